What follows belongs to an exercise in optimizing a design on an open flow for a short achievable clock period and few clock cycles; a production flow would make more cautious choices.
Where RTL was checked, it was by simulation tests only, not by an equivalence proof against the original.
Runs are listed by start time; runs that overlapped did not see each other's results, and the first one shown may already differ from the original design.
The series may have gaps, and a smaller design here may also do less where the tests do not look.
Function not checked in run 2: the RTL went through the layout flow alone.
Power and IR drop assume default switching activity.

## flow/config.mk

```make
export PLATFORM = sky130hd
export DESIGN_NAME = CPU
export DESIGN_NICKNAME = CPU
export VERILOG_FILES = /design/flow/design.v
export SDC_FILE = /design/flow/constraint.sdc
export NUM_CORES = 4
export LEC_CHECK = 0
export CAP_MARGIN = 20
export CORE_MARGIN = 2
export CORE_UTILIZATION = 40
export PLACE_DENSITY = 0.6
export SLEW_MARGIN = 20
```

## flow/design.v

```verilog
module setHexValue (output reg [6:0] display, input [3:0] value);
always @(*)begin 
	case(value)
		0: display  <= 7'b0000001;
		1: display  <= 7'b1001111;
		2: display  <= 7'b0010010;
		3: display  <= 7'b0000110;
		4: display  <= 7'b1001100;
		5: display  <= 7'b0100100;
		6: display  <= 7'b0100000;
		7: display  <= 7'b0001111;
		8: display  <= 7'b0000000;
		9: display  <= 7'b0001100;
		10: display  <= 7'b0001000;
		11: display  <= 7'b1100000;
		12: display  <= 7'b0110001;
		14: display  <= 7'b0110000;
		15: display  <= 7'b0111000;
		default: display <= 7'b1111111;  
		endcase
end
endmodule
module displayHex(output [6:0] Out0, Out1, Out2, Out3, 
					output reg [6:0]Out4, Out5, 
					 Out6, Out7, Out8, Out9, Out10, Out11, Out12, Out13,
					 input [13:0] inputBinary);
reg [3:0] temp0, temp1, temp2, temp3;
wire [6:0] tempOut0, tempOut1, tempOut2, tempOut3;
always @(*)begin
	temp0 <= (inputBinary[0]*1) + (inputBinary[1]*2) +
			(inputBinary[2]*4)+ (inputBinary[3]*8);		
	temp1 <= (inputBinary[4]*1) + (inputBinary[5]*2) +
			(inputBinary[6]*4)+ (inputBinary[7]*8);			
	temp2 <= (inputBinary[8]*1) + (inputBinary[9]*2) +
			(inputBinary[10]*4)+ (inputBinary[11]*8);		
	temp3 <= (inputBinary[12]*1) + (inputBinary[13]*2);	
	Out4 <= 7'b1111111;
	Out5 <= 7'b1111111;
	Out6 <= 7'b1111111;
	Out7 <= 7'b1111111;
	Out8 <= 7'b1111111;
	Out9 <= 7'b1111111;
	Out10 <= 7'b1111111;
	Out11 <= 7'b1111111;
	Out12 <= 7'b1111111;
	Out13 <= 7'b1111111;	
end
setHexValue u1(tempOut0, temp0);
setHexValue u2(tempOut1, temp1);
setHexValue u3(tempOut2, temp2);
setHexValue u4(tempOut3, temp3);
assign Out0 = tempOut0;
assign Out1 = tempOut1;
assign Out2 = tempOut2;
assign Out3 = tempOut3;
endmodule
module displayBinary(output reg [6:0] Out0, Out1, Out2, Out3, Out4, Out5, 
					 Out6, Out7, Out8, Out9, Out10, Out11, Out12, Out13,
					input [13:0] inputBinary);
always @(*)begin
	Out0 <= (inputBinary[0] == 1'b0)?(7'b0000001):(7'b1001111);
	Out1 <= (inputBinary[1] == 1'b0)?(7'b0000001):(7'b1001111);
	Out2 <= (inputBinary[2] == 1'b0)?(7'b0000001):(7'b1001111);
	Out3 <= (inputBinary[3] == 1'b0)?(7'b0000001):(7'b1001111);
	Out4 <= (inputBinary[4] == 1'b0)?(7'b0000001):(7'b1001111);
	Out5 <= (inputBinary[5] == 1'b0)?(7'b0000001):(7'b1001111);
	Out6 <= (inputBinary[6] == 1'b0)?(7'b0000001):(7'b1001111);
	Out7 <= (inputBinary[7] == 1'b0)?(7'b0000001):(7'b1001111);
	Out8 <= (inputBinary[8] == 1'b0)?(7'b0000001):(7'b1001111);
	Out9 <= (inputBinary[9] == 1'b0)?(7'b0000001):(7'b1001111);
	Out10 <= (inputBinary[10] == 1'b0)?(7'b0000001):(7'b1001111);
	Out11 <= (inputBinary[11] == 1'b0)?(7'b0000001):(7'b1001111);
	Out12 <= (inputBinary[12] == 1'b0)?(7'b0000001):(7'b1001111);
	Out13 <= (inputBinary[13] == 1'b0)?(7'b0000001):(7'b1001111);
end 
endmodule
module mux21( 
output reg [6:0] disp0, disp1, disp2, disp3, disp4, disp5, disp6, disp7,  
				disp8, disp9, disp10, disp11, disp12, disp13,
input [13:0] inputBinary, 
input DispSelect);
wire [6:0]Out0, Out1, Out2, Out3, Out4, Out5, Out6, 
	Out7, Out8, Out9, Out10, Out11, Out12, Out13, 
	Out14, Out15, Out16, Out17, Out18, Out19, Out20, 
	Out21, Out22, Out23, Out24, Out25, Out26, Out27;
displayHex hex(Out0, Out1, Out2, Out3, Out4, Out5, Out6, Out7, Out8, 
			Out9, Out10, Out11, Out12, Out13,inputBinary);
displayBinary binary(Out14, Out15, Out16, Out17, Out18, Out19, Out20, 
			Out21, Out22, Out23, Out24, Out25, Out26, Out27, inputBinary);	
always@ (*)begin
	if (DispSelect == 1'b1)begin 
		disp0 <= Out0;
		disp1 <= Out1;
		disp2 <= Out2;
		disp3 <= Out3;
		disp4 <= Out4;
		disp5 <= Out5;
		disp6 <= Out6;
		disp7 <= Out7;
		disp8 <= Out8;
		disp9 <= Out9;
		disp10 <= Out10;
		disp11 <= Out11;
		disp12 <= Out12;
		disp13 <= Out13;
		end
	else begin 
		disp0 <= Out14;
		disp1 <= Out15;
		disp2 <= Out16;
		disp3 <= Out17;
		disp4 <= Out18;
		disp5 <= Out19;
		disp6 <= Out20;
		disp7 <= Out21;
		disp8 <= Out22;
		disp9 <= Out23;
		disp10 <= Out24;
		disp11 <= Out25;
		disp12 <= Out26;
		disp13 <= Out27;
		end
end
endmodule
module MUX81 (
    output reg [13:0] dout,
    input [2:0] sel,
    input [13:0] d1, d2, d3, d4, d5, d6, d7, d8,
    input clk);
    always @ (posedge clk) begin
        casez(sel)
            3'b000: dout <= d1;
            3'b001: dout <= d2;
            3'b010: dout <= d3;
            3'b011: dout <= d4;
            3'b100: dout <= d5;
            3'b101: dout <= d6;
            3'b110: dout <= d7;
            3'b111: dout <= d8;
            default: dout <= 14'bz;
        endcase
    end
endmodule
module register(
    output reg [13:0] q,
    input [13:0] R, ALUout,
    input clk, ldR, ldALU, rst);
    always @ (posedge clk) begin
        if (rst == 1'b1) q <= 14'b0;
        else if (ldR == 1'b1) q <= R;
        else if (ldALU == 1'b1) q <= ALUout;
    end
endmodule
module registerArray(
    output [13:0] rout1, rout2, ramOut,
    input [13:0] rin, ALUin,
    input [7:0] ldR, ldALU,
    input [2:0] selrd1, selrd2, selram,
    input clk, rst);
    wire [13:0] rd0, rd1, rd2, rd3, rd4, rd5, rd6, rd7;
    register R0 (rd0, rin, ALUin, clk, ldR[0], ldALU[0], rst);  
    register R1 (rd1, rin, ALUin, clk, ldR[1], ldALU[1], rst);  
    register R2 (rd2, rin, ALUin, clk, ldR[2], ldALU[2], rst);  
    register R3 (rd3, rin, ALUin, clk, ldR[3], ldALU[3], rst);  
    register R4 (rd4, rin, ALUin, clk, ldR[4], ldALU[4], rst);  
    register R5 (rd5, rin, ALUin, clk, ldR[5], ldALU[5], rst);  
    register R6 (rd6, rin, ALUin, clk, ldR[6], ldALU[6], rst);  
    register R7 (rd7, rin, ALUin, clk, ldR[7], ldALU[7], rst);  
    MUX81 M1 (rout1, selrd1, rd0, rd1, rd2, rd3, rd4, rd5, rd6, rd7, clk);
    MUX81 M2 (rout2, selrd2, rd0, rd1, rd2, rd3, rd4, rd5, rd6, rd7, clk);
    MUX81 M3 (ramOut, selram, rd0, rd1, rd2, rd3, rd4, rd5, rd6, rd7, clk);
endmodule
module ALU (ALU_OUTPUT, ALU_FLAGS, A, B, ALU_OpCode, en, rstFlags, clk);
	output reg [13:0] ALU_OUTPUT;
	output reg [2:0] ALU_FLAGS;
	input [13:0] A, B;
	input [4:0] ALU_OpCode;
	input en, rstFlags, clk;
	reg [27:0] tempMult;
	reg [14:0] tempOver;
	always @(posedge clk or posedge rstFlags) begin
		if (rstFlags == 1'b1) begin  
			ALU_OUTPUT <= 14'd0;
			ALU_FLAGS <= 2'd0;
			tempMult <= 15'd0;
			tempOver <= 15'd0;
		end
		else if (en) case (ALU_OpCode)
			5'b00000: ALU_OUTPUT <= 14'b0;  
			5'b00001: ALU_OUTPUT <= 14'b0;  
			5'b00010: ALU_OUTPUT <= 14'b0;  
			5'b00011: begin  
					tempOver = A + B;
					if (tempOver[14] == 1'b1) ALU_FLAGS <= 3'd3;  
					ALU_OUTPUT <= tempOver[13:0];
			end
			5'b00100: begin  
					if (A < B) begin
						ALU_FLAGS <= 3'd4;  
						ALU_OUTPUT <= 14'b0;
					end
					else ALU_OUTPUT <= A - B; 
			end
			5'b00101: begin  
					tempMult = A * B;
					if (tempMult > 14'd255) ALU_FLAGS <= 3'd3;  
					ALU_OUTPUT <= tempMult[13:0];
			end
			5'b00110: begin  
					if (B == 1'd0) begin
						ALU_FLAGS <= 3'd5;  
						ALU_OUTPUT <= A;
					end
					else ALU_OUTPUT <= A / B; 
			end
			5'b00111: ALU_FLAGS <= (A < B) ? 3'd1:3'd2;  
			5'b01000: ALU_FLAGS <= (A > B) ? 3'd1:3'd2;  
			5'b01001: ALU_FLAGS <= (A <= B) ? 3'd1:3'd2;  
			5'b01010: ALU_FLAGS <= (A >= B) ? 3'd1:3'd2;  
			5'b01011: ALU_FLAGS <= (A == B) ? 3'd1:3'd2;  
			5'b01100: ALU_FLAGS <= (A != B) ? 3'd1:3'd2;  
			5'b01101: ALU_OUTPUT <= A & B;  
			5'b01110: ALU_OUTPUT <= A | B;  
			5'b01111: ALU_OUTPUT <= ~A;  
			5'b10000: ALU_OUTPUT <= A ^ B;  
			5'b10001: begin  
					tempOver = (~A) + 1; 
					if (tempOver[14] == 1'b1) ALU_FLAGS <= 3'd3;  
					ALU_OUTPUT <= tempOver[13:0];
			end
			5'b10010: ALU_OUTPUT <= A << B;  
			5'b10011: ALU_OUTPUT <= A >> B;  
			5'b10100: ALU_OUTPUT <= A << 1;  
			5'b10101: ALU_OUTPUT <= A >> 1;  
			5'b10110: ALU_OUTPUT <= A <<< 1;  
			5'b10111: ALU_OUTPUT <= A >>> 1;  
			5'b11000: ALU_OUTPUT <= {A[12:0], A[13]};  
			5'b11001: ALU_OUTPUT <= {A[0], A[13:1]};  
			5'b11010: ALU_OUTPUT <= 14'b0;  
			5'b11011: ALU_OUTPUT <= 14'b0;  
			5'b11100: begin 
					if((A % 2'd2)== 0) ALU_FLAGS <= 3'd6;
					else ALU_FLAGS <= 3'd7;
			end	
			5'b11101: ALU_OUTPUT <= A;  
			5'b11110: ALU_OUTPUT <= 14'b0;  
			5'b11111: ALU_OUTPUT <= 14'b0;  
			default: ALU_FLAGS <= 3'd0;
		endcase
	end
endmodule
module controlUnit (
    output reg readRAM, writeRAM, ldA, ldB,
    output reg [5:0] address,
    output reg [4:0] opcode,
    output reg [7:0] ldALU, ldR,
    output reg [2:0] result, rega, regb, selram,
    output reg displaySelect,
    output aluEn, halted,
    input [13:0] RAMdata,
    input clk, rst);
    reg [3:0] state;
    reg [5:0] pc;
    reg [13:0] currentInstruction;
    assign aluEn = (state == 4'b0011) || (state == 4'b0110);
    assign halted = (state == 4'b1111);
    always @ (posedge clk, posedge rst) begin
        if (rst == 1'b1) begin
            state <= 4'b0000;
            readRAM <= 1'b0;
            writeRAM <= 1'b0;
            ldA <= 1'b0;
            ldB <= 1'b0;
            displaySelect <= 1'b0;
            selram <= 3'b000;
            opcode <= 5'b00000;
            address <= 6'b000000;
            result <= 3'b000;
            rega <= 3'b000;
            regb <= 3'b000;
            ldALU <= 8'b00000000;
            ldR <= 8'b00000000;
            pc <= 6'b000000;
            currentInstruction <= 14'b0;
        end
        else begin
            case(state)
                4'b0000: begin  
                    readRAM <= 1'b1;
                    state <= 4'b0001;
                    address <= pc;
                end
                4'b0001: begin  
                    readRAM <= 1'b0;
                    opcode <= RAMdata[13:9];
                    result <= RAMdata[8:6];
                    rega <= RAMdata[5:3];
                    regb <= RAMdata[2:0];
                    currentInstruction <= RAMdata[13:0];
                    state <= 4'b0010;
                end
                4'b0010: begin  
                    case (opcode)
                        5'b00000:     state <= 4'b0110;
                        5'b00001:       state <= 4'b0110;
                        5'b00010:      state <= 4'b0110;
                        5'b00011:       state <= 4'b0011;
                        5'b00100:       state <= 4'b0011;
                        5'b00101:       state <= 4'b0011;
                        5'b00110:       state <= 4'b0011;
                        5'b00111:     state <= 4'b0110;
                        5'b01000:     state <= 4'b0110;
                        5'b01001:     state <= 4'b0110;
                        5'b01010:     state <= 4'b0110;
                        5'b01011:     state <= 4'b0110;
                        5'b01100:     state <= 4'b0110;
                        5'b01101:      state <= 4'b0011;
                        5'b01110:       state <= 4'b0011;
                        5'b01111:      state <= 4'b0011;
                        5'b10000:      state <= 4'b0011;
                        5'b10001:   state <= 4'b0011;
                        5'b10010:      state <= 4'b0011;
                        5'b10011:      state <= 4'b0011;
                        5'b10100:       state <= 4'b0011;
                        5'b10101:       state <= 4'b0011;
                        5'b10110:       state <= 4'b0011;
                        5'b10111:       state <= 4'b0011;
                        5'b11000:       state <= 4'b0011;
                        5'b11001:       state <= 4'b0011;
                        5'b11010:     state <= 4'b1100;
                        5'b11011:     state <= 4'b1101;
                        5'b11100:       state <= 4'b0110;
                        5'b11101:       state <= 4'b0011;
                        5'b11110:       state <= 4'b0100;
                        5'b11111:       state <= 4'b0101;
                        default:    state <= 4'b0000;
                    endcase
                end
                4'b0011: begin  
                    case(result)
                        3'b000: ldALU <= 8'b00000001;
                        3'b001: ldALU <= 8'b00000010;
                        3'b010: ldALU <= 8'b00000100;
                        3'b011: ldALU <= 8'b00001000;
                        3'b100: ldALU <= 8'b00010000;
                        3'b101: ldALU <= 8'b00100000;
                        3'b110: ldALU <= 8'b01000000;
                        3'b111: ldALU <= 8'b10000000;
                        default: ldALU <= 8'b00000000;
                    endcase
                    state <= 4'b0111;
                end
                4'b0100: begin  
                    readRAM <= 1'b1;
                    address <= RAMdata[5:0];
                    case(result)
                        3'b000: ldR <= 8'b00000001;
                        3'b001: ldR <= 8'b00000010;
                        3'b010: ldR <= 8'b00000100;
                        3'b011: ldR <= 8'b00001000;
                        3'b100: ldR <= 8'b00010000;
                        3'b101: ldR <= 8'b00100000;
                        3'b110: ldR <= 8'b01000000;
                        3'b111: ldR <= 8'b10000000;
                        default: ldR <= 8'b00000000;
                    endcase
                    state <= 4'b0111;
                end
                4'b0101: begin  
                    address <= RAMdata[5:0];
                    selram <= result;
                    state <= 4'b0111;
                end
                4'b0110: begin  
                    if (opcode == 5'b00001) state <= 4'b1111;
                    else state <= 4'b0111;
                end
                4'b0111: begin  
                    if (opcode == 5'b11111) writeRAM <= 1'b1;
                    if (opcode == 5'b11010) displaySelect <= 1'b0;
                    if (opcode == 5'b11011) displaySelect <= 1'b1;
                    state <= 4'b1000;
                end 
                4'b1000: begin  
                    state <= 4'b1011;
                end
                4'b1001: begin
                end
                4'b1010: begin
                end
                4'b1011: begin  
                    ldALU <= 8'b00000000;
                    readRAM <= 1'b0;
                    ldR <= 8'b00000000;
                    writeRAM <= 1'b0;
                    ldA <= 1'b0;
                    pc <= pc + 1;
                    state <= 4'b0000;
                end
                4'b1100: begin  
                    ldA <= 1'b1;
                    state <= 4'b0111;
                end
                4'b1101: begin  
                    ldA <= 1'b1;
                    state <= 4'b0111;
                end
                4'b1111: begin  
                    state <= 4'b1111;
                end
                default: state <= 4'b0000;
            endcase
        end
    end
endmodule
module CPU (
    output [6:0] disp0, disp1, disp2, disp3, disp4, disp5, disp6, disp7, disp8, disp9, disp10, disp11, disp12, disp13,
    output [2:0] flags,
    output halted,
    output [5:0] mem_addr,
    output mem_wr,
    output [13:0] mem_wdata,
    input [13:0] mem_rdata,
    input clk, rst);
    wire [13:0] data_o, A, B, ALUout, ramOut, inputBinary;
    wire [7:0] ldR, ldALU;
    wire [5:0] address;
    wire [4:0] opcode;
    wire [2:0] result, rega, regb, selram;
    wire readRAM, writeRAM, displaySelect, ldA, ldB, aluEn;
    assign data_o = mem_rdata;
    assign mem_addr = address;
    assign mem_wr = writeRAM;
    assign mem_wdata = ramOut;
    registerArray RA1 (A, B, ramOut, data_o, ALUout, ldR, ldALU, rega, regb, selram, clk, rst);
    ALU A1 (ALUout, flags, A, B, opcode, aluEn, rst, clk);
    controlUnit CU1 (readRAM, writeRAM, ldA, ldB, address, opcode, ldALU, ldR, result, rega, regb, selram, displaySelect, aluEn, halted, data_o, clk, rst);
    register disreg (inputBinary, A, B, clk, ldA, ldB, rst);
    mux21 display (disp0, disp1, disp2, disp3, disp4, disp5, disp6, disp7, disp8, disp9, disp10, disp11, disp12, disp13, inputBinary, displaySelect); 
endmodule
```

## flow/constraint.sdc

```tcl
create_clock -name core_clock -period 24.0 [get_ports {clk}]
set_input_delay 4.8000 -clock core_clock [delete_from_list [all_inputs] [get_ports {clk}]]
set_output_delay 4.8000 -clock core_clock [all_outputs]
set_load 0.01 [all_outputs]
```

## flow/run.sh

```bash
#!/bin/bash
# synth_recipe.tcl (not shown) runs the flow's synth.tcl, then flattens the netlist and writes it again
# the make line also repeats each setting of config.mk as NAME=value (left out here)
make -C /OpenROAD-flow-scripts/flow DESIGN_CONFIG=/design/flow/config.mk WORK_HOME=/design/flow/orfs CLKGATE_MAP_FILE= SYNTH_SCRIPT=/design/flow/synth_recipe.tcl finish
```

==> impl_metrics.py, run 1 <==
metrics = {
    "worst_setup_path": {
        "r2r_start": "RA1.M2.dout[0]",
        "arrival_ns": 23.21,
        "start_kind": "flop",
        "cp_max_fo": 10,
        "required_ns": 24.44,
        "crit_path_end_kind": "flop",
        "reg2reg_setup_slack_ns": 1.23,
        "critPathSlowestCell": "or4b_1",
        "max_stage_delay_ns": 0.53,
        "r2r_end": "A1.ALU_OUTPUT[0]",
        "crit_start": "RA1.M2.dout[0]",
        "r2r_cells": 109,
        "crit_type": "flop to flop",
        "path_common_cell": "ha_1",
    },
    "sta": {
        "final.setup.tns_ns": 0,
        "max_clock_freq_mhz": 43.92,
        "maxSlewHeadroom_pct": 29.55,
        "holdWs_ns": 0.4731,
        "worst_slack_ns": 1.233,
        "finalCritPeriodShare_pct": 94.86,
        "worstMarginPinSlew_ns": 1.046,
        "period_needed_ns": 22.77,
        "clock-skew-final_ns": 0.02771,
        "finalSetupViolations": 0,
        "drv_slew": 0,
        "finalHoldViolations": 0,
    },
    "placed_design": {
        "gp_congestion": 1.029,
        "dp_hpwl_mm": 78.21,
        "placed_area_sq_um": 31290,
        "place_ws_ns": -0.1211,
        "port_buffers": 127,
    },
    "route": {
        "avgRoutedWirePerCell_microns": 23.57,
        "first_pass_iters": 6,
        "vias": 28237,
        "wirelength_mm": 110.3,
        "drt_iter0_drc": 3025,
        "ant_nets": 0,
        "via_per_inst": 6.031,
        "drc": 0,
    },
    "layout": {
        "num_antenna_cells": 0,
        "area_delta_synth_final_pct": 10.35,
        "finalInstanceArea_sq_um": 32460,
        "nNetsFinal": 4121,
        "drive_above_1_share_pct": 10.10,
    },
    "yosys": {
        "yosys_warnings": 9,
        "yosysTopAreaCellShare_pct": 11.43,
        "synthesis.area_sq_um": 29410,
        "ys.flop_type": "dfxtp_1",
        "synth-edff-count": 0,
        "ys_top_cells_by_area": "dfxtp_1 (11%), ha_1 (11%), fa_1 (9.7%)",
        "synth_top_cell_by_area": "dfxtp_1",
        "ys_seq_area_share_pct": 17.30,
        "synth-async-reset-ratio_pct": 29.11,
        "syn_avg_cell_area_sq_um": 7.837,
        "synth_cells": 3753,
        "ys_ff_latch": 237,
        "synth_cell_types": 99,
    },
    "floorplan": {
        "fp.dieW_microns": 275.2,
        "ios": 139,
        "die_h_microns": 275.2,
        "dieArea_sq_um": 75720,
        "start_util_pct": 40.38,
        "core-area_sq_um": 72830,
        "rows": 99,
    },
    "min_path": {
        "hold_depth": 1,
        "hold_end": "CU1.pc[5]",
        "hp-start": "CU1.pc[5]",
        "hp-class": "flop to flop",
    },
    "clock_network": {
        "root_buffer": "clkbuf_16",
        "clock_path_buffers": 3,
        "cts.hold.buffers_added": 0,
        "cts_sinks": 237,
        "clkLatencyLatePin_ns": 0.60,
        "clkTransAtPathRegs_ns": 0.06,
        "htreeDepth": 1,
        "cts_buffers": 29,
        "tritoncts": "yes",
    },
    "grt": {
        "grt_usage_pct": 28.39,
        "grt_max_degree": 78,
        "grt_pass1_vias": 26472,
        "antenna_found_initial": 1,
        "grt_pass1_wl_mm": 165.5,
        "grt_overflow": 0,
    },
    "run_status": {
        "outcome": "complete, no violations",
    },
    "job": {
        "drv_cap": 0,
    },
}
==> cell usage after synthesis (all sizes together), types with 13 or more instances <==
master   count
o21ai      196
fa         143
o21a        55
buf        101
nor2       552
and3        26
a21oi      271
mux2        67
nor2b       35
o22ai       20
o21bai      16
clkbuf     233
o2111ai     13
xor2        29
nand2      328
or3         21
dfrtp       69
a211oi      24
a221oi      22
nand2b      25
mux2i      166
ha         260
a22oi       21
nor4        16
o211ai      17
nor3        92
inv        252
nand3       49
dfxtp      168
xnor2       47
a22o        23
o31ai       26
a31oi       34
nand4       18
or2         32
a2111oi     16
a21o        32
mux4        54
and2        22
==> cell type report <==
class                   count  area (sq um)
multi-input cells        2931         22110
clock buffers              44         822.0
inverters                 260         975.9
fillers                  7286         40380
repair buffers            243          2160
clock inverters             8         92.59
flip-flops and latches    237          5096
well taps                 959          1200
==> worst max-delay path by stage <==
stage                  endpoint  slack [ns]
2_1_floorplan  A1.ALU_OUTPUT[0]        0.11
3_3_place_gp   A1.ALU_OUTPUT[0]        0.44
3_5_place_dp   A1.ALU_OUTPUT[0]       -0.12
4_1_cts        A1.ALU_OUTPUT[0]       0.001
5_1_grt        A1.ALU_OUTPUT[0]       -0.18
6_report       A1.ALU_OUTPUT[0]        1.23
==> critical path: cells and delay by family, from the launching register on <==
family / cells / cell delay [ns]
DFF: 1 / 0.33
AOI/OAI and AO/OA: 53 / 10.45
and+or+nand+nor: 31 / 5.45
adders and majority gates: 14 / 4.09
muxes: 3 / 1.08
buffers and inverters: 8 / 1.24
==> per-layer routing <==
| layer | GRT usage [%] | wire, microns | up-vias |
|---|---|---|---|
| met5 | 0 | 0 | - |
| met4 | 11.58 | 5300 | 0 |
| met3 | 5.001 | 10120 | 292 |
| met2 | 45.16 | 49250 | 1367 |
| met1 | 38.06 | 45660 | 13596 |
| li1 | - | - | 12982 |
==> cell families after synthesis <==
kind of cell,synth area share (%)
simple gates,18.83
compound gates,20.04
buf+inv,8.380
fa+ha+maj,20.79
mux,12.36
flops,17.30
xor+xnor,2.263
other cells,0.02553
==> timing repair <==
item                                    CTS  global route
setup buffers                             0             5
pin swaps                                 0             5
resized for setup                         2            40
endpoints found under the setup margin    1             1
==> placed cells by master (no fill, tap or decap), types with 32 or more instances in the layout <==
cell / count
a21o_1: 32
a21oi_1: 267
buf_4: 116
clkdlybuf4s50_1: 126
dfrtp_1: 66
dfxtp_1: 166
fa_1: 143
ha_1: 258
inv_1: 245
mux2_2: 66
mux2i_1: 164
mux4_2: 54
nand2_1: 327
nand3_1: 49
nor2_1: 550
nor2b_1: 35
nor3_1: 86
o21a_1: 54
o21ai_0: 185
or2_2: 32
xnor2_1: 47
==> metrics by stage <==
step	instances	util, %
floorplan	3762	-
global placement	4624	42.92
detailed placement	4625	42.96
CTS	4677	44.23
global route	4682	44.56
finish	4682	44.56
Testbench counts, summed over its fixed seeds: cycles 315,326.
Power of run 1 is left out: the tool's default activity adds up to more than one toggle a clock period on the data nets, which glitch-free logic cannot reach.
==> run 2: changes to the inputs <==
==> flow/design.v (replaced) <==
module CPU (
    output [6:0] disp0, disp1, disp2, disp3, disp4, disp5, disp6, disp7, disp8, disp9, disp10, disp11, disp12, disp13,
    output [2:0] flags,
    output halted,
    output [5:0] mem_addr,
    output mem_wr,
    output [13:0] mem_wdata,
    input [13:0] mem_rdata,
    input clk, rst);
    parameter K = 3;  
    reg [5:0] addr;         
    reg [5:0] pc;           
    reg halt_r;
    reg dcyc;               
    reg wr_r;
    reg [13:0] wdata_r;
    reg ev;                 
    reg [13:0] ir;
    reg [111:0] rf;         
    reg [2:0] flags_r;
    reg [97:0] disp_r;
    reg mph;
    reg [20:0] p0, p1;
    reg dbusy;
    reg [2:0] dcnt;
    reg [13:0] drem, dq;
    reg [28:0] dd;
    assign mem_addr = addr;
    assign mem_wr = wr_r;
    assign mem_wdata = wdata_r;
    assign flags = flags_r;
    assign halted = halt_r;
    assign {disp13, disp12, disp11, disp10, disp9, disp8, disp7,
            disp6, disp5, disp4, disp3, disp2, disp1, disp0} = disp_r;
    wire [4:0] op = ir[13:9];
    wire [2:0] rd = ir[8:6];
    wire [2:0] ra = ir[5:3];
    wire [2:0] rb = ir[2:0];
    wire [13:0] A = rf[ra*14 +: 14];
    wire [13:0] B = rf[rb*14 +: 14];
    wire [14:0] addAB = {1'b0, A} + {1'b0, B};
    wire [14:0] subAB = {1'b0, A} - {1'b0, B};
    wire ltAB = subAB[14];
    wire eqAB = (A == B);
    wire [14:0] B2 = {B, 1'b0};
    wire lt2B = ({1'b0, A} < B2);
    wire bz = (B == 14'd0);
    wire bbig = |B[13:4];
    wire [13:0] shl = bbig ? 14'd0 : (A << B[3:0]);
    wire [13:0] shr = bbig ? 14'd0 : (A >> B[3:0]);
    wire [13:0] mulres = p0[13:0] + {p1[6:0], 7'd0};
    wire mulovf = (p1 > 21'd1) || (p1 == 21'd1 && p0 >= 21'd128) || (p0 >= 21'd256);
    function [3:0] msb14(input [13:0] x);
        integer i;
        begin
            msb14 = 4'd0;
            for (i = 0; i < 14; i = i + 1) if (x[i]) msb14 = i;
        end
    endfunction
    wire [3:0] ma = msb14(A);
    wire [3:0] mb = msb14(B);
    wire [3:0] s0 = ma - mb;
    wire [2:0] ngrp = (s0 + K) / K;          
    wire [4:0] dshift = ngrp * K - 1;
    wire div_slow = !bz && !lt2B;            
    reg [13:0] dr_n;
    reg [K-1:0] dbits;
    integer j;
    always @(*) begin
        dr_n = drem;
        for (j = 0; j < K; j = j + 1) begin
            if ({15'd0, dr_n} >= (dd >> j)) begin
                dr_n = dr_n - (dd >> j);
                dbits[K-1-j] = 1'b1;
            end else
                dbits[K-1-j] = 1'b0;
        end
    end
    wire [13:0] dq_n = (dq << K) | dbits;
    wire dlast = (dcnt == 3'd1);
    wire isMUL = (op == 5'b00101);
    wire isDIV = (op == 5'b00110);
    wire stall = ev && ((isMUL && !mph) ||
                        (isDIV && !dbusy && div_slow) ||
                        (isDIV && dbusy && !dlast));
    reg [13:0] res;
    reg wreg;
    always @(*) begin
        wreg = 1'b1;
        res = 14'd0;
        case (op)
            5'b00011: res = addAB[13:0];
            5'b00100: res = ltAB ? 14'd0 : subAB[13:0];
            5'b00101: res = mulres;
            5'b00110: res = dbusy ? dq_n : (bz ? A : (ltAB ? 14'd0 : 14'd1));
            5'b01101: res = A & B;
            5'b01110: res = A | B;
            5'b01111: res = ~A;
            5'b10000: res = A ^ B;
            5'b10001: res = 14'd0 - A;
            5'b10010: res = shl;
            5'b10011: res = shr;
            5'b10100, 5'b10110: res = {A[12:0], 1'b0};
            5'b10101, 5'b10111: res = {1'b0, A[13:1]};
            5'b11000: res = {A[12:0], A[13]};
            5'b11001: res = {A[0], A[13:1]};
            5'b11101: res = A;
            default: wreg = 1'b0;
        endcase
    end
    reg fset;
    reg [2:0] fval;
    always @(*) begin
        fset = 1'b0;
        fval = 3'd0;
        case (op)
            5'b00011: begin fset = addAB[14]; fval = 3'd3; end
            5'b00100: begin fset = ltAB; fval = 3'd4; end
            5'b00101: begin fset = mulovf; fval = 3'd3; end
            5'b00110: begin fset = !dbusy && bz; fval = 3'd5; end
            5'b00111: begin fset = 1'b1; fval = ltAB ? 3'd1 : 3'd2; end
            5'b01000: begin fset = 1'b1; fval = (!ltAB && !eqAB) ? 3'd1 : 3'd2; end
            5'b01001: begin fset = 1'b1; fval = (ltAB || eqAB) ? 3'd1 : 3'd2; end
            5'b01010: begin fset = 1'b1; fval = !ltAB ? 3'd1 : 3'd2; end
            5'b01011: begin fset = 1'b1; fval = eqAB ? 3'd1 : 3'd2; end
            5'b01100: begin fset = 1'b1; fval = !eqAB ? 3'd1 : 3'd2; end
            5'b10001: begin fset = (A != 14'd0); fval = 3'd3; end
            5'b11100: begin fset = 1'b1; fval = A[0] ? 3'd7 : 3'd6; end
            default: ;
        endcase
    end
    function [6:0] hex7(input [3:0] v);
        case (v)
            4'd0: hex7 = 7'b0000001;
            4'd1: hex7 = 7'b1001111;
            4'd2: hex7 = 7'b0010010;
            4'd3: hex7 = 7'b0000110;
            4'd4: hex7 = 7'b1001100;
            4'd5: hex7 = 7'b0100100;
            4'd6: hex7 = 7'b0100000;
            4'd7: hex7 = 7'b0001111;
            4'd8: hex7 = 7'b0000000;
            4'd9: hex7 = 7'b0001100;
            4'd10: hex7 = 7'b0001000;
            4'd11: hex7 = 7'b1100000;
            4'd12: hex7 = 7'b0110001;
            4'd14: hex7 = 7'b0110000;
            4'd15: hex7 = 7'b0111000;
            default: hex7 = 7'b1111111;
        endcase
    endfunction
    reg [97:0] dispb, disph;
    integer k;
    always @(*) begin
        for (k = 0; k < 14; k = k + 1)
            dispb[k*7 +: 7] = A[k] ? 7'b1001111 : 7'b0000001;
        disph = {98{1'b1}};
        disph[6:0] = hex7(A[3:0]);
        disph[13:7] = hex7(A[7:4]);
        disph[20:14] = hex7(A[11:8]);
        disph[27:21] = hex7({2'b00, A[13:12]});
    end
    wire ex = ev && !stall;                   
    wire [7:0] wsel = (ex && wreg) ? (8'd1 << rd) : 8'd0;
    wire [7:0] lsel = (ev && op == 5'b11110) ? (8'd1 << rd) : 8'd0;
    reg [111:0] rf_fwd;
    always @(*) begin
        for (k = 0; k < 8; k = k + 1)
            rf_fwd[k*14 +: 14] = wsel[k] ? res : rf[k*14 +: 14];
    end
    wire fetch = !halt_r && !dcyc && !stall;
    wire [4:0] fop = mem_rdata[13:9];
    wire fmem = (fop == 5'b11110) || (fop == 5'b11111);
    wire [5:0] addr1 = addr + 6'd1;
    always @(posedge clk or posedge rst) begin
        if (rst) begin
            addr <= 6'd0;
            pc <= 6'd0;
            halt_r <= 1'b0;
            dcyc <= 1'b0;
            wr_r <= 1'b0;
            ev <= 1'b0;
            ir <= 14'd0;
            mph <= 1'b0;
            dbusy <= 1'b0;
            dcnt <= 3'd0;
        end else begin
            wr_r <= fetch && fop == 5'b11111;
            if (fetch) begin
                pc <= addr1;
                addr <= fmem ? mem_rdata[5:0] : addr1;
                dcyc <= fmem;
                ir <= mem_rdata;
                ev <= (fop != 5'b00001);
                if (fop == 5'b00001) halt_r <= 1'b1;
            end else if (dcyc) begin
                addr <= pc;
                dcyc <= 1'b0;
                ev <= 1'b0;
            end
            if (ev && isMUL) mph <= !mph;
            if (ev && isDIV) begin
                if (!dbusy) begin
                    dbusy <= div_slow;
                    dcnt <= ngrp;
                end else begin
                    dcnt <= dcnt - 3'd1;
                    if (dlast) dbusy <= 1'b0;
                end
            end
        end
    end
    always @(posedge clk) begin
        if (fetch) wdata_r <= rf_fwd[mem_rdata[8:6]*14 +: 14];
        if (ev && isMUL && !mph) begin
            p0 <= A * B[6:0];
            p1 <= A * B[13:7];
        end
        if (ev && isDIV) begin
            if (!dbusy) begin
                drem <= A;
                dq <= 14'd0;
                dd <= {15'd0, B} << dshift;
            end else begin
                drem <= dr_n;
                dq <= dq_n;
                dd <= dd >> K;
            end
        end
    end
    always @(posedge clk or posedge rst) begin
        if (rst) begin
            rf <= 112'd0;
            flags_r <= 3'd0;
            disp_r <= {14{7'b0000001}};
        end else begin
            for (k = 0; k < 8; k = k + 1) begin
                if (lsel[k]) rf[k*14 +: 14] <= mem_rdata;
                else if (wsel[k]) rf[k*14 +: 14] <= res;
            end
            if (ex && fset) flags_r <= fval;
            if (ev && op == 5'b11010) disp_r <= dispb;
            if (ev && op == 5'b11011) disp_r <= disph;
        end
    end
endmodule
==> impl_metrics.py, run 2 <==
metrics = {
    "yosys": {
        "ys_top_cells_by_area": "dfrtp_1 (15%), edfxtp_1 (11%), ha_1 (8.8%)",
        "synth_cell_types": 95,
        "yosys_warnings": 1,
        "ys_ff_latch": 297,
        "synth.most_common_cell": "nand2_1",
        "yosysTopAreaCellShare_pct": 14.69,
        "ys.flop_type": "dfrtp_1",
        "syn_avg_cell_area_sq_um": 8.654,
        "synth-edff-count": 110,
        "synthTopCellsByCount": "nand2_1 (467), o21ai_0 (301), nor2_1 (280)",
        "synth_cells": 3603,
        "synth_top_cell_by_area": "dfrtp_1",
        "synthesis.area_sq_um": 31180,
        "ys_seq_area_share_pct": 25.62,
        "synth-async-reset-ratio_pct": 62.96,
    },
    "worst_setup_path": {
        "crit_type": "flop to flop",
        "arrival_ns": 11.52,
        "critPathSlowestCell": "fa_1",
        "max_stage_delay_ns": 0.99,
        "crit_path_end_kind": "flop",
        "path_buf_inv": 6,
        "cp_top_family": "adder cells",
        "required_ns": 24.35,
        "cp_max_fo": 23,
        "start_kind": "flop",
    },
    "clock_network": {
        "cts_setup_buffers": 0,
        "cts_sinks": 297,
        "cts.hold.buffers_added": 0,
        "clkLatencyLatePin_ns": 0.63,
        "cts_buffers": 40,
        "clkTransAtPathRegs_ns": 0.06,
        "clock_path_buffers": 3,
        "cts_resized": 0,
        "htreeDepth": 2,
        "root_buffer": "clkbuf_16",
        "tritoncts": "yes",
    },
    "layout": {
        "nNetsFinal": 3954,
        "fillers": 7553,
        "num_antenna_cells": 0,
        "drive_above_1_share_pct": 10.32,
        "largest_reg_flops": 112,
        "fin_cells": 4664,
        "mostFrequentLayoutCell": "nand2_1",
        "final_cell_mix": "nand2_1 (467), o21ai_0 (301), nor2_1 (271)",
        "area_delta_synth_final_pct": 11.18,
        "final_util_pct": 44.82,
        "seqCellArea_sq_um": 7993,
        "multi_input_area_sq_um": 21090,
    },
    "sta": {
        "max_clock_freq_mhz": 89.50,
        "drv_slew": 0,
        "finalHoldViolations": 0,
        "final.setup.tns_ns": 0,
        "grt_setup_unrepaired": "false",
        "clock-skew-final_ns": 0.06614,
        "finalCritPeriodShare_pct": 46.55,
        "finalSetupViolations": 0,
        "worst_slack_ns": 12.83,
        "maxSlewHeadroom_pct": 16.74,
        "worstMarginPinSlew_ns": 1.241,
        "period_needed_ns": 11.17,
    },
    "floorplan": {
        "dieArea_sq_um": 80200,
        "start_util_pct": 40.32,
        "core-area_sq_um": 77340,
        "die_h_microns": 283.2,
        "rows": 102,
        "ios": 139,
        "fp.dieW_microns": 283.2,
    },
    "route": {
        "first_pass_iters": 8,
        "drc": 0,
        "drt_iter0_drc": 3149,
        "vias": 28751,
        "via_per_inst": 6.164,
        "ant_nets": 0,
        "wirelength_mm": 117.5,
        "avgRoutedWirePerCell_microns": 25.19,
    },
    "placed_design": {
        "port_buffers": 127,
        "dp_hpwl_mm": 83.07,
        "gp_congestion": 1.017,
        "place_ws_ns": 13.02,
        "dp.cells": 4589,
    },
    "job": {
        "drv_cap": 0,
    },
    "run_status": {
        "outcome": "complete, no violations",
    },
    "grt": {
        "grt_pass1_wl_mm": 176.7,
        "grt_overflow": 0,
        "grt_pass1_vias": 27520,
        "antenna_found_initial": 4,
        "grt_max_degree": 69,
        "grt_usage_pct": 28.57,
    },
    "min_path": {
        "hp-class": "flop to flop",
    },
}
run 2: worst min-delay path, cell delays in order (launching register included):
cell	delay [ns]
dfrtp_1	0.34
nand2_1	0.05
nand2_1	0.04
run 2: layer usage:
layer / vias to the layer above / share of wire (%) / GRT usage, %
met2: 1605 / 44 / 43.79
met3: 352 / 9.7 / 5.250
met1: 13927 / 41 / 39.18
met5: - / 0.020 / 0
li1: 12863 / - / -
met4: 4 / 5.3 / 13.06
run 2: layout make-up:
| class | instances | area share [%] |
|---|---|---|
| Tap cell | 1040 | 3.754 |
| Multi-Input combinational cell | 2783 | 60.83 |
| Clock inverter | 26 | 0.7904 |
| Timing Repair Buffer | 227 | 5.832 |
| Sequential cell | 297 | 23.06 |
| Inverter | 243 | 2.653 |
| Clock buffer | 48 | 3.089 |
run 2: stage by stage:
stage | hold slack (ns) | cell area (sq um)
6_report | 0.4633 | 34670
5_1_grt | 0.5084 | 34670
4_1_cts | 0.4723 | 34650
3_5_place_dp | 0.4598 | 33310
3_3_place_gp | 0.4536 | 33310
2_1_floorplan | 0.4456 | 31210
run 2: path summary, 6_finish.rpt:
check	from	to	slack (ns)	depth (start not counted)
min in group asynchronous	rst	disp_r[8]	4.59	2
min	disp_r[17]	disp_r[17]	0.46	2
max in group asynchronous	rst	dbusy	18.02	3
max	ir[3]	dd[27]	12.83	33
min reg2reg	disp_r[17]	disp_r[17]	0.46	2
max reg2reg	ir[3]	dd[27]	12.83	33
run 2: logic make-up after synthesis:
| logic type | count (synthesis) | share of synthesized area, % |
|---|---|---|
| fa+ha+maj | 346 | 16.92 |
| xor+xnor | 97 | 2.885 |
| mux | 267 | 11.79 |
| compound gates | 984 | 20.00 |
| other cells | 2 | 0.02409 |
| buf+inv | 532 | 7.388 |
| simple gates | 1078 | 15.39 |
| flops | 297 | 25.62 |
Power of run 2 is left out for the same reason.
==> run 3: changes to the inputs <==
==> flow/design.v (replaced) <==
module CPU (
    output [6:0] disp0, disp1, disp2, disp3, disp4, disp5, disp6, disp7, disp8, disp9, disp10, disp11, disp12, disp13,
    output [2:0] flags,
    output halted,
    output [5:0] mem_addr,
    output mem_wr,
    output [13:0] mem_wdata,
    input [13:0] mem_rdata,
    input clk, rst);
    reg rst_q;              
    reg [5:0] addr;         
    reg [5:0] pc;           
    reg halt_r;
    reg dcyc;               
    reg wr_r;
    reg [13:0] wdata_r;
    reg ev;                 
    reg [13:0] ir;
    reg [13:0] A, B;        
    reg [111:0] rf;         
    reg [2:0] flags_r;
    reg [97:0] disp_r;
    reg mph;
    reg [20:0] p0, p1;
    reg dbusy;
    reg [3:0] dcnt;
    reg [13:0] drem, dq;
    reg [27:0] dd;
    assign mem_addr = addr;
    assign mem_wr = wr_r;
    assign mem_wdata = wdata_r;
    assign flags = flags_r;
    assign halted = halt_r;
    assign {disp13, disp12, disp11, disp10, disp9, disp8, disp7,
            disp6, disp5, disp4, disp3, disp2, disp1, disp0} = disp_r;
    wire [4:0] op = ir[13:9];
    wire [2:0] rd = ir[8:6];
    function [14:0] addc14(input [13:0] a, input [13:0] b, input cin);
        reg [13:0] g, p, G, P;
        integer i, d;
        begin
            g = a & b;
            p = a ^ b;
            G = g;
            P = p;
            G[0] = g[0] | (p[0] & cin);
            for (d = 1; d < 14; d = d * 2)
                for (i = 13; i >= d; i = i - 1) begin
                    G[i] = G[i] | (P[i] & G[i-d]);
                    P[i] = P[i] & P[i-d];
                end
            addc14 = {G[13], p ^ {G[12:0], cin}};
        end
    endfunction
    wire [14:0] addAB = addc14(A, B, 1'b0);
    wire [14:0] subAB = addc14(A, ~B, 1'b1);     
    wire ltAB = !subAB[14];
    wire eqAB = (A == B);
    wire [14:0] cmp2 = addc14({1'b0, A[13:1]}, ~{1'b0, B[12:0]}, 1'b1);
    wire lt2B = B[13] || !cmp2[14];
    wire bz = (B == 14'd0);
    wire bbig = |B[13:4];
    wire [13:0] shl = bbig ? 14'd0 : (A << B[3:0]);
    wire [13:0] shr = bbig ? 14'd0 : (A >> B[3:0]);
    wire [14:0] mulhi = addc14({7'd0, p0[13:7]}, {7'd0, p1[6:0]}, 1'b0);
    wire [13:0] mulres = {mulhi[6:0], p0[6:0]};
    wire mulovf = (p1 > 21'd1) || (p1 == 21'd1 && p0 >= 21'd128) || (p0 >= 21'd256);
    wire [14:0] cg1 = addc14(A >> 3, ~B, 1'b1);
    wire [14:0] cg2 = addc14(A >> 6, ~B, 1'b1);
    wire [14:0] cg3 = addc14(A >> 9, ~B, 1'b1);
    wire [14:0] cg4 = addc14(A >> 12, ~B, 1'b1);
    wire c1 = cg1[14];
    wire c2 = cg2[14];
    wire c3 = cg3[14];
    wire c4 = cg4[14];
    wire [3:0] nstep = c4 ? 4'd15 : c3 ? 4'd12 : c2 ? 4'd9 : c1 ? 4'd6 : 4'd3;
    wire [27:0] dd0 = c4 ? {B, 14'd0} : c3 ? {3'd0, B, 11'd0} : c2 ? {6'd0, B, 8'd0} :
                      c1 ? {9'd0, B, 5'd0} : {12'd0, B, 2'd0};
    wire div_slow = !bz && !lt2B;            
    wire [14:0] dt = addc14(drem, ~dd[13:0], 1'b1);
    wire dbit = dt[14] && (dd[27:14] == 14'd0);
    wire [13:0] dr_n = dbit ? dt[13:0] : drem;
    wire [13:0] dq_n = {dq[12:0], dbit};
    wire dlast = (dcnt == 4'd1);
    wire mz = (A == 14'd0) || (B == 14'd0);
    wire isMUL = (op == 5'b00101);
    wire isDIV = (op == 5'b00110);
    wire stall = ev && ((isMUL && !mph && !mz) ||
                        (isDIV && !dbusy && div_slow) ||
                        (isDIV && dbusy && !dlast));
    reg [13:0] res;
    reg wreg;
    always @(*) begin
        wreg = 1'b1;
        res = 14'd0;
        case (op)
            5'b00011: res = addAB[13:0];
            5'b00100: res = ltAB ? 14'd0 : subAB[13:0];
            5'b00101: res = mph ? mulres : 14'd0;
            5'b00110: res = dbusy ? dq_n : (bz ? A : (ltAB ? 14'd0 : 14'd1));
            5'b01101: res = A & B;
            5'b01110: res = A | B;
            5'b01111: res = ~A;
            5'b10000: res = A ^ B;
            5'b10001: res = ~A + 14'd1;
            5'b10010: res = shl;
            5'b10011: res = shr;
            5'b10100, 5'b10110: res = {A[12:0], 1'b0};
            5'b10101, 5'b10111: res = {1'b0, A[13:1]};
            5'b11000: res = {A[12:0], A[13]};
            5'b11001: res = {A[0], A[13:1]};
            5'b11101: res = A;
            default: wreg = 1'b0;
        endcase
    end
    reg fset;
    reg [2:0] fval;
    always @(*) begin
        fset = 1'b0;
        fval = 3'd0;
        case (op)
            5'b00011: begin fset = addAB[14]; fval = 3'd3; end
            5'b00100: begin fset = ltAB; fval = 3'd4; end
            5'b00101: begin fset = mph && mulovf; fval = 3'd3; end
            5'b00110: begin fset = !dbusy && bz; fval = 3'd5; end
            5'b00111: begin fset = 1'b1; fval = ltAB ? 3'd1 : 3'd2; end
            5'b01000: begin fset = 1'b1; fval = (!ltAB && !eqAB) ? 3'd1 : 3'd2; end
            5'b01001: begin fset = 1'b1; fval = (ltAB || eqAB) ? 3'd1 : 3'd2; end
            5'b01010: begin fset = 1'b1; fval = !ltAB ? 3'd1 : 3'd2; end
            5'b01011: begin fset = 1'b1; fval = eqAB ? 3'd1 : 3'd2; end
            5'b01100: begin fset = 1'b1; fval = !eqAB ? 3'd1 : 3'd2; end
            5'b10001: begin fset = (A != 14'd0); fval = 3'd3; end
            5'b11100: begin fset = 1'b1; fval = A[0] ? 3'd7 : 3'd6; end
            default: ;
        endcase
    end
    function [6:0] hex7(input [3:0] v);
        case (v)
            4'd0: hex7 = 7'b0000001;
            4'd1: hex7 = 7'b1001111;
            4'd2: hex7 = 7'b0010010;
            4'd3: hex7 = 7'b0000110;
            4'd4: hex7 = 7'b1001100;
            4'd5: hex7 = 7'b0100100;
            4'd6: hex7 = 7'b0100000;
            4'd7: hex7 = 7'b0001111;
            4'd8: hex7 = 7'b0000000;
            4'd9: hex7 = 7'b0001100;
            4'd10: hex7 = 7'b0001000;
            4'd11: hex7 = 7'b1100000;
            4'd12: hex7 = 7'b0110001;
            4'd14: hex7 = 7'b0110000;
            4'd15: hex7 = 7'b0111000;
            default: hex7 = 7'b1111111;
        endcase
    endfunction
    reg [97:0] dispb, disph;
    integer k;
    always @(*) begin
        for (k = 0; k < 14; k = k + 1)
            dispb[k*7 +: 7] = A[k] ? 7'b1001111 : 7'b0000001;
        disph = {98{1'b1}};
        disph[6:0] = hex7(A[3:0]);
        disph[13:7] = hex7(A[7:4]);
        disph[20:14] = hex7(A[11:8]);
        disph[27:21] = hex7({2'b00, A[13:12]});
    end
    wire ex = ev && !stall;                   
    wire wen = ex && wreg;
    wire [7:0] wsel = wen ? (8'd1 << rd) : 8'd0;
    wire [7:0] lsel = (ev && op == 5'b11110) ? (8'd1 << rd) : 8'd0;
    wire fetch = !halt_r && !dcyc && !stall;
    wire [4:0] fop = mem_rdata[13:9];
    wire [2:0] fd = mem_rdata[8:6];
    wire [2:0] fa = mem_rdata[5:3];
    wire [2:0] fb = mem_rdata[2:0];
    wire fmem = (fop == 5'b11110) || (fop == 5'b11111);
    wire [5:0] addr1 = addr + 6'd1;
    wire [13:0] rfa = (wen && rd == fa) ? res : rf[fa*14 +: 14];
    wire [13:0] rfb = (wen && rd == fb) ? res : rf[fb*14 +: 14];
    wire [13:0] rfd = (wen && rd == fd) ? res : rf[fd*14 +: 14];
    always @(posedge clk or posedge rst) begin
        if (rst) begin
            rst_q <= 1'b1;
            addr <= 6'd0;
            halt_r <= 1'b0;
            dcyc <= 1'b0;
            wr_r <= 1'b0;
            ev <= 1'b0;
        end else begin
            rst_q <= 1'b0;
            wr_r <= fetch && fop == 5'b11111;
            if (fetch) begin
                addr <= fmem ? mem_rdata[5:0] : addr1;
                dcyc <= fmem;
                ev <= (fop != 5'b00001);
                if (fop == 5'b00001) halt_r <= 1'b1;
            end else if (dcyc) begin
                addr <= pc;
                dcyc <= 1'b0;
                ev <= 1'b0;
            end
        end
    end
    always @(posedge clk) begin
        if (fetch) begin
            pc <= addr1;
            ir <= mem_rdata;
            A <= rfa;
            B <= rfb;
            wdata_r <= rfd;
        end
        if (ev && isMUL && !mph) begin
            p0 <= A * B[6:0];
            p1 <= A * B[13:7];
        end
        if (ev && isDIV) begin
            if (!dbusy) begin
                drem <= A;
                dq <= 14'd0;
                dd <= dd0;
                dcnt <= nstep;
            end else begin
                drem <= dr_n;
                dq <= dq_n;
                dd <= dd >> 1;
                dcnt <= dcnt - 4'd1;
            end
        end
    end
    always @(posedge clk) begin
        if (rst_q) begin
            rf <= 112'd0;
            flags_r <= 3'd0;
            disp_r <= {14{7'b0000001}};
            mph <= 1'b0;
            dbusy <= 1'b0;
        end else begin
            for (k = 0; k < 8; k = k + 1) begin
                if (lsel[k]) rf[k*14 +: 14] <= mem_rdata;
                else if (wsel[k]) rf[k*14 +: 14] <= res;
            end
            if (ex && fset) flags_r <= fval;
            if (ev && op == 5'b11010) disp_r <= dispb;
            if (ev && op == 5'b11011) disp_r <= disph;
            if (ev && isMUL) mph <= !mph && !mz;
            if (ev && isDIV) begin
                if (!dbusy) dbusy <= div_slow;
                else if (dlast) dbusy <= 1'b0;
            end
        end
    end
endmodule
==> impl_metrics.py, run 3 <==
metrics = {
    "grt": {
        "busiest_layer": "met2",
        "grt_pass1_vias": 24058,
        "grt_overflow": 0,
        "grt_usage_pct": 26.49,
        "use_met3_pct": 5.037,
        "grt_max_degree": 107,
        "met1_usage_pct": 34.87,
        "grtUsageMet2_pct": 43.06,
        "grt_pass1_wl_mm": 156.1,
        "antenna_found_initial": 1,
    },
    "yosys": {
        "yosys_warnings": 1,
        "synth-edff-count": 157,
        "ys_top_cells_by_area": "edfxtp_1 (16%), dfxtp_1 (12%), ha_1 (9.8%)",
        "synth_cell_types": 107,
        "ys_ff_latch": 343,
        "yosysTopAreaCellShare_pct": 15.77,
        "synth-async-reset-ratio_pct": 3.207,
        "ys.flop_type": "dfxtp_1",
        "synth_cells": 3209,
        "syn_avg_cell_area_sq_um": 9.316,
        "synthTopCellsByCount": "nor2_1 (352), ha_1 (233), inv_1 (224)",
        "synth_top_cell_by_area": "edfxtp_1",
        "ys_seq_area_share_pct": 28.41,
        "synthesis.area_sq_um": 29900,
        "synth.most_common_cell": "nor2_1",
    },
    "floorplan": {
        "die_h_microns": 277.4,
        "start_util_pct": 40.29,
        "core-area_sq_um": 74200,
        "rows": 100,
        "ios": 139,
        "dieArea_sq_um": 76940,
        "fp.dieW_microns": 277.4,
    },
    "worst_setup_path": {
        "reg2reg_setup_slack_ns": 17.60,
        "cp_top_family": "buffers and inverters",
        "path_buf_inv": 4,
        "arrival_ns": 8.06,
        "r2r_cells": 16,
        "cp_cell_sequence": "clkdlybuf4s50_1, buf_4, xor2_1, nor3_1, nand4_1, a21oi_2, buf_4, mux2_2, mux2_4, inv_1, ha_1, nor3_1, a31o_2, a311oi_1",
        "max_stage_delay_ns": 0.47,
        "crit_start": "mem_rdata[5]",
        "crit_path_end_kind": "flop",
        "r2r_start": "B[6]",
        "start_kind": "input pin",
        "required_ns": 24.49,
        "crit_type": "input pin to flop",
        "cp_max_fo": 28,
        "r2r_end": "disph[10]",
        "critPathSlowestCell": "clkdlybuf4s50_1",
    },
    "layout": {
        "final_cell_mix": "nor2_1 (348), ha_1 (233), inv_1 (223)",
        "num_antenna_cells": 0,
        "drive_above_1_share_pct": 11.45,
        "nNetsFinal": 3559,
        "largest_reg_flops": 112,
        "mostFrequentLayoutCell": "nor2_1",
        "fillers": 7203,
        "area_delta_synth_final_pct": 10.97,
        "fin_cells": 4191,
    },
    "sta": {
        "worst_slack_ns": 16.44,
        "max_clock_freq_mhz": 132.2,
        "clock-skew-final_ns": 0.03988,
        "finalHoldViolations": 0,
        "period_needed_ns": 7.563,
        "worstMarginPinSlew_ns": 1.197,
        "final.setup.tns_ns": 0,
        "drv_slew": 0,
        "finalSetupViolations": 0,
        "grt_setup_unrepaired": "false",
        "maxSlewHeadroom_pct": 19.78,
        "finalCritPeriodShare_pct": 31.51,
    },
    "placed_design": {
        "dp.cells": 4112,
        "port_buffers": 127,
        "dp_hpwl_mm": 72.64,
        "place_ws_ns": 15.82,
        "gp_congestion": 1.038,
    },
    "job": {
        "drv_cap": 0,
    },
    "route": {
        "wirelength_mm": 104.5,
        "drt_iter0_drc": 2922,
        "vias": 25319,
        "via_per_inst": 6.041,
        "avgRoutedWirePerCell_microns": 24.94,
        "ant_nets": 0,
        "drc": 0,
        "first_pass_iters": 7,
    },
    "min_path": {
        "hp-class": "flop to flop",
        "hold_end": "addr[2]",
        "hold_depth": 1,
        "hp-start": "pc[2]",
    },
    "clock_network": {
        "clock_path_buffers": 3,
        "root_buffer": "clkbuf_16",
        "cts_buffers": 42,
        "cts.hold.buffers_added": 0,
        "clkTransAtPathRegs_ns": 0.06,
        "htreeDepth": 2,
        "cts_resized": 0,
        "cts_setup_buffers": 0,
        "cts_sinks": 343,
        "clkLatencyLatePin_ns": 0.62,
        "tritoncts": "yes",
    },
    "run_status": {
        "outcome": "complete, no violations",
    },
    "power": {
        "ir_worst_vdd_uv": 54.76,
        "power.density_nw_per_um2": 109.5,
        "p_leak_nw": 13.09,
    },
}
[run 3: changes by cell type after synthesis, moves of 36 or more]
cell      previous run  this run
a211oi_1            39        94
a21oi_1            246       158
a311oi_1             6        42
dfrtp_1            183        10
dfxtp_1              0       175
edfxtp_1           110       157
mux2i_1            150        72
nand2_1            467       215
nor2_1             280       352
o21ai_0            301       134
[run 3: power by group]
group / switching (mW) / internal, mW
clock network: 0.284 / 0.390
registers: 0.0923 / 0.761
logic: 1.32 / 0.786
total: 1.70 / 1.94
[run 3: layer usage]
metal  vias to the layer above  share of wire [%]
li1                      11498                  -
met1                     12405                 41
met2                      1156                 47
met3                       260                8.7
met4                         0                4.0
met5                         -                  0
[run 3: logic make-up (layout without fill, tap and decap cells)]
| group | Yosys count | in the layout | share of synthesized area, % |
|---|---|---|---|
| and+or+nand+nor | 959 | 959 | 15.27 |
| muxes | 210 | 210 | 11.37 |
| other | 2 | 13 | 0.02512 |
| AOI/OAI and AO/OA | 727 | 727 | 16.81 |
| adders and majority gates | 354 | 354 | 17.85 |
| xor gates and xnor gates | 82 | 82 | 2.402 |
| DFF | 343 | 343 | 28.41 |
| buffers and inverters | 532 | 534 | 7.851 |
[run 3: area by class of cell]
type / count / area, sq um / area share (%)
clock inverters: 21 / 245.2 / 0.7392
clock buffers: 56 / 1207 / 3.639
multi-input cells: 2345 / 19170 / 57.77
repair buffers: 218 / 1946 / 5.865
flip-flops and latches: 343 / 8499 / 25.62
inverters: 239 / 898.4 / 2.708
well taps: 969 / 1212 / 3.655
[run 3: worst max path at each step]
| stage | end | slack (ns) | cells after the start |
|---|---|---|---|
| 2_1_floorplan | disph[10] | 16.12 | 12 |
| 3_3_place_gp | disph[10] | 15.81 | 13 |
| 3_5_place_dp | disph[3] | 15.82 | 14 |
| 4_1_cts | disph[3] | 16.45 | 14 |
| 5_1_grt | disph[19] | 16.21 | 14 |
| 6_report | disph[3] | 16.44 | 14 |
[run 3: per-stage QoR]
step	hold slack [ns]	utilization [%]	total power, mW	area, sq um
6_report	0.4470	44.71	3.633	33180
5_1_grt	0.4778	44.71	3.873	33180
4_1_cts	0.4504	44.64	3.616	33120
3_5_place_dp	0.4442	42.68	2.931	31670
3_3_place_gp	0.4359	42.68	2.913	31670
2_1_floorplan	0.4281	-	2.291	29940
Testbench counts for the RTL of run 3, summed over its fixed seeds: cycles 63,354.
==> run 4: changes to the inputs <==
--- a/flow/design.v
+++ b/flow/design.v
@@ -20,8 +20,11 @@
     reg [111:0] rf;         
     reg [2:0] flags_r;
     reg [97:0] disp_r;
-    reg mph;
-    reg [20:0] p0, p1;
+    reg [1:0] mph;
+    reg [17:0] pp0, pp1, pp2;
+    reg [15:0] pp3;
+    reg [13:0] mres;
+    reg movf;
     reg dbusy;
     reg [3:0] dcnt;
     reg [13:0] drem, dq;
@@ -62,9 +65,9 @@
     wire bbig = |B[13:4];
     wire [13:0] shl = bbig ? 14'd0 : (A << B[3:0]);
     wire [13:0] shr = bbig ? 14'd0 : (A >> B[3:0]);
-    wire [14:0] mulhi = addc14({7'd0, p0[13:7]}, {7'd0, p1[6:0]}, 1'b0);
-    wire [13:0] mulres = {mulhi[6:0], p0[6:0]};
-    wire mulovf = (p1 > 21'd1) || (p1 == 21'd1 && p0 >= 21'd128) || (p0 >= 21'd256);
+    wire [21:0] mlo = {4'd0, pp0} + {pp1, 4'd0};
+    wire [13:0] mfull = mlo[13:0] + {pp2[5:0], 8'd0} + {pp3[1:0], 12'd0};
+    wire mover = (|mlo[21:8]) || (|pp2) || (|pp3);
     wire [14:0] cg1 = addc14(A >> 3, ~B, 1'b1);
     wire [14:0] cg2 = addc14(A >> 6, ~B, 1'b1);
     wire [14:0] cg3 = addc14(A >> 9, ~B, 1'b1);
@@ -85,7 +88,7 @@
     wire mz = (A == 14'd0) || (B == 14'd0);
     wire isMUL = (op == 5'b00101);
     wire isDIV = (op == 5'b00110);
-    wire stall = ev && ((isMUL && !mph && !mz) ||
+    wire stall = ev && ((isMUL && mph == 2'd0 && !mz) || (isMUL && mph == 2'd1) ||
                         (isDIV && !dbusy && div_slow) ||
                         (isDIV && dbusy && !dlast));
     reg [13:0] res;
@@ -96,7 +99,7 @@
         case (op)
             5'b00011: res = addAB[13:0];
             5'b00100: res = ltAB ? 14'd0 : subAB[13:0];
-            5'b00101: res = mph ? mulres : 14'd0;
+            5'b00101: res = mph[1] ? mres : 14'd0;
             5'b00110: res = dbusy ? dq_n : (bz ? A : (ltAB ? 14'd0 : 14'd1));
             5'b01101: res = A & B;
             5'b01110: res = A | B;
@@ -121,7 +124,7 @@
         case (op)
             5'b00011: begin fset = addAB[14]; fval = 3'd3; end
             5'b00100: begin fset = ltAB; fval = 3'd4; end
-            5'b00101: begin fset = mph && mulovf; fval = 3'd3; end
+            5'b00101: begin fset = mph[1] && movf; fval = 3'd3; end
             5'b00110: begin fset = !dbusy && bz; fval = 3'd5; end
             5'b00111: begin fset = 1'b1; fval = ltAB ? 3'd1 : 3'd2; end
             5'b01000: begin fset = 1'b1; fval = (!ltAB && !eqAB) ? 3'd1 : 3'd2; end
@@ -135,24 +138,17 @@
         endcase
     end
     function [6:0] hex7(input [3:0] v);
-        case (v)
-            4'd0: hex7 = 7'b0000001;
-            4'd1: hex7 = 7'b1001111;
-            4'd2: hex7 = 7'b0010010;
-            4'd3: hex7 = 7'b0000110;
-            4'd4: hex7 = 7'b1001100;
-            4'd5: hex7 = 7'b0100100;
-            4'd6: hex7 = 7'b0100000;
-            4'd7: hex7 = 7'b0001111;
-            4'd8: hex7 = 7'b0000000;
-            4'd9: hex7 = 7'b0001100;
-            4'd10: hex7 = 7'b0001000;
-            4'd11: hex7 = 7'b1100000;
-            4'd12: hex7 = 7'b0110001;
-            4'd14: hex7 = 7'b0110000;
-            4'd15: hex7 = 7'b0111000;
-            default: hex7 = 7'b1111111;
-        endcase
+        reg [15:0] m;
+        begin
+            m = 16'd1 << v;
+            hex7[6] = |(m & 16'h2812);
+            hex7[5] = |(m & 16'hf860);
+            hex7[4] = |(m & 16'hf004);
+            hex7[3] = |(m & 16'ha692);
+            hex7[2] = |(m & 16'h22ba);
+            hex7[1] = |(m & 16'h208e);
+            hex7[0] = |(m & 16'h3083);
+        end
     endfunction
     reg [97:0] dispb, disph;
     integer k;
@@ -176,9 +172,10 @@
     wire [2:0] fb = mem_rdata[2:0];
     wire fmem = (fop == 5'b11110) || (fop == 5'b11111);
     wire [5:0] addr1 = addr + 6'd1;
-    wire [13:0] rfa = (wen && rd == fa) ? res : rf[fa*14 +: 14];
-    wire [13:0] rfb = (wen && rd == fb) ? res : rf[fb*14 +: 14];
-    wire [13:0] rfd = (wen && rd == fd) ? res : rf[fd*14 +: 14];
+    wire fw = ev && wreg;
+    wire [13:0] rfa = (fw && rd == fa) ? res : rf[fa*14 +: 14];
+    wire [13:0] rfb = (fw && rd == fb) ? res : rf[fb*14 +: 14];
+    wire [13:0] rfd = (fw && rd == fd) ? res : rf[fd*14 +: 14];
     always @(posedge clk or posedge rst) begin
         if (rst) begin
             rst_q <= 1'b1;
@@ -203,16 +200,22 @@
         end
     end
     always @(posedge clk) begin
+        wdata_r <= rfd;
         if (fetch) begin
             pc <= addr1;
             ir <= mem_rdata;
             A <= rfa;
             B <= rfb;
-            wdata_r <= rfd;
-        end
-        if (ev && isMUL && !mph) begin
-            p0 <= A * B[6:0];
-            p1 <= A * B[13:7];
+        end
+        if (ev && isMUL && mph == 2'd0) begin
+            pp0 <= A * B[3:0];
+            pp1 <= A * B[7:4];
+            pp2 <= A * B[11:8];
+            pp3 <= A * B[13:12];
+        end
+        if (ev && isMUL && mph == 2'd1) begin
+            mres <= mfull;
+            movf <= mover;
         end
         if (ev && isDIV) begin
             if (!dbusy) begin
@@ -233,7 +236,7 @@
             rf <= 112'd0;
             flags_r <= 3'd0;
             disp_r <= {14{7'b0000001}};
-            mph <= 1'b0;
+            mph <= 2'd0;
             dbusy <= 1'b0;
         end else begin
             for (k = 0; k < 8; k = k + 1) begin
@@ -243,7 +246,7 @@
             if (ex && fset) flags_r <= fval;
             if (ev && op == 5'b11010) disp_r <= dispb;
             if (ev && op == 5'b11011) disp_r <= disph;
-            if (ev && isMUL) mph <= !mph && !mz;
+            if (ev && isMUL) mph <= (mph == 2'd0) ? {1'b0, !mz} : (mph == 2'd1) ? 2'd2 : 2'd0;
             if (ev && isDIV) begin
                 if (!dbusy) dbusy <= div_slow;
                 else if (dlast) dbusy <= 1'b0;
==> flow/flow/run.sh (new file) <==
#!/bin/bash
# The standard layout, with timing repair aimed well below the clock period
# (the constraints are unchanged): a setup margin for repair_timing, cell
# resizing not held to the same footprint, and ports buffered with buf_4.
set -euo pipefail
bash standard.sh SETUP_SLACK_MARGIN=18 MATCH_CELL_FOOTPRINT=0 \
    "BUFFER_PORTS_ARGS=-buffer_cell sky130_fd_sc_hd__buf_4" finish > make_finish.log 2>&1
==> flow/standard.sh (new file) <==
#!/bin/bash
# synth_recipe.tcl (not shown) runs the flow's synth.tcl, then flattens the netlist and writes it again
# the make line also repeats each setting of config.mk as NAME=value (left out here)
make -C /OpenROAD-flow-scripts/flow DESIGN_CONFIG=/design/flow/config.mk WORK_HOME=/design/flow/orfs CLKGATE_MAP_FILE= SYNTH_SCRIPT=/design/flow/synth_recipe.tcl "${@:-finish}"
removed: flow/run.sh
==> impl_metrics.py, run 4 <==
metrics = {
    "run_status": {
        "outcome": "complete, no violations",
    },
    "floorplan": {
        "ios": 139,
        "fp.dieW_microns": 279.3,
        "rows": 100,
        "start_util_pct": 40.57,
        "dieArea_sq_um": 77990,
        "core-area_sq_um": 74700,
        "die_h_microns": 279.3,
    },
    "sta": {
        "clock-skew-final_ns": 0.03271,
        "max_clock_freq_mhz": 165.9,
        "finalCritPeriodShare_pct": 25.11,
        "holdWs_ns": 0.4263,
        "final.setup.tns_ns": 0,
        "period_needed_ns": 6.027,
        "finalSetupViolations": 0,
        "grt_setup_unrepaired": "true",
        "drv_slew": 0,
        "finalHoldViolations": 0,
        "maxSlewHeadroom_pct": 22.50,
        "worstMarginPinSlew_ns": 1.158,
    },
    "worst_setup_path": {
        "crit_type": "flop to output pin",
        "arrival_ns": 1.23,
        "crit_path_end_kind": "output pin",
        "required_ns": 19.20,
        "start_kind": "flop",
        "cp_max_fo": 11,
    },
    "job": {
        "drv_cap": 0,
    },
    "clock_network": {
        "cts_buffers": 43,
        "tritoncts": "yes",
        "clkLatencyLatePin_ns": 0.62,
        "htreeDepth": 2,
        "root_buffer": "clkbuf_16",
        "cts_sinks": 366,
        "cts.hold.buffers_added": 0,
        "clkTransAtPathRegs_ns": 0.07,
        "clock_path_buffers": 3,
    },
    "route": {
        "wirelength_mm": 99.96,
        "vias": 25908,
        "avgRoutedWirePerCell_microns": 23.08,
        "drt_iter0_drc": 2617,
        "via_per_inst": 5.983,
        "first_pass_iters": 5,
        "drc": 0,
        "ant_nets": 0,
    },
    "yosys": {
        "synth.most_common_cell": "nor2_1",
        "synth_cells": 3353,
        "synth-async-reset-ratio_pct": 3.005,
        "syn_avg_cell_area_sq_um": 9.039,
        "ys_top_cells_by_area": "edfxtp_1 (18%), dfxtp_1 (11%), ha_1 (9.9%)",
        "ys_ff_latch": 366,
        "synth-edff-count": 186,
        "ys_seq_area_share_pct": 30.50,
        "ys.flop_type": "edfxtp_1",
        "yosysTopAreaCellShare_pct": 18.43,
        "synthesis.area_sq_um": 30310,
        "synth_top_cell_by_area": "edfxtp_1",
        "synth_cell_types": 90,
        "yosys_warnings": 1,
        "synthTopCellsByCount": "nor2_1 (298), nand2_1 (263), inv_1 (243)",
    },
    "layout": {
        "nNetsFinal": 3662,
        "largest_reg_flops": 112,
        "mostFrequentLayoutCell": "nor2_1",
        "drive_above_1_share_pct": 13.92,
        "final_cell_mix": "nor2_1 (294), nand2_1 (263), inv_1 (242)",
        "finalInstanceArea_sq_um": 33500,
        "num_antenna_cells": 0,
        "fillers": 7210,
        "multi_input_area_sq_um": 19030,
        "seqCellArea_sq_um": 9255,
        "area_delta_synth_final_pct": 10.55,
    },
    "grt": {
        "grt_pass1_vias": 24441,
        "grt_usage_pct": 25.22,
        "antenna_found_initial": 1,
        "grt_pass1_wl_mm": 151.7,
        "grt_overflow": 0,
        "grt_max_degree": 86,
    },
    "placed_design": {
        "port_buffers": 127,
        "dp_hpwl_mm": 67.57,
        "placed_area_sq_um": 31960,
        "gp_congestion": 0.9775,
    },
    "power": {
        "swShare_pct": 45.82,
        "p_leak_nw": 13.53,
        "p_int_mw": 1.859,
        "power.switching_mw": 1.572,
        "power.density_nw_per_um2": 102.4,
        "power.total_mw": 3.431,
        "seqPwrFrac_pct": 25.6,
        "ir_worst_vdd_uv": 56.28,
        "power_frac_clock_pct": 19.5,
        "comb_power_share_pct": 54.9,
    },
    "min_path": {
        "hp-class": "flop to flop",
    },
}
-- run 4: area by class of cell --
class	count	area share, %
clock inverter	16	0.5975
inverter	256	2.868
tap	969	3.619
clock buffer	60	3.522
timing repair buffer	213	4.967
sequential	366	27.62
multi-input combinational	2450	56.80
-- run 4: cell families (layout without fill, tap and decap cells) --
family                     after synthesis  in the layout  synth area share (%)
and+or+nand+nor                        978            978                 15.37
AOI/OAI and AO/OA                      889            889                 19.48
buffers and inverters                  548            545                 7.860
DFF                                    366            366                 30.50
adders and majority gates              316            316                 14.95
muxes                                  156            156                 8.975
xor gates and xnor gates                98             98                 2.832
other                                    2             13               0.02478
-- run 4: power by group through the flow --
| stage | logic (mW) | registers (mW) | clock network [mW] |
|---|---|---|---|
| detailed placement | 1.83 | 0.891 | 0 |
| global placement | 1.82 | 0.892 | 0 |
| finish | 1.88 | 0.878 | 0.669 |
| global route | 2.07 | 0.885 | 0.705 |
| CTS | 1.85 | 0.875 | 0.680 |
| floorplan | 1.27 | 0.883 | 0 |
-- run 4: path summary, 6_finish.rpt --
check	startpoint	to	slack [ns]	cells past startpoint
max in group asynchronous	rst	rst_q	19.43	2
min	pp0[3]	mres[3]	0.43	0
min reg2reg	pp0[3]	mres[3]	0.43	0
max	disp_r[96]	disp12[4]	17.97	2
min in group asynchronous	rst	ev	4.23	2
max reg2reg	A[3]	B[0]	18.62	11
-- run 4: what timing repair did --
action,in CTS,in global routing
pin swaps,3,0
resized for setup,5,11
buffers inserted,8,2
setup endpoints to repair,59,41
-- run 4: critical path, cell delays in order, from the launching register on --
cell	delay, ns
dfxtp_4	0.35
buf_12	0.13
buf_4	0.14
-- run 4: metal layers --
layer	share of wire [%]	GRT usage (%)	vias to the layer above
met3	8.9	5.171	258
met1	41	33.61	12475
met2	45	40.08	1110
met4	4.3	9.967	0
li1	-	-	12065
met5	0	0	-
-- run 4: through the flow --
step / utilization [%] / setup slack (ns) / cells
global placement: 42.75 / 16.93 / 4241
floorplan: - / 17.86 / 3364
detailed placement: 42.79 / 16.91 / 4243
finish: 44.85 / 17.97 / 4330
CTS: 44.74 / 17.95 / 4327
global route: 44.85 / 17.95 / 4330
Testbench counts for the RTL of run 4, summed over its fixed seeds: cycles 63,495.
==> run 5: changes to the inputs <==
--- a/flow/design.v
+++ b/flow/design.v
@@ -151,7 +151,7 @@
         end
     endfunction
     reg [97:0] dispb, disph;
-    integer k;
+    integer k, kf, kw;
     always @(*) begin
         for (k = 0; k < 14; k = k + 1)
             dispb[k*7 +: 7] = A[k] ? 7'b1001111 : 7'b0000001;
@@ -172,10 +172,15 @@
     wire [2:0] fb = mem_rdata[2:0];
     wire fmem = (fop == 5'b11110) || (fop == 5'b11111);
     wire [5:0] addr1 = addr + 6'd1;
-    wire fw = ev && wreg;
-    wire [13:0] rfa = (fw && rd == fa) ? res : rf[fa*14 +: 14];
-    wire [13:0] rfb = (fw && rd == fb) ? res : rf[fb*14 +: 14];
-    wire [13:0] rfd = (fw && rd == fd) ? res : rf[fd*14 +: 14];
+    wire [7:0] fsel = (ev && wreg) ? (8'd1 << rd) : 8'd0;
+    reg [111:0] rfn;
+    always @(*) begin
+        for (kf = 0; kf < 8; kf = kf + 1)
+            rfn[kf*14 +: 14] = fsel[kf] ? res : rf[kf*14 +: 14];
+    end
+    wire [13:0] rfa = rfn[fa*14 +: 14];
+    wire [13:0] rfb = rfn[fb*14 +: 14];
+    wire [13:0] rfd = rfn[fd*14 +: 14];
     always @(posedge clk or posedge rst) begin
         if (rst) begin
             rst_q <= 1'b1;
@@ -200,12 +205,12 @@
         end
     end
     always @(posedge clk) begin
+        A <= rfa;
+        B <= rfb;
         wdata_r <= rfd;
         if (fetch) begin
             pc <= addr1;
             ir <= mem_rdata;
-            A <= rfa;
-            B <= rfb;
         end
         if (ev && isMUL && mph == 2'd0) begin
             pp0 <= A * B[3:0];
@@ -239,9 +244,9 @@
             mph <= 2'd0;
             dbusy <= 1'b0;
         end else begin
-            for (k = 0; k < 8; k = k + 1) begin
-                if (lsel[k]) rf[k*14 +: 14] <= mem_rdata;
-                else if (wsel[k]) rf[k*14 +: 14] <= res;
+            for (kw = 0; kw < 8; kw = kw + 1) begin
+                if (lsel[kw]) rf[kw*14 +: 14] <= mem_rdata;
+                else if (wsel[kw]) rf[kw*14 +: 14] <= res;
             end
             if (ex && fset) flags_r <= fval;
             if (ev && op == 5'b11010) disp_r <= dispb;
==> flow/flow/run.sh (replaced) <==
#!/bin/bash
# The standard layout, with timing repair aimed well below the clock period
# (the constraints are unchanged): a setup margin for repair_timing, cell
# resizing not held to the same footprint, and ports buffered with buf_4.
set -euo pipefail
bash standard.sh SETUP_SLACK_MARGIN=18.5 MATCH_CELL_FOOTPRINT=0 \
    "BUFFER_PORTS_ARGS=-buffer_cell sky130_fd_sc_hd__buf_4" finish > make_finish.log 2>&1
==> impl_metrics.py, run 5 <==
metrics = {
    "worst_setup_path": {
        "cp_top_family": "flip-flops",
        "arrival_ns": 1.26,
        "cp_max_fo": 10,
        "max_stage_delay_ns": 0.36,
        "crit_start": "disp_r[96]",
        "required_ns": 19.20,
        "critPathSlowestCell": "dfxtp_4",
        "reg2reg_setup_slack_ns": 18.65,
        "cp_cell_sequence": "buf_6, buf_4",
        "r2r_start": "A[1]",
        "r2r_end": "wdata_r[13]",
        "r2r_cells": 14,
        "crit_path_end_kind": "output pin",
        "path_buf_inv": 2,
        "start_kind": "flop",
        "path_depth": 2,
        "crit_type": "flop to output pin",
    },
    "yosys": {
        "ys_seq_area_share_pct": 28.95,
        "synth_cells": 3714,
        "yosysTopAreaCellShare_pct": 15.32,
        "synthTopCellsByCount": "nor2_1 (420), nand2_1 (397), a21oi_1 (248)",
        "synth-async-reset-ratio_pct": 3.005,
        "yosys_warnings": 1,
        "ys_ff_latch": 366,
        "synth_cell_types": 100,
        "ys.flop_type": "dfxtp_1",
        "synth_top_cell_by_area": "edfxtp_1",
        "ys_top_cells_by_area": "edfxtp_1 (15%), dfxtp_1 (13%), ha_1 (9.6%)",
        "synth-edff-count": 158,
        "syn_avg_cell_area_sq_um": 8.338,
        "synthesis.area_sq_um": 30970,
        "synth.most_common_cell": "nor2_1",
    },
    "clock_network": {
        "htreeDepth": 2,
        "clkLatencyLatePin_ns": 0.66,
        "tritoncts": "yes",
        "clkTransAtPathRegs_ns": 0.07,
        "cts_buffers": 47,
        "cts.hold.buffers_added": 0,
        "clock_path_buffers": 3,
        "root_buffer": "clkbuf_16",
        "cts_sinks": 366,
    },
    "power": {
        "ir_worst_vdd_uv": 56.48,
        "power.density_nw_per_um2": 75.47,
        "power_frac_clock_pct": 27.3,
        "swShare_pct": 42.38,
        "p_leak_nw": 14.06,
        "seqPwrFrac_pct": 29.6,
        "power.switching_mw": 1.132,
        "comb_power_share_pct": 43.1,
        "p_int_mw": 1.539,
    },
    "route": {
        "drt_iter0_drc": 3147,
        "ant_nets": 0,
        "vias": 29646,
        "first_pass_iters": 6,
        "avgRoutedWirePerCell_microns": 25.30,
        "drc": 0,
        "via_per_inst": 6.188,
        "wirelength_mm": 121.2,
    },
    "floorplan": {
        "start_util_pct": 40.17,
        "ios": 139,
        "fp.dieW_microns": 282.2,
        "rows": 102,
        "die_h_microns": 282.2,
        "dieArea_sq_um": 79660,
        "core-area_sq_um": 77080,
    },
    "placed_design": {
        "port_buffers": 127,
        "gp_congestion": 1.022,
        "dp_hpwl_mm": 85.08,
    },
    "min_path": {
        "hold_end": "mres[0]",
        "hp-class": "flop to flop",
        "hold_depth": 0,
        "hp-start": "pp0[0]",
    },
    "sta": {
        "maxSlewHeadroom_pct": 23.09,
        "finalSetupViolations": 0,
        "period_needed_ns": 6.061,
        "worstMarginPinSlew_ns": 1.154,
        "holdWs_ns": 0.4170,
        "drv_slew": 0,
        "finalCritPeriodShare_pct": 25.25,
        "max_clock_freq_mhz": 165.0,
        "clock-skew-final_ns": 0.06860,
        "final.setup.tns_ns": 0,
        "finalHoldViolations": 0,
        "grt_setup_unrepaired": "true",
    },
    "grt": {
        "grt_overflow": 0,
        "grt_pass1_wl_mm": 179.7,
        "grt_pass1_vias": 28066,
        "grt_max_degree": 82,
        "antenna_found_initial": 0,
        "grt_usage_pct": 29.78,
    },
    "layout": {
        "mostFrequentLayoutCell": "nor2_1",
        "final_cell_mix": "nor2_1 (411), nand2_1 (383), a21oi_1 (245)",
        "drive_above_1_share_pct": 15.68,
        "area_delta_synth_final_pct": 14.28,
        "largest_reg_flops": 112,
        "num_antenna_cells": 0,
        "nNetsFinal": 4044,
    },
    "run_status": {
        "outcome": "complete, no violations",
    },
    "job": {
        "drv_cap": 0,
    },
}
## run 5: per-layer routing
layer | vias up | global-route usage, % | part of all wire, %
met3 | 440 | 6.170 | 9.5
met4 | 0 | 17.47 | 6.6
met1 | 14237 | 38.82 | 41
met5 | - | 0 | 0
met2 | 1608 | 45.63 | 43
li1 | 13361 | - | -
## run 5: how the worst max path moves through the flow
stage | endpoint | slack [ns]
after floorplan | addr[1] | 18.22
after global placement | wdata_r[6] | 17.63
after detailed placement | wdata_r[6] | 17.60
after CTS | disp5[4] | 17.94
after global routing | disp6[5] | 17.91
final | disp8[5] | 17.94
## run 5: cell type report
class / instances / area [sq um]
inverter: 211 / 828.3
clock buffer: 52 / 1195
multi-input combinational: 2843 / 20320
tap: 1040 / 1301
timing repair buffer: 243 / 2273
sequential: 366 / 9089
fill: 7705 / 41700
clock inverter: 36 / 379.1
## run 5: cells by family (layout without fill, tap and decap cells)
group	count (synthesis)	after routing	share of synthesized area, %
fa+ha+maj	316	316	14.66
simple gates	1272	1272	19.01
flops	366	366	28.95
buf+inv	516	542	7.289
other cells	2	13	0.02425
mux	135	135	5.810
xor+xnor	97	97	2.744
compound gates	1010	1010	21.51
## run 5: stage by stage
| stage | setup slack, ns | util (%) | total power, mW | std cells | area [sq um] |
|---|---|---|---|---|---|
| finish | 17.94 | 45.91 | 2.671 | 4791 | 35390 |
| global route | 17.91 | 45.91 | 2.791 | 4791 | 35390 |
| CTS | 17.94 | 45.67 | 2.643 | 4778 | 35200 |
| detailed placement | 17.60 | 42.84 | 1.883 | 4678 | 33020 |
| global placement | 17.63 | 42.84 | 1.878 | 4678 | 33020 |
| floorplan | 18.22 | - | 1.522 | 3725 | 31860 |
## run 5: timing repair
| item | in CTS | in global routing |
|---|---|---|
| gates cloned | 0 | 0 |
| endpoints found under the setup margin | 149 | 147 |
| resized for setup | 184 | 21 |
| pin swaps | 0 | 1 |
| setup buffers | 12 | 12 |
## run 5: power groups by stage
stage	clock [mW]	sequential, mW	combinational (mW)
floorplan	0	0.783	0.739
global placement	0	0.800	1.08
detailed placement	0	0.800	1.08
CTS	0.739	0.789	1.12
global route	0.762	0.796	1.23
finish	0.729	0.790	1.15
Testbench counts for the RTL of run 5, summed over its fixed seeds: cycles 63,495.
==> run 6: changes to the inputs <==
--- a/flow/design.v
+++ b/flow/design.v
@@ -11,6 +11,9 @@
     reg [5:0] addr;         
     reg [5:0] pc;           
     reg halt_r;
+    reg [447:0] shadow;
+    reg [6:0] hw;
+    reg lh;                 
     reg dcyc;               
     reg wr_r;
     reg [13:0] wdata_r;
@@ -113,6 +116,7 @@
             5'b11000: res = {A[12:0], A[13]};
             5'b11001: res = {A[0], A[13:1]};
             5'b11101: res = A;
+            5'b11110: begin wreg = lh; res = shadow[ir[4:0]*14 +: 14]; end
             default: wreg = 1'b0;
         endcase
     end
@@ -164,13 +168,14 @@
     wire ex = ev && !stall;                   
     wire wen = ex && wreg;
     wire [7:0] wsel = wen ? (8'd1 << rd) : 8'd0;
-    wire [7:0] lsel = (ev && op == 5'b11110) ? (8'd1 << rd) : 8'd0;
+    wire [7:0] lsel = (dcyc && op == 5'b11110) ? (8'd1 << rd) : 8'd0;
     wire fetch = !halt_r && !dcyc && !stall;
     wire [4:0] fop = mem_rdata[13:9];
     wire [2:0] fd = mem_rdata[8:6];
     wire [2:0] fa = mem_rdata[5:3];
     wire [2:0] fb = mem_rdata[2:0];
-    wire fmem = (fop == 5'b11110) || (fop == 5'b11111);
+    wire fhit = ({1'b0, mem_rdata[5:0]} < hw) && (mem_rdata[5:5] == 0);
+    wire fmem = (fop == 5'b11110 && !fhit) || (fop == 5'b11111);
     wire [5:0] addr1 = addr + 6'd1;
     wire [7:0] fsel = (ev && wreg) ? (8'd1 << rd) : 8'd0;
     reg [111:0] rfn;
@@ -186,15 +191,18 @@
             rst_q <= 1'b1;
             addr <= 6'd0;
             halt_r <= 1'b0;
+            hw <= 7'd0;
             dcyc <= 1'b0;
             wr_r <= 1'b0;
             ev <= 1'b0;
         end else begin
             rst_q <= 1'b0;
             wr_r <= fetch && fop == 5'b11111;
+            if (fetch && !hw[6] && addr == hw[5:0]) hw <= hw + 7'd1;
             if (fetch) begin
                 addr <= fmem ? mem_rdata[5:0] : addr1;
                 dcyc <= fmem;
+                lh <= (fop == 5'b11110);
                 ev <= (fop != 5'b00001);
                 if (fop == 5'b00001) halt_r <= 1'b1;
             end else if (dcyc) begin
@@ -205,6 +213,7 @@
         end
     end
     always @(posedge clk) begin
+        if (addr[5:5] == 0) shadow[addr[4:0]*14 +: 14] <= wr_r ? wdata_r : mem_rdata;
         A <= rfa;
         B <= rfb;
         wdata_r <= rfd;
==> impl_metrics.py, run 6 <==
metrics = {
    "sta": {
        "holdWs_ns": 0.4199,
        "final.setup.tns_ns": 0,
        "finalSetupViolations": 0,
        "finalHoldViolations": 0,
        "clock-skew-final_ns": 0.09045,
        "max_clock_freq_mhz": 160.4,
        "period_needed_ns": 6.233,
        "worst_slack_ns": 17.77,
        "worstMarginPinSlew_ns": 1.302,
        "maxSlewHeadroom_pct": 12.53,
        "finalCritPeriodShare_pct": 25.97,
        "grt_setup_unrepaired": "true",
        "drv_slew": 0,
    },
    "yosys": {
        "synth-simple-area-share_pct": 16.65,
        "synth_mux_area_share_pct": 8.374,
        "synthTopCellsByCount": "nand2_1 (964), edfxtp_1 (612), nor2_1 (590)",
        "synthesis.area_sq_um": 57960,
        "synth_cells": 6265,
        "yosysTopAreaCellShare_pct": 31.71,
        "synth_top_cell_by_area": "edfxtp_1",
        "ys_seq_area_share_pct": 39.29,
        "yosys_warnings": 1,
        "synthXorXnorAreaFrac_pct": 1.818,
        "synthAdderAreaFrac_pct": 8.364,
        "ys_ff_latch": 827,
        "synth_top_family_by_area": "compound AO/OA/AOI/OAI gates",
        "synth-compound-area-share_pct": 19.86,
        "syn_avg_cell_area_sq_um": 9.251,
        "ys.flop_type": "edfxtp_1",
        "synth.most_common_cell": "nand2_1",
        "synth-async-reset-ratio_pct": 2.177,
        "synth-edff-count": 612,
        "synth_cell_types": 113,
        "ys_top_cells_by_area": "edfxtp_1 (32%), dfxtp_1 (6.8%), nand2_1 (6.2%)",
    },
    "route": {
        "vias": 56290,
        "first_pass_iters": 22,
        "drt_iter0_drc": 7586,
        "via_per_inst": 6.591,
        "wirelength_mm": 267.4,
        "avgRoutedWirePerCell_microns": 31.32,
        "drc": 0,
        "ant_nets": 0,
    },
    "worst_setup_path": {
        "cp_max_fo": 5,
        "path_buf_inv": 2,
        "max_stage_delay_ns": 0.38,
        "r2r_start": "addr[0]",
        "start_kind": "flop",
        "required_ns": 19.20,
        "r2r_cells": 16,
        "cp_top_family": "flip-flops",
        "r2r_end": "shadow[102]",
        "reg2reg_setup_slack_ns": 18.12,
        "crit_path_end_kind": "output pin",
        "critPathSlowestCell": "dfxtp_4",
        "crit_type": "flop to output pin",
        "arrival_ns": 1.43,
        "crit_start": "disp_r[96]",
        "path_depth": 2,
        "cp_cell_sequence": "clkbuf_16, buf_4",
    },
    "clock_network": {
        "clock_path_buffers": 3,
        "tritoncts": "yes",
        "htreeDepth": 3,
        "cts_sinks": 827,
        "clkTransAtPathRegs_ns": 0.06,
        "root_buffer": "clkbuf_16",
        "cts_buffers": 98,
        "clkLatencyLatePin_ns": 0.77,
    },
    "layout": {
        "multi_input_area_sq_um": 35970,
        "seqCellArea_sq_um": 22930,
        "largest_reg_flops": 448,
        "mostFrequentLayoutCell": "nand2_1",
        "nNetsFinal": 6901,
        "fillers": 12913,
        "final_util_pct": 51.11,
        "area_delta_synth_final_pct": 26.68,
        "drive_above_1_share_pct": 27.93,
        "final_cell_mix": "nand2_1 (913), edfxtp_1 (612), nor2_1 (499)",
    },
    "floorplan": {
        "start_util_pct": 40.34,
        "core-area_sq_um": 143700,
        "fp.dieW_microns": 384.6,
        "die_h_microns": 384.6,
        "dieArea_sq_um": 147900,
        "rows": 139,
        "ios": 139,
    },
    "grt": {
        "grt_usage_pct": 34.71,
        "grt_max_degree": 82,
        "grt_pass1_wl_mm": 374.7,
        "grt_overflow": 0,
        "grt_pass1_vias": 52288,
        "antenna_found_initial": 15,
    },
    "placed_design": {
        "gp_congestion": 0.9881,
        "place_ws_ns": 16.22,
        "dp_hpwl_mm": 178.6,
        "port_buffers": 127,
    },
    "min_path": {
        "hold_depth": 0,
        "hp-class": "flop to flop",
        "hp-start": "pp0[2]",
        "hold_end": "mres[2]",
    },
    "job": {
        "drv_cap": 0,
    },
    "run_status": {
        "outcome": "complete, no violations",
    },
}
==> run 6: cell types whose count changed after synthesis, sizes merged, moves of 55 or more <==
| cell | previous run | this run |
|---|---|---|
| nor2 | 420 | 590 |
| nand2 | 398 | 964 |
| nand3 | 61 | 198 |
| o211ai | 29 | 129 |
| clkbuf | 167 | 304 |
| a22o | 6 | 89 |
| o21ai | 210 | 561 |
| buf | 138 | 193 |
| a21oi | 248 | 351 |
| edfxtp | 158 | 612 |
| mux4 | 33 | 146 |
==> run 6: how the worst max path moves through the flow <==
stage | to | slack (ns)
floorplan | shadow[0] | 16.44
global placement | shadow[185] | 16.22
detailed placement | shadow[193] | 16.22
CTS | mem_addr[0] | 17.74
global route | disp5[5] | 17.74
finish | disp11[5] | 17.77
==> run 6: stage by stage <==
step	cell area, sq um	instances
after global routing	73400	8535
final	73420	8540
after floorplan	59600	6276
after CTS	70650	8414
after global placement	61530	7979
after detailed placement	61560	7981
==> run 6: repair_timing <==
action                                 4_1_cts  5_1_grt
setup endpoints to repair                  669      627
pin swaps                                   90      104
setup buffers                              223      112
endpoints found under the hold margin        0        0
gates resized for setup                    745      367
cloned                                      27        7
hold buffers                                 0        0
==> run 6: metal layers <==
layer / wire [microns] / vias up / GRT usage (%)
met5: 112 / - / 0
met4: 21450 / 18 / 21.98
met3: 32220 / 1016 / 9.024
met2: 114900 / 3944 / 52.10
met1: 98790 / 27564 / 44.43
li1: - / 23748 / -
==> run 6: area by class of cell <==
type | instances | area share [%]
multi-input cells | 4717 | 48.99
flip-flops and latches | 827 | 31.23
repair buffers | 665 | 10.31
clock buffers | 127 | 3.763
well taps | 1903 | 3.243
inverters | 235 | 1.357
clock inverters | 56 | 0.9902
repair inverters | 4 | 0.08862
diodes | 6 | 0.02045
==> run 6: kinds of logic after synthesis <==
logic type / count (synthesis)
compound gates: 1761
simple gates: 2198
flops: 827
fa+ha+maj: 337
xor+xnor: 117
mux: 291
other cells: 2
buf+inv: 732
==> run 6: worst register-to-register path: stages (launching register included) <==
cell and delay (ns):
dfrtp_2 0.42, buf_12 0.13, buf_4 0.14, buf_4 0.23
inv_2 0.48, ha_1 0.34, buf_4 0.28, nor3_1 0.41
xnor2_2 0.16, buf_4 0.46, nand2_1 0.49, nor2_2 0.68
a22oi_1 0.13, nor2_1 0.86, nand2_1 0.18, nand2_1 0.18
o21ai_4 0.07
Testbench counts for the RTL of run 6, summed over its fixed seeds: cycles 60,953.
Power of run 6 is left out: the tool's default activity adds up to more than one toggle a clock period on the data nets, which glitch-free logic cannot reach.
==> run 7: changes to the inputs <==
--- a/flow/design.v
+++ b/flow/design.v
@@ -11,9 +11,6 @@
     reg [5:0] addr;         
     reg [5:0] pc;           
     reg halt_r;
-    reg [447:0] shadow;
-    reg [6:0] hw;
-    reg lh;                 
     reg dcyc;               
     reg wr_r;
     reg [13:0] wdata_r;
@@ -116,7 +113,6 @@
             5'b11000: res = {A[12:0], A[13]};
             5'b11001: res = {A[0], A[13:1]};
             5'b11101: res = A;
-            5'b11110: begin wreg = lh; res = shadow[ir[4:0]*14 +: 14]; end
             default: wreg = 1'b0;
         endcase
     end
@@ -168,14 +164,13 @@
     wire ex = ev && !stall;                   
     wire wen = ex && wreg;
     wire [7:0] wsel = wen ? (8'd1 << rd) : 8'd0;
-    wire [7:0] lsel = (dcyc && op == 5'b11110) ? (8'd1 << rd) : 8'd0;
+    wire [7:0] lsel = (ev && op == 5'b11110) ? (8'd1 << rd) : 8'd0;
     wire fetch = !halt_r && !dcyc && !stall;
     wire [4:0] fop = mem_rdata[13:9];
     wire [2:0] fd = mem_rdata[8:6];
     wire [2:0] fa = mem_rdata[5:3];
     wire [2:0] fb = mem_rdata[2:0];
-    wire fhit = ({1'b0, mem_rdata[5:0]} < hw) && (mem_rdata[5:5] == 0);
-    wire fmem = (fop == 5'b11110 && !fhit) || (fop == 5'b11111);
+    wire fmem = (fop == 5'b11110) || (fop == 5'b11111);
     wire [5:0] addr1 = addr + 6'd1;
     wire [7:0] fsel = (ev && wreg) ? (8'd1 << rd) : 8'd0;
     reg [111:0] rfn;
@@ -191,18 +186,15 @@
             rst_q <= 1'b1;
             addr <= 6'd0;
             halt_r <= 1'b0;
-            hw <= 7'd0;
             dcyc <= 1'b0;
             wr_r <= 1'b0;
             ev <= 1'b0;
         end else begin
             rst_q <= 1'b0;
             wr_r <= fetch && fop == 5'b11111;
-            if (fetch && !hw[6] && addr == hw[5:0]) hw <= hw + 7'd1;
             if (fetch) begin
                 addr <= fmem ? mem_rdata[5:0] : addr1;
                 dcyc <= fmem;
-                lh <= (fop == 5'b11110);
                 ev <= (fop != 5'b00001);
                 if (fop == 5'b00001) halt_r <= 1'b1;
             end else if (dcyc) begin
@@ -213,7 +205,6 @@
         end
     end
     always @(posedge clk) begin
-        if (addr[5:5] == 0) shadow[addr[4:0]*14 +: 14] <= wr_r ? wdata_r : mem_rdata;
         A <= rfa;
         B <= rfb;
         wdata_r <= rfd;
==> flow/flow/run.sh (replaced) <==
#!/bin/bash
# The standard layout, with timing repair aimed well below the clock period
# (the constraints are unchanged): a setup margin for repair_timing, cell
# resizing not held to the same footprint, ports buffered with buf_4, and a
# denser floorplan for a smaller clock tree.
set -euo pipefail
bash standard.sh SETUP_SLACK_MARGIN=18.8 MATCH_CELL_FOOTPRINT=0 \
    "BUFFER_PORTS_ARGS=-buffer_cell sky130_fd_sc_hd__buf_4" \
    CORE_UTILIZATION=60 PLACE_DENSITY=0.72 finish > make_finish.log 2>&1
==> impl_metrics.py, run 7 <==
metrics = {
    "power": {
        "p_leak_nw": 14.60,
        "power.total_mw": 2.653,
        "power.density_nw_per_um2": 72.96,
        "ir_worst_vdd_uv": 98.07,
    },
    "yosys": {
        "ys_ff_latch": 366,
        "synth.most_common_cell": "nor2_1",
        "synth_top_cell_by_area": "edfxtp_1",
        "synth_cells": 3714,
        "ys_top_cells_by_area": "edfxtp_1 (15%), dfxtp_1 (13%), ha_1 (9.6%)",
        "synth-async-reset-ratio_pct": 3.005,
        "synth-edff-count": 158,
        "yosysTopAreaCellShare_pct": 15.32,
        "yosys_warnings": 1,
        "ys.flop_type": "dfxtp_1",
        "ys_seq_area_share_pct": 28.95,
        "synthTopCellsByCount": "nor2_1 (420), nand2_1 (397), a21oi_1 (248)",
        "syn_avg_cell_area_sq_um": 8.338,
        "synth_cell_types": 100,
        "synthesis.area_sq_um": 30970,
    },
    "worst_setup_path": {
        "cp_max_fo": 9,
        "r2r_start": "B[2]",
        "max_stage_delay_ns": 0.36,
        "r2r_cells": 15,
        "crit_path_end_kind": "output pin",
        "arrival_ns": 1.25,
        "endpoint": "disp5[4]",
        "crit_start": "disp_r[96]",
        "required_ns": 19.20,
        "start_kind": "flop",
        "reg2reg_setup_slack_ns": 18.82,
        "cp_cell_sequence": "buf_12, buf_4",
        "path_buf_inv": 2,
        "r2r_end": "wdata_r[13]",
        "cp_top_family": "flip-flops",
        "path_depth": 2,
        "crit_type": "flop to output pin",
        "critPathSlowestCell": "dfxtp_4",
    },
    "placed_design": {
        "gp_congestion": 1.055,
        "dp_hpwl_mm": 85.11,
        "port_buffers": 127,
    },
    "route": {
        "wl_met3_mm": 16.47,
        "avgRoutedWirePerCell_microns": 28.94,
        "ant_nets": 0,
        "top_layer": "met4",
        "via_per_inst": 7.105,
        "vias": 31857,
        "m1WireLength_mm": 43.41,
        "drt_iter0_drc": 4637,
        "drc": 0,
        "wl_met2_mm": 56.97,
        "wirelength_mm": 129.8,
        "first_pass_iters": 8,
    },
    "layout": {
        "seqCellArea_sq_um": 9072,
        "nNetsFinal": 4100,
        "final_util_pct": 71.03,
        "final_cell_mix": "nor2_1 (403), nand2_1 (378), a21oi_1 (242)",
        "fillers": 3713,
        "mostFrequentLayoutCell": "nor2_1",
        "largest_reg_flops": 112,
        "multi_input_area_sq_um": 20970,
        "area_delta_synth_final_pct": 17.44,
        "drive_above_1_share_pct": 19.10,
    },
    "sta": {
        "maxSlewHeadroom_pct": 12.71,
        "finalHoldViolations": 0,
        "finalSetupViolations": 0,
        "clock-skew-final_ns": 0.06649,
        "worstMarginPinSlew_ns": 1.309,
        "period_needed_ns": 6.046,
        "finalCritPeriodShare_pct": 25.19,
        "final.setup.tns_ns": 0,
        "drv_slew": 0,
        "grt_setup_unrepaired": "true",
        "max_clock_freq_mhz": 165.4,
    },
    "clock_network": {
        "root_buffer": "clkbuf_16",
        "clkTransAtPathRegs_ns": 0.07,
        "tritoncts": "yes",
        "cts_sinks": 366,
        "cts.hold.buffers_added": 0,
        "clock_path_buffers": 3,
        "clkLatencyLatePin_ns": 0.64,
        "cts_buffers": 42,
        "htreeDepth": 2,
    },
    "grt": {
        "grt_max_degree": 87,
        "grt_overflow": 0,
        "grt_pass1_vias": 30988,
        "antenna_found_initial": 1,
        "grt_usage_pct": 46.76,
        "grt_pass1_wl_mm": 188.8,
    },
    "floorplan": {
        "dieArea_sq_um": 53440,
        "core-area_sq_um": 51200,
        "ios": 139,
        "start_util_pct": 60.48,
        "rows": 83,
        "die_h_microns": 231.2,
        "fp.dieW_microns": 231.2,
    },
    "run_status": {
        "outcome": "complete, no violations",
    },
    "min_path": {
        "hp-start": "pp0[1]",
        "hp-class": "flop to flop",
    },
    "job": {
        "drv_cap": 0,
    },
}
-- run 7: cell types whose count changed after synthesis, sizes merged, moves of 83 or more --
cell / change
a22o: -83
nor2: -170
o211ai: -100
mux4: -113
nand3: -137
o21ai: -351
nand2: -566
clkbuf: -137
edfxtp: -454
a21oi: -103
-- run 7: kinds of logic after synthesis --
logic type / synth area share (%)
XOR/XNOR: 2.744
multiplexers: 5.810
AO/OA/AOI/OAI: 21.51
adder cells (fa/ha/maj): 14.66
flip-flops: 28.95
buffers and inverters: 7.289
other: 0.02425
AND/OR/NAND/NOR: 19.01
-- run 7: area by class of cell --
cell class	count	area share (%)
clock buffers	61	3.169
clock inverters	17	0.4025
multi-input cells	2843	57.67
well taps	680	2.340
inverters	211	2.384
diodes	2	0.01376
repair buffers	304	9.073
flip-flops and latches	366	24.95
-- run 7: repair_timing --
item	CTS	global route
endpoints found under the setup margin	164	158
pin swaps	13	33
resized for setup	225	89
setup buffers	37	39
cloned	11	6
-- run 7: metrics by stage --
stage / std cells / hold WS [ns] / setup slack, ns / area (sq um)
global placement: 4311 / 0.4139 / 17.56 / 32820
finish: 4484 / 0.4261 / 17.95 / 36370
floorplan: 3725 / 0.4003 / 18.22 / 32460
global route: 4482 / 0.4385 / 17.94 / 36360
CTS: 4437 / 0.4268 / 17.96 / 35510
detailed placement: 4311 / 0.4104 / 17.54 / 32830
-- run 7: worst min-delay path by stage --
stage / endpoint / slack (ns) / cells past startpoint
2_1_floorplan: mres[0] / 0.40 / 0
3_3_place_gp: mres[0] / 0.41 / 0
3_5_place_dp: mres[0] / 0.41 / 0
4_1_cts: mres[1] / 0.43 / 0
5_1_grt: mres[3] / 0.44 / 0
6_report: mres[1] / 0.43 / 0
-- run 7: routing by layer --
| metal | GRT usage [%] | up-vias |
|---|---|---|
| met4 | 38.77 | 0 |
| met5 | 0 | - |
| met1 | 54.86 | 14931 |
| met3 | 11.01 | 801 |
| li1 | - | 13440 |
| met2 | 72.94 | 2685 |
-- run 7: power by group --
part	switching, mW	total, mW	internal, mW
sequential	0.0648	0.793	0.728
clock	0.294	0.632	0.338
combinational	0.796	1.23	0.432
total	1.15	2.65	1.50
Testbench counts for the RTL of run 7, summed over its fixed seeds: cycles 63,495.
==> run 8: changes to the inputs <==
--- a/flow/design.v
+++ b/flow/design.v
@@ -11,6 +11,9 @@
     reg [5:0] addr;         
     reg [5:0] pc;           
     reg halt_r;
+    reg [447:0] shadow;
+    reg [6:0] hw;
+    reg lh;                 
     reg dcyc;               
     reg wr_r;
     reg [13:0] wdata_r;
@@ -113,6 +116,7 @@
             5'b11000: res = {A[12:0], A[13]};
             5'b11001: res = {A[0], A[13:1]};
             5'b11101: res = A;
+            5'b11110: begin wreg = lh; res = shadow[ir[4:0]*14 +: 14]; end
             default: wreg = 1'b0;
         endcase
     end
@@ -164,13 +168,14 @@
     wire ex = ev && !stall;                   
     wire wen = ex && wreg;
     wire [7:0] wsel = wen ? (8'd1 << rd) : 8'd0;
-    wire [7:0] lsel = (ev && op == 5'b11110) ? (8'd1 << rd) : 8'd0;
+    wire [7:0] lsel = (dcyc && op == 5'b11110) ? (8'd1 << rd) : 8'd0;
     wire fetch = !halt_r && !dcyc && !stall;
     wire [4:0] fop = mem_rdata[13:9];
     wire [2:0] fd = mem_rdata[8:6];
     wire [2:0] fa = mem_rdata[5:3];
     wire [2:0] fb = mem_rdata[2:0];
-    wire fmem = (fop == 5'b11110) || (fop == 5'b11111);
+    wire fhit = ({1'b0, mem_rdata[5:0]} < hw) && (mem_rdata[5:5] == 0);
+    wire fmem = (fop == 5'b11110 && !fhit) || (fop == 5'b11111);
     wire [5:0] addr1 = addr + 6'd1;
     wire [7:0] fsel = (ev && wreg) ? (8'd1 << rd) : 8'd0;
     reg [111:0] rfn;
@@ -186,15 +191,18 @@
             rst_q <= 1'b1;
             addr <= 6'd0;
             halt_r <= 1'b0;
+            hw <= 7'd0;
             dcyc <= 1'b0;
             wr_r <= 1'b0;
             ev <= 1'b0;
         end else begin
             rst_q <= 1'b0;
             wr_r <= fetch && fop == 5'b11111;
+            if (fetch && !hw[6] && addr == hw[5:0]) hw <= hw + 7'd1;
             if (fetch) begin
                 addr <= fmem ? mem_rdata[5:0] : addr1;
                 dcyc <= fmem;
+                lh <= (fop == 5'b11110);
                 ev <= (fop != 5'b00001);
                 if (fop == 5'b00001) halt_r <= 1'b1;
             end else if (dcyc) begin
@@ -205,6 +213,7 @@
         end
     end
     always @(posedge clk) begin
+        if (addr[5:5] == 0) shadow[addr[4:0]*14 +: 14] <= wr_r ? wdata_r : mem_rdata;
         A <= rfa;
         B <= rfb;
         wdata_r <= rfd;
==> impl_metrics.py, run 8 <==
metrics = {
    "sta": {
        "maxSlewHeadroom_pct": 5.630,
        "drv_slew": 0,
        "grt_setup_unrepaired": "true",
        "worstMarginPinSlew_ns": 1.414,
        "final.setup.tns_ns": 0,
        "clock-skew-final_ns": 0.07628,
        "period_needed_ns": 6.259,
        "finalCritPeriodShare_pct": 26.08,
        "finalHoldViolations": 0,
        "finalSetupViolations": 0,
        "max_clock_freq_mhz": 159.8,
        "holdWs_ns": 0.4009,
    },
    "worst_setup_path": {
        "start_kind": "input pin",
        "crit_type": "input pin to flop",
        "path_buf_inv": 4,
        "r2r_end": "shadow[424]",
        "r2r_start": "addr[0]",
        "reg2reg_setup_slack_ns": 18.02,
        "max_stage_delay_ns": 0.35,
        "path_common_cell": "buf_12",
        "crit_path_end_kind": "flop",
        "cp_top_family": "buffers and inverters",
        "required_ns": 24.46,
        "cp_max_fo": 7,
        "cp_cell_sequence": "buf_12, mux2i_4, nand2_1, o21ai_2, nor2_1, or3_1, o211ai_1, buf_4, nor2_4, a21oi_4, buf_6, buf_12, o21ai_1",
        "critPathSlowestCell": "or3_1",
        "r2r_cells": 15,
        "arrival_ns": 6.72,
    },
    "route": {
        "first_pass_iters": 12,
        "via_per_inst": 7.460,
        "vias": 58866,
        "drt_iter0_drc": 10849,
        "ant_nets": 0,
        "avgRoutedWirePerCell_microns": 33.68,
        "wirelength_mm": 265.7,
        "drc": 0,
    },
    "floorplan": {
        "start_util_pct": 60.82,
        "fp.dieW_microns": 314.8,
        "rows": 113,
        "ios": 139,
        "core-area_sq_um": 95290,
        "dieArea_sq_um": 99100,
        "die_h_microns": 314.8,
    },
    "yosys": {
        "synth_top_cell_by_area": "edfxtp_1",
        "yosysTopAreaCellShare_pct": 31.71,
        "ys_ff_latch": 827,
        "synth-async-reset-ratio_pct": 2.177,
        "ys.flop_type": "edfxtp_1",
        "ys_seq_area_share_pct": 39.29,
        "synth_cells": 6265,
        "syn_avg_cell_area_sq_um": 9.251,
        "ys_top_cells_by_area": "edfxtp_1 (32%), dfxtp_1 (6.8%), nand2_1 (6.2%)",
        "synth-edff-count": 612,
        "synth.most_common_cell": "nand2_1",
        "yosys_warnings": 1,
        "synthesis.area_sq_um": 57960,
        "synthTopCellsByCount": "nand2_1 (964), edfxtp_1 (612), nor2_1 (590)",
        "synth_cell_types": 113,
    },
    "clock_network": {
        "clkLatencyLatePin_ns": 0.77,
        "cts.hold.buffers_added": 0,
        "clock_path_buffers": 3,
        "cts_sinks": 827,
        "root_buffer": "clkbuf_16",
        "cts_buffers": 94,
        "tritoncts": "yes",
        "clkTransAtPathRegs_ns": 0.06,
        "htreeDepth": 3,
    },
    "placed_design": {
        "gp_congestion": 1.100,
        "dp.cells": 7342,
        "dp_hpwl_mm": 166.8,
        "port_buffers": 127,
    },
    "layout": {
        "largest_reg_flops": 448,
        "final_cell_mix": "nand2_1 (873), edfxtp_1 (612), nor2_1 (497)",
        "final_util_pct": 76.14,
        "nNetsFinal": 6886,
        "area_delta_synth_final_pct": 25.19,
        "fillers": 6362,
        "fin_cells": 7891,
        "drive_above_1_share_pct": 27.82,
        "mostFrequentLayoutCell": "nand2_1",
    },
    "min_path": {
        "hp-start": "pp0[3]",
        "hold_end": "mres[3]",
        "hold_depth": 0,
        "hp-class": "flop to flop",
    },
    "job": {
        "drv_cap": 0,
    },
    "grt": {
        "grt_max_degree": 106,
        "grt_overflow": 0,
        "grt_usage_pct": 51.44,
        "grt_pass1_vias": 53960,
        "antenna_found_initial": 28,
        "grt_pass1_wl_mm": 370.0,
    },
    "run_status": {
        "outcome": "complete, no violations",
    },
}
## run 8: worst max-delay path by stage
| stage | start | to | depth (start not counted) |
|---|---|---|---|
| 2_1_floorplan | addr[5] | shadow[0] | 1 |
| 3_3_place_gp | mem_rdata[5] | shadow[401] | 12 |
| 3_5_place_dp | mem_rdata[5] | shadow[385] | 12 |
| 4_1_cts | addr[0] | mem_addr[0] | 2 |
| 5_1_grt | mem_rdata[7] | shadow[33] | 13 |
| 6_report | mem_rdata[7] | shadow[49] | 13 |
## run 8: metrics by stage
stage | area (sq um) | setup slack, ns
detailed placement | 60940 | 16.14
global placement | 60910 | 16.17
finish | 72560 | 17.74
CTS | 70160 | 17.82
floorplan | 60110 | 16.44
global route | 72520 | 17.73
## run 8: cell type report
class,instances,area [sq um],share of cell area [%]
multi-input cells,4717,36190,49.87
flip-flops and latches,827,22920,31.59
repair buffers,653,7508,10.35
clock buffers,126,2619,3.609
well taps,1265,1583,2.181
inverters,235,1011,1.393
clock inverters,48,636.9,0.8778
repair inverters,5,53.80,0.07415
diodes,15,37.54,0.05173
## run 8: per-layer routing
| layer | part of all wire, % | track usage, % |
|---|---|---|
| met2 | 41 | 73.19 |
| met1 | 32 | 62.01 |
| met5 | 0.19 | 0 |
| met3 | 16 | 19.70 |
| met4 | 11 | 41.94 |
## run 8: cells by family (layout without fill, tap and decap cells)
| kind of cell | count (synthesis) | in the layout | synth area share, % |
|---|---|---|---|
| flops | 827 | 827 | 39.29 |
| mux | 291 | 291 | 8.374 |
| xor+xnor | 117 | 117 | 1.818 |
| simple gates | 2198 | 2198 | 16.65 |
| compound gates | 1761 | 1761 | 19.86 |
| fa+ha+maj | 337 | 337 | 8.364 |
| buf+inv | 732 | 1067 | 5.620 |
| other cells | 2 | 28 | 0.01296 |
## run 8: timing repair
action,in CTS,in global routing
cloned,31,5
hold endpoints to repair,0,0
pin swaps,127,100
setup buffers,221,102
resized for setup,797,301
setup endpoints to repair,636,621
Testbench counts for the RTL of run 8, summed over its fixed seeds: cycles 60,953.
Power of run 8 is left out: the tool's default activity adds up to more than one toggle a clock period on the data nets, which glitch-free logic cannot reach.

[afterwards: timing with drivers on the ports]
No port has a modelled driver above. Below, the same layouts with a new extraction and two added sets of constraints.
Step 1: set_driving_cell puts a clkbuf_16 on clk and a buf_2 on each other input, an assumption about the parent block.
Step 2 times the ports against the registers' clock, not the clock port: input delays grow and output delays shrink by t, the midpoint of the rising clock arrivals with the driver on.
Slacks: ideal / step 1 / step 2; pairs: ideal / step 1.
| run | t, ns | slack for setup (ns) | latest minus earliest clock arrival (ns) | worst register clock-pin slew, ns |
|---|---|---|---|---|
| run 1 | 0.649 | 1.233 / 1.233 / 1.233 | 0.029 / 0.029 | 0.08 / 0.08 |
| run 2 | 0.667 | 12.827 / 12.827 / 12.827 | 0.066 / 0.066 | 0.07 / 0.07 |
| run 3 | 0.664 | 16.437 / 16.478 / 15.814 | 0.040 / 0.040 | 0.07 / 0.07 |
| run 4 | 0.661 | 17.973 / 17.911 / 17.498 | 0.034 / 0.035 | 0.07 / 0.07 |
| run 5 | 0.699 | 17.939 / 17.871 / 17.853 | 0.069 / 0.069 | 0.07 / 0.07 |
| run 6 | 0.812 | 17.767 / 17.683 / 17.007 | 0.103 / 0.103 | 0.07 / 0.07 |
| run 7 | 0.665 | 17.954 / 17.890 / 17.921 | 0.073 / 0.073 | 0.07 / 0.07 |
| run 8 | 0.806 | 17.741 / 17.682 / 16.876 | 0.078 / 0.078 | 0.08 / 0.08 |
After both steps setup and hold are still met in every run listed. The setup slack of run 8, which loses most, moves by -0.059 ns with the drivers and by -0.865 ns with both steps.
